This design comes from an exercise in tuning for small area on the open sky130 flow, not from production work. Where RTL was checked, it was by simulation tests only, not by an equivalence proof against the original. The runs stand in the order in which they began. Some may have run side by side, so a run need not build on the results above it, and the first need not be the original design. Some runs may be left out. An edit can pass the tests and still lose a function that they never use. Only the layout flow was run in runs 8 and 9; the RTL was not checked for function there. The flow treats the clock pin as an ideal source. Dropping or thinning the clock tree relies on that and would not hold on a real chip.

File: run.sh
#!/bin/bash
# synth_recipe.tcl (not shown) runs the flow's synth.tcl, then flattens the netlist and writes it again
# the make line also repeats each setting of config.mk as NAME=value (left out here)
make -C /OpenROAD-flow-scripts/flow DESIGN_CONFIG=/design/flow/config.mk WORK_HOME=/design/flow/orfs CLKGATE_MAP_FILE= SYNTH_SCRIPT=/design/flow/synth_recipe.tcl finish
File: config.mk
export PLATFORM = sky130hd
export DESIGN_NAME = top
export DESIGN_NICKNAME = top
export VERILOG_FILES = /design/flow/design.v
export SDC_FILE = /design/flow/constraint.sdc
export NUM_CORES = 4
export LEC_CHECK = 0
export CAP_MARGIN = 20
export CORE_MARGIN = 2
export CORE_UTILIZATION = 40
export SLEW_MARGIN = 20
File: design.v
`timescale 1ns/1ps
module top(clk, por, master, slave, led, an, seg, reset, switch, resume);
    input clk, por, reset, switch, resume;
    input [6:0] slave;
    output reg [5:0] led;
    output reg[3:0] an;
    output reg[7:0] seg;
    output [9:0] master;
    wire rst_db, rst_op, switch_db, switch_op, resume_db, resume_op;
    wire clk17, clk22;
    wire [9:0] player0_score, player1_score;
    wire [5:0] led_tmp;  
    wire [23:0] out_0, out_1;  
    reg [1:0]count;
    reg player;  
    clk_div #(.n(2**4-1)) clk_17 (clk, rst_op | por, clk17);
    clk_div #(.n(2**7-1)) clk_22 (clk, rst_op | por, clk22);
    debounce rstdb(clk, por, clk17, reset, rst_db);
    onepulse rstop(clk, por, clk22, rst_db, rst_op);
    debounce switchdb(clk, por, clk17, switch, switch_db);
    onepulse switchop(clk, por, clk22, switch_db, switch_op);
    debounce resumedb(clk, por, clk17, resume, resume_db);
    onepulse resumeop(clk, por, clk22, resume_db, resume_op);
    dartboard player_0( .clk(clk), .por(por), .clk_board(clk22), .reset(rst_op), .switch(switch_op), .resume(resume_op), .slave(slave), .player(player),
                            .player_score(player0_score), .remain_times(led_tmp[2:0]) );
    dartboard player_1( .clk(clk), .por(por), .clk_board(clk22), .reset(rst_op), .switch(switch_op), .resume(resume_op), .slave(slave), .player(~player),
                            .player_score(player1_score), .remain_times(led_tmp[5:3]) );
    segmentDisplay dis_0(.score(player0_score), .out(out_0));
    segmentDisplay dis_1(.score(player1_score), .out(out_1)); 
    assign master = 10'b0;
    always@(posedge clk) begin
        if(por) begin
            player <= 1'b1;
        end
        else if(clk22) begin
            if(rst_op) begin
                player <= 1'b1;
            end
            else begin
                if(switch_op) player <= ~player;
                else    player <= player;
            end
        end
    end
    always@(*) begin
        if(player) begin
            led[2:0] = led_tmp[2:0];
            led[5:3] = 3'b000;
        end
        else begin
            led[2:0] = 3'b000;
            led[5:3] = led_tmp[5:3];
        end
    end
    always @(posedge clk) begin
        if(por) begin
            count <= 2'b0;
        end
        else if(clk17) begin
            if(rst_op) begin
                count <= 2'b0;
            end
            else begin
                count <= count+1'b1;
            end
        end
        else begin
        end
    end
    always @(*)begin
        if(player) begin
            case(count)
                2'b00:begin
                    seg = (player0_score==10'd0)? 8'b11110101 : out_0[7:0];  
                    an = 4'b1110;
                end
                2'b01:begin
                    if(player0_score<10'd10 && player0_score>10'd0) seg = 8'b11111111;
                    else if (player0_score==8'd0) seg = 8'b11110011;  
                    else seg = out_0[15:8];
                    an = 4'b1101;
                end
                2'b10:begin
                    seg = (player0_score==10'd0)? 8'b11100101 : out_0[23:16];  
                    an = 4'b1011;
                end
                2'b11:begin
                    seg = 8'b11111111;
                    an = 4'b0111;
                end
                default:begin
                    seg = 8'b11111111;
                    an = 4'b1111;
                end
            endcase
        end
        else begin
            case(count)
                2'b00:begin
                    seg = (player1_score==10'd0)? 8'b11110101 : out_1[7:0];
                    an = 4'b1110;
                end
                2'b01:begin
                    if(player1_score<10'd10 && player1_score>10'd0) seg = 8'b11111111;
                    else if (player1_score==10'd0) seg = 8'b11110011;
                    else seg = out_1[15:8];
                    an = 4'b1101;
                end
                2'b10:begin
                    seg = (player1_score==10'd0)? 8'b11100101 : out_1[23:16];
                    an = 4'b1011;
                end
                2'b11:begin
                    seg = 8'b11111111;
                    an = 4'b0111;
                end
                default:begin
                    seg = 8'b11111111;
                    an = 4'b1111;
                end
            endcase
        end
    end
endmodule
module segmentDisplay(score, out);
    input [9:0] score;
    output [23:0] out;
    wire [3:0] num_hun,num_ten,num_one;
    reg [7:0] hun, ten, one;
    assign num_hun = score/100;
    assign num_ten = score/10%10;
    assign num_one = score%10;
    assign out = {hun, ten, one};
    always @(*) begin
        case (num_hun)
            4'd0 : hun = 8'b11111111;	
            4'd1 : hun = 8'b10011111;                                                   
            4'd2 : hun = 8'b00100101;                                                   
            4'd3 : hun = 8'b00001101;                                                
            4'd4 : hun = 8'b10011001;                                                  
            4'd5 : hun = 8'b01001001; 
            4'd11: hun = 8'b11100101;                                                 
            default : hun = 8'b11111111;
        endcase
    end
    always @(*) begin
        case (num_ten)
            4'd0 : ten = 8'b00000011;	
            4'd1 : ten = 8'b10011111;                                                   
            4'd2 : ten = 8'b00100101;                                                   
            4'd3 : ten = 8'b00001101;                                                
            4'd4 : ten = 8'b10011001;                                                  
            4'd5 : ten = 8'b01001001;                                                  
            4'd6 : ten = 8'b01000001;   
            4'd7 : ten = 8'b00011111;   
            4'd8 : ten = 8'b00000001;   
            4'd9 : ten = 8'b00001001;
            4'd11: ten = 8'b11110011;
            default : ten = 8'b00000011;
        endcase
    end
    always @(*) begin
        case (num_one)
            4'd0 : one = 8'b00000011;	
            4'd1 : one = 8'b10011111;                                                   
            4'd2 : one = 8'b00100101;                                                   
            4'd3 : one = 8'b00001101;                                                
            4'd4 : one = 8'b10011001;                                                  
            4'd5 : one = 8'b01001001;                                                  
            4'd6 : one = 8'b01000001;   
            4'd7 : one = 8'b00011111;   
            4'd8 : one = 8'b00000001;   
            4'd9 : one = 8'b00001001;
            4'd11: one = 8'b11110101;
            default : one = 8'b11111111;
        endcase
    end
endmodule
module dartboard(clk, por, clk_board, reset, switch, resume, slave, player, player_score, remain_times);
    input clk, por, clk_board, reset, switch, resume, player;
    input [6:0] slave;
    output reg [9:0] player_score;
    output reg [2:0] remain_times;
    reg [2:0] state, next_state;
    reg [9:0] score, next_score;
    reg [9:0] dec_score;  
    reg [2:0] next_remain;
    parameter WAIT = 3'b000;
    parameter CNT = 3'b001;
    parameter HOLD = 3'b010;
    parameter SWITCH = 3'b011;
    parameter FINISH = 3'b100;
    always@(posedge clk) begin
        if(por) begin
            state <= WAIT;
            player_score <= 10'd101;
            remain_times <= 3'b111;
            score <= 10'd0;
        end
        else if(clk_board) begin
            if(reset) begin
                state <= WAIT;
                player_score <= 10'd101;
                remain_times <= 3'b111;
                score <= 10'd0;
            end
            else begin
                state <= next_state;
                player_score <= next_score;
                remain_times <= next_remain;
                if(player && state==WAIT) score <= dec_score;
            end
        end
        else begin
        end
    end
    always@(*) begin
        dec_score = 10'd0;
        if(player) begin
            case(state)
            WAIT:begin
                next_score = player_score;
                next_remain = remain_times;
                if(slave==7'b1011111)begin 
                    next_state = CNT;
                    dec_score = 10'd2;
                end
                else if(slave==7'b1111101)begin 
                    next_state = CNT;
                    dec_score = 10'd2;
                end
                else if(slave==7'b1101111)begin 
                    next_state = CNT;
                    dec_score = 10'd1;
                end
                else if(slave==7'b1111011)begin 
                    next_state = CNT;
                    dec_score = 10'd1;
                end
                else if(slave==7'b1110111)begin 
                    next_state = CNT;
                    dec_score = 10'd10;
                end
                else if(slave==7'b0111111)begin 
                    next_state = CNT;
                    dec_score = 10'd3;
                end
                else if(slave==7'b1111110)begin 
                    next_state = CNT;
                    dec_score = 10'd3;
                end 
                else begin
                    next_state = WAIT;
                    dec_score = 10'd0;
                end
            end
            CNT:begin
                next_score = (player_score>=score) ? player_score-score : player_score;
                if((player_score-score)==10'd0)begin
                    next_remain = remain_times;
                    next_state = FINISH;
                end
                else begin 
                    if(remain_times==3'b111) begin
                        next_remain = 3'b011;
                        next_state = HOLD;
                    end
                    else if(remain_times==3'b011) begin
                        next_remain = 3'b001;
                        next_state = HOLD;
                    end
                    else if(remain_times==3'b001) begin
                        next_remain = 3'b000;
                        next_state = SWITCH;
                    end
                    else begin
                        next_remain = 3'b000;
                        next_state = HOLD;
                    end
                end
            end
            HOLD:begin
                next_score = player_score;
                next_remain = remain_times;
                next_state = (resume)?WAIT:HOLD;
            end
            SWITCH:begin 
                if(switch) begin
                    next_remain = 3'b111;
                    next_score = player_score;
                    next_state = WAIT;
                end else begin
                    next_remain = remain_times;
                    next_score = player_score;
                    next_state = SWITCH;
                end
            end
            FINISH:begin
                if(player_score==10'd0) next_remain = 3'b111;
                else    next_remain = 3'b111;
                next_score = player_score;
                next_state = FINISH;
            end
            default:begin
                next_remain = remain_times;
                next_score = player_score;
                next_state = state;
            end
            endcase
        end
        else begin
            next_remain = remain_times;
            next_score = player_score;
            next_state = state;
        end
    end
endmodule
module clk_div #(parameter n=(10**7-1)) (clk, rst, new_clk);
input clk, rst;
output new_clk;
reg [32-1:0] cnt;
wire [32-1:0] next_cnt;
    always@(posedge clk)begin
        if(rst) begin
            cnt <= 0;
        end
        else begin
            cnt <= next_cnt;
        end
    end
    assign next_cnt = (cnt==n)?0:cnt+1;
    assign new_clk = (cnt==0)?1'b1:1'b0;
endmodule
module debounce (clk, por, clk_db, btn, btn_debounced);
input clk, por, clk_db, btn;
output btn_debounced;
reg [2:0] dff;
    always@(posedge clk) begin
        if(por) begin
            dff <= 3'b000;
        end
        else if(clk_db) begin
            dff[2:1] <= dff[1:0];
            dff[0] <= btn;
        end
    end
    assign btn_debounced = (dff==3'b111) ? 1'b1 : 1'b0;
endmodule
module onepulse (clk, por, clk_op, btn_debounced, btn_onepulse);
input clk, por, clk_op, btn_debounced;
output reg btn_onepulse;
reg debounced_delay;
    always@(posedge clk) begin
        if(por) begin
            btn_onepulse <= 1'b0;
            debounced_delay <= 1'b0;
        end
        else if(clk_op) begin
            btn_onepulse <= btn_debounced & (!debounced_delay);
            debounced_delay <= btn_debounced;
        end
    end
endmodule
File: constraint.sdc
create_clock -name core_clock -period 11.0 [get_ports {clk}]
set_input_delay 2.2000 -clock core_clock [delete_from_list [all_inputs] [get_ports {clk}]]
set_output_delay 2.2000 -clock core_clock [all_outputs]
set_load 0.01 [all_outputs]
==> metrics.csv, run 1 <==
metric,value,unit
syn_inst,1773,
clockRootBuffer,clkbuf_16,
antenna_cells,0,
cts_tree,yes,
vias,13120,
core_area,0.0308,mm²
synth-edff-count,0,
place_ws,338,ps
path_clk_slew,60,ps
portBuffers,28,
die_y,181,µm
required,8800,ps
ctsHoldBuffers,0,
dp_hpwl,25.5,mm
r2r-end,player_0.remain_times[2],
crit_slowest_cell,clkdlybuf4s50_1,
crit_end,seg[5],
period_minus_slack,10550,ps
setup_viol,0,
vias_per_cell,6.02,
area_growth,11.5,%
grt_pass1_wl,57.6,mm
synthesis.area,0.0126,mm²
status,timing/DRC/antenna clean,
design.die.area,0.0329,mm²
hold_path.class,register to register,
final_cells,2178,
initial_core_util,40.8,%
fmax,0.0947,GHz
wl,35.0,mm
place_inst,2134,
grt_max_degree,48,
worstHoldStart,clk_17.cnt[0],
maxSlewHeadroom,34.1,%
rr_startpoint,player_0.player_score[1],
finalCritPeriodShare,95.9,%
first_global_vias,11841,
final_nets,1840,
firstDrtPassIters,5,
dr.first_iter.drc_count,1239,
row_count,64,
ys_seq_area_share,19.1,%
grt_util_all_layers,20.4,%
slew_violations,0,
cp-startpoint,player_0.player_score[7],
arrival,8350,ps
chipWidth,181,µm
r2r_slack,7240,ps
gp_congestion,0.911,
ys_async_sr_fraction,0,%
cts_sinks,120,
slowest_delay,600,ps
finalHoldViolCount,0,
crit_type,register to output pin,
gr-total-overflow,0,
drv_cap,0,
drcViolationCount,0,
antenna_left,0,
fin_hold_ws,485,ps
cts_inserted_buffers,17,
avgSynthCellArea,7.10,µm²
clock_latency,420,ps
synthFlopType,dfxtp_1,
startpoint_type,register,
final_layout_size_suffix_gt1_share,10.6,%
pin_count,40,
clk_path_buf_depth,2,
path_max_fanout,11,
reg2reg_depth,12,
wl_per_cell,16.1,µm
skew,9.62,ps
worst_slew_pin_slew,988,ps
antenna_found_initial,0,
worst_slack,446,ps
ys_types,116,
ys_ff_latch,120,
h-tree-depth,4,
yosys_warnings,7,
end_kind,output pin,
==> layout make-up <==
cell class | count | area (µm²)
Inverter | 80 | 303
Sequential cell | 120 | 2410
Tap cell | 396 | 495
Clock buffer | 17 | 425
Timing Repair Buffer | 70 | 591
Clock inverter | 15 | 155
Fill cell | 3078 | 16800
Multi-Input combinational cell | 1480 | 9670
==> what timing repair did <==
action | 4_1_cts | 5_1_grt
buffers inserted | 0 | 10
resized for setup | 3 | 50
setup endpoints to repair | 3 | 7
gates cloned | 0 | 2
pin swaps | 0 | 9
==> synth_stat cells, types with 19 or more instances <==
cell type	number	area [µm²]
nor2_1	239	897
nand2_1	147	552
a21oi_1	124	621
dfxtp_1	120	2400
o21ai_0	109	546
nand3_1	68	340
inv_1	67	251
clkbuf_1	59	221
ha_1	57	713
nor3_1	56	280
xor2_1	46	403
xnor2_1	42	368
nand4_1	41	257
mux2i_1	31	310
or3_1	27	169
a211oi_1	24	180
o211ai_1	24	180
nand2b_1	23	144
nor4_1	22	138
buf_4	21	158
and3_1	20	125
a31oi_1	19	119
==> placed cells by master, fill, tap and decap left out, drive strengths merged, types with 32 or more instances in the layout <==
cell type  synthesis  routed
nand4             41      41
nor2             244     244
a21oi            126     126
nand3             69      69
nand2            147     147
nor3              56      56
buf               45      43
xor2              47      47
dfxtp            120     120
mux2i             32      32
inv               75      76
xnor2             42      42
o21ai            118     118
ha                57      57
==> per-layer routing <==
layer | GRT usage [%] | share of wire, % | up-vias
met2 | 32.7 | 45 | 455
met3 | 3.21 | 5.8 | 56
met4 | 5.24 | 1.8 | 0
li1 | - | - | 6475
met1 | 28.5 | 48 | 6134
met5 | 0 | 0 | -
==> per-stage QoR <==
step,util (%),TNS [ps],instance area (µm²)
2_1_floorplan,-,0,12600
3_3_place_gp,42.5,0,13100
3_5_place_dp,42.5,0,13100
4_1_cts,44.5,0,13700
5_1_grt,45.6,-240,14000
6_report,45.6,0,14000
==> critical path, delay by kind of cell (launching register included) <==
kind            cells  cell delay [ps]
buf+inv             3              830
compound gates     16             3560
flops               1              330
mux                 1              300
fa+ha+maj           3             1020
simple gates        7             1590
xor+xnor            1              290
==> cells by family (layout without fill, tap and decap cells) <==
group | count (synthesis) | in the layout | synth area share, %
buf+inv | 184 | 182 | 6.56
fa+ha+maj | 65 | 65 | 6.48
simple gates | 760 | 761 | 30.4
xor+xnor | 89 | 89 | 6.25
other cells | 2 | 11 | 0.0596
flops | 120 | 120 | 19.1
mux | 37 | 37 | 3.02
compound gates | 516 | 517 | 28.2
==> state kept, by name, indices dropped and copies added, names as in the netlist, 3 cells and up <==
signal / cells
clk_17.cnt: 32
player_0.remain_times: 3
clk_22.cnt: 32
rstdb.dff: 3
player_0.score: 3
switchdb.dff: 3
player_1.score: 3
player_0.player_score: 10
player_1.player_score: 10
resumedb.dff: 3
player_0.state: 3
player_1.remain_times: 3
player_1.state: 3
==> worst min path at each step <==
stage,end,slack [ps],cells after the start
finish,clk_17.cnt[0],480,1
detailed placement,clk_17.cnt[0],480,1
CTS,clk_17.cnt[0],490,1
floorplan,clk_17.cnt[0],440,1
global route,clk_17.cnt[0],500,1
global placement,clk_17.cnt[0],460,1
Power of run 1 is not shown: the default activity estimate is doubtful for this run.
==> run 2: changes to the inputs <==
==> design.v (replaced) <==
`timescale 1ns/1ps
module top(clk, por, master, slave, led, an, seg, reset, switch, resume);
    input clk, por, reset, switch, resume;
    input [6:0] slave;
    output reg [5:0] led;
    output reg [3:0] an;
    output reg [7:0] seg;
    output [9:0] master;
    assign master = 10'b0;
    localparam DB = 4;       
    localparam GB = 7;       
    reg [GB-1:0] k;
    reg rst_op, rst_dl, sw_op, sw_dl, rs_op, rs_dl;
    reg [1:0] rst_c, sw_c, rs_c;
    wire e17 = &k[DB-1:0];
    wire e22 = e17 & ~(|k[GB-1:DB]);
    always @(posedge clk) begin
        if (por | rst_op) k <= (1 << DB) - 1;
        else k <= k + 1'b1;
    end
    always @(posedge clk) begin
        if (por) begin
            rst_c <= 2'b00; sw_c <= 2'b00; rs_c <= 2'b00;
        end else if (e17) begin
            rst_c <= reset  ? {rst_c[1] | rst_c[0], rst_c[1] | ~rst_c[0]} : 2'b00;
            sw_c  <= switch ? {sw_c[1]  | sw_c[0],  sw_c[1]  | ~sw_c[0]}  : 2'b00;
            rs_c  <= resume ? {rs_c[1]  | rs_c[0],  rs_c[1]  | ~rs_c[0]}  : 2'b00;
        end
    end
    always @(posedge clk) begin
        if (por) begin
            rst_op <= 1'b0; rst_dl <= 1'b0;
            sw_op <= 1'b0; sw_dl <= 1'b0;
            rs_op <= 1'b0; rs_dl <= 1'b0;
        end else if (e22) begin
            rst_op <= (&rst_c) & ~rst_dl; rst_dl <= &rst_c;
            sw_op  <= (&sw_c)  & ~sw_dl;  sw_dl  <= &sw_c;
            rs_op  <= (&rs_c)  & ~rs_dl;  rs_dl  <= &rs_c;
        end
    end
    localparam [2:0] P_WAIT = 3'b000, P_HOLD = 3'b001, P_FIN = 3'b010;
    reg player;
    reg [3:0] t_a, t_b, o_a, o_b;    
    reg [1:0] r_a, r_b;
    reg [2:0] ph_a, ph_b;
    reg hit;
    reg [1:0] dv;
    always @(*) begin
        hit = 1'b1;
        case (slave)
            7'b1011111, 7'b1111101: dv = 2'b01;
            7'b1101111, 7'b1111011: dv = 2'b00;
            7'b1110111:             dv = 2'b11;
            7'b0111111, 7'b1111110: dv = 2'b10;
            default: begin dv = 2'b00; hit = 1'b0; end
        endcase
    end
    wire ten = (ph_a[1:0] == 2'b11);
    wire [1:0] sv = ph_a[1:0] + 2'd1;
    wire [4:0] od = {1'b0, o_a} - {3'b000, ten ? 2'b00 : sv};
    wire ob = od[4];                         
    wire [3:0] o_n = ob ? od[3:0] + 4'd10 : od[3:0];
    wire tdec = ten | ob;
    wire t0 = (t_a == 4'd0);
    wire bust = t0 & tdec;
    wire [3:0] t_n = t_a - {3'b000, tdec};
    wire fin = (t_n == 4'd0) & (o_n == 4'd0) & ~bust;
    reg [3:0] n_t, n_o;
    reg [1:0] n_r;
    reg [2:0] n_ph;
    always @(*) begin
        n_t = t_a; n_o = o_a; n_r = r_a; n_ph = ph_a;
        if (ph_a[2]) begin
            if (!bust) begin n_t = t_n; n_o = o_n; end
            if (fin) n_ph = P_FIN;
            else begin
                n_ph = P_HOLD;
                n_r = r_a - 1'b1;
            end
        end else begin
            case (ph_a[1:0])
                2'b00: if (hit) n_ph = {1'b1, dv};
                2'b01: begin
                    if (r_a == 2'd0) begin
                        if (sw_op) begin n_ph = P_WAIT; n_r = 2'd3; end
                    end else if (rs_op) n_ph = P_WAIT;
                end
                default: n_r = 2'd3;
            endcase
        end
    end
    always @(posedge clk) begin
        if (por) begin
            player <= 1'b1;
            t_a <= 4'd10; o_a <= 4'd1; r_a <= 2'd3; ph_a <= P_WAIT;
            t_b <= 4'd10; o_b <= 4'd1; r_b <= 2'd3; ph_b <= P_WAIT;
        end else if (e22) begin
            if (rst_op) begin
                player <= 1'b1;
                t_a <= 4'd10; o_a <= 4'd1; r_a <= 2'd3; ph_a <= P_WAIT;
                t_b <= 4'd10; o_b <= 4'd1; r_b <= 2'd3; ph_b <= P_WAIT;
            end else if (sw_op) begin
                player <= ~player;
                t_a <= t_b; o_a <= o_b; r_a <= r_b; ph_a <= ph_b;
                t_b <= n_t; o_b <= n_o; r_b <= n_r; ph_b <= n_ph;
            end else begin
                t_a <= n_t; o_a <= n_o; r_a <= n_r; ph_a <= n_ph;
            end
        end
    end
    wire [2:0] lt = {r_a[1] & r_a[0], r_a[1], r_a[1] | r_a[0]};
    always @(*) led = player ? {3'b000, lt} : {lt, 3'b000};
    wire [1:0] count = {k[DB+1], k[DB] | (rst_op & e22)};
    wire zero = (t_a == 4'd0) & (o_a == 4'd0);
    wire hun = (t_a == 4'd10);
    function [7:0] digit;
        input [3:0] d;
        case (d)
            4'd0: digit = 8'b00000011;
            4'd1: digit = 8'b10011111;
            4'd2: digit = 8'b00100101;
            4'd3: digit = 8'b00001101;
            4'd4: digit = 8'b10011001;
            4'd5: digit = 8'b01001001;
            4'd6: digit = 8'b01000001;
            4'd7: digit = 8'b00011111;
            4'd8: digit = 8'b00000001;
            4'd9: digit = 8'b00001001;
            default: digit = 8'b11111111;
        endcase
    endfunction
    wire [3:0] dsel = count[0] ? (hun ? 4'd0 : t_a) : o_a;
    wire [7:0] dpat = digit(dsel);
    always @(*) begin
        case (count)
            2'b00: begin
                seg = zero ? 8'b11110101 : dpat;
                an = 4'b1110;
            end
            2'b01: begin
                if (zero) seg = 8'b11110011;
                else if (t_a == 4'd0) seg = 8'b11111111;
                else seg = dpat;
                an = 4'b1101;
            end
            2'b10: begin
                seg = zero ? 8'b11100101 : (hun ? 8'b10011111 : 8'b11111111);
                an = 4'b1011;
            end
            default: begin
                seg = 8'b11111111;
                an = 4'b0111;
            end
        endcase
    end
endmodule
--- a/config.mk
+++ b/config.mk
@@ -5,6 +5,7 @@
 export SDC_FILE = /design/flow/constraint.sdc
 export NUM_CORES = 4
 export LEC_CHECK = 0
+export ABC_AREA = 1
 export CAP_MARGIN = 20
 export CORE_MARGIN = 2
 export CORE_UTILIZATION = 40
==> run 2 against run 1 <==
Net effect: maximum frequency is 81% higher; critical path depth is 14 lower; clock skew is 1.1 ps lower; register-to-register slack better by 610 ps; non-clock buffer count is 42 lower; wire length is 81% lower; worst setup slack better by 4700 ps; cell count is 72% lower; via count is 78% lower.
==> metrics.csv, run 2 <==
metric,value,unit,change
status,timing/DRC/antenna clean,,
period_minus_slack,5840,ps,-4720 ps
synthTopCellsByCount,"131 x nand2_1, 58 x inv_1, 48 x nor2_1",,
use_met1,22.2,%,-6.4 points
antenna_cells,0,,unchanged
chipWidth,91.8,µm,-49%
avgSynthCellArea,6.46,µm²,-9.0%
largest_reg_flops,7,,
clockRootBuffer,clkbuf_8,,
crit_slowest_cell,nor2_4,,
cts_sinks,46,,-62%
yosys_warnings,1,,-6
grt_pass1_wl,11.9,mm,-79%
layout_commonest_cell,nand2_1,,
first_global_vias,2678,,-77%
synth_area_leaders,"dfxtp_1 30%, nand2_1 16%, inv_1 7.1%, a21oi_1 6.5%, ha_1 6.1%",,
fin_setup_tns,0,ps,unchanged
fmax,0.171,GHz,+81%
gp_congestion,0.829,,-9.0%
vias_per_cell,4.84,,-20%
ys_seq_area_share,29.9,%,+11 points
yosys.area.top_type,dfxtp_1,,
synth.most_common_cell,nand2_1,,
path_max_fanout,21,,+10
gr-usage-met2,28.6,%,-4.1 points
rsz0062_at_grt,false,,
design.die.area,0.00842,mm²,-74%
antenna_found_initial,0,,unchanged
ys_types,38,,-67%
dp_hpwl,5.28,mm,-79%
synthFlopType,dfxtp_1,,
wl_per_cell,11.3,µm,-30%
end_kind,output pin,,
h-tree-depth,2,,-2
path_clk_slew,80,ps,+20 ps
area_growth,13.5,%,
pin_count,40,,unchanged
mostFrequentLayoutCells,"131 x nand2_1, 58 x inv_1, 48 x nor2_1",,
arrival,3640,ps,-4710 ps
grt_max_degree,25,,-48%
cp_num_buf_inv,4,,+1
antenna_left,0,,unchanged
die_y,91.8,µm,-49%
portBuffers,28,,unchanged
worst_slew_pin_slew,912,ps,-76.4 ps
gr-total-overflow,0,,unchanged
row_count,32,,-50%
ctsHoldBuffers,0,,unchanged
firstDrtPassIters,4,,-1
slowest_delay,540,ps,-60 ps
clk_path_buf_depth,2,,unchanged
ys_ff_latch,46,,-62%
setup_viol,0,,unchanged
vias,2920,,-78%
hold_path.class,register to register,,
yosysTopAreaCellShare,29.9,%,+11 points
syn_inst,477,,-73%
final_layout_size_suffix_gt1_share,6.39,%,-4.2 points
required,8800,ps,about the same
synthesis.area,0.00308,mm²,-76%
met3_usage,3.37,%,+0.16 points
path_cells,ha_1 > nand3_1 > nor2_4 > nand2_4 > nand2_4 > nand2_1 > o21ai_1 > inv_1 > ha_1 > inv_1 > nand2_1 > nand3_1 > nand3_1 > nand2_1 > inv_1 > o21ai_2 > clkdlybuf4s50_1,,
slew_violations,0,,unchanged
initial_core_util,40.5,%,-0.34 points
finalHoldViolCount,0,,unchanged
finalCritPeriodShare,53.1,%,-43 points
crit_family,simple AND/OR/NAND/NOR gates,,
cts_tree,yes,,
busiest_layer,met2,,
final_nets,528,,-71%
core_area,0.00761,mm²,-75%
skew,8.56,ps,-1.06 ps
top_register,k,,
cts.repair.resized,0,,-3
maxSlewHeadroom,39.0,%,+4.9 points
cts_inserted_buffers,5,,-12
drcViolationCount,0,,unchanged
crit_type,register to output pin,,
dr.first_iter.drc_count,140,,-89%
wl,6.82,mm,-81%
grt_util_all_layers,17.1,%,-3.3 points
startpoint_type,register,,
synth-edff-count,0,,unchanged
clock_latency,300,ps,-120 ps
drv_cap,0,,unchanged
cts_setup_buffers,0,,unchanged
ys_async_sr_fraction,0,%,unchanged
==> run 2: cell type report <==
cell class | instances | area (µm²)
sequential | 46 | 921
multi-input combinational | 355 | 1810
clock inverter | 3 | 43.8
fill | 798 | 4110
tap | 102 | 128
timing repair buffer | 28 | 280
clock buffer | 5 | 68.8
inverter | 64 | 243
==> run 2: per-stage QoR <==
stage	cell area (µm²)	instances	hold slack (ps)	utilization, %	setup slack (ps)
after floorplan	3120	486	383	-	6760
after global placement	3390	595	395	44.5	5600
after detailed placement	3390	595	401	44.5	5500
after CTS	3500	603	423	46.0	5150
after global routing	3500	603	435	46.0	4780
final	3500	603	418	46.0	5160
==> run 2: per-layer routing <==
layer  routed length [µm]  up-vias  part of all wire [%]
met5                    0        -                     0
met4                  113        0                   1.7
met3                  238        9                   3.5
met2                 3080       46                    45
met1                 3390     1308                    50
li1                     -     1557                     -
==> run 2: worst paths after layout <==
check	startpoint	to	slack, ps	cells past startpoint
worst max register to register	ph_a[0]	r_a[1]	7850	22
worst max-delay path	k[0]	seg[3]	5160	17
worst min register to register	k[0]	k[0]	420	1
worst min-delay path	k[0]	k[0]	420	1
==> run 2: cell families (layout without fill, tap and decap cells) <==
group                    count (synthesis)  count (layout)  synth area share [%]
AND/OR/NAND/NOR                        228             228                  31.7
AO/OA/AOI/OAI                           96              96                  17.9
buffers and inverters                   85             100                  12.3
flip-flops                              46              46                  29.9
adder cells (fa/ha/maj)                 16              16                  6.74
XOR/XNOR                                 4               4                  1.14
other                                    2              11                 0.244
==> run 2: worst reg2reg max path, cell delays in order (launching register included) <==
cell     delay, ps
dfxtp_1        350
ha_1           220
nor2_1         120
ha_1           170
inv_1           60
fa_1           380
inv_1          130
nand2_1         90
nand2_1        110
ha_1           170
ha_1           150
xor2_1         190
nor2_1          60
nand2_1         60
nor2_1          40
nand3_1        130
nand2_1        160
nand2_1        100
nand3_1        120
nand2_1         80
nand2_1         50
nand2_1         50
nand2_1         50
Power of run 2 is not shown: the default activity estimate is doubtful for this run.
==> run 3: changes to the inputs <==
==> flow/run.sh (new file) <==
#!/bin/bash
set -euo pipefail
H=$(pwd)
sed "s#SYNTH_SCRIPT=[^ ]*#SYNTH_SCRIPT=$H/flow/synth.tcl#" standard.sh > my_standard.sh
export MY_ABC_SCRIPT=$H/flow/area.abc
bash my_standard.sh ADDER_MAP_FILE= SYNTH_OPERATIONS_ARGS=-nofsm \
  "BUFFER_PORTS_ARGS=-buffer_cell sky130_fd_sc_hd__buf_1" \
  "CTS_ARGS=-sink_clustering_enable -repair_clock_nets -dont_use_dummy_load" \
  finish > make.log 2>&1
==> flow/area.abc (new file) <==
strash
dc2
balance; rewrite; refactor; balance; rewrite; rewrite -z; balance; refactor -z; rewrite -z; balance
&get -n
&dch -f
&nf -R 1000
&put
topo
==> flow/synth.tcl (new file) <==
# synth_recipe.tcl with an area-oriented ABC script in place of ORFS's
set ::my_abc_script $::env(MY_ABC_SCRIPT)
proc synth {args} { yosys synth -nofsm -noshare {*}$args }
proc abc {args} {
  set i [lsearch -exact $args -script]
  if {$i >= 0} { lset args [expr {$i + 1}] $::my_abc_script }
  yosys abc {*}$args
}
source $::env(SCRIPTS_DIR)/synth.tcl
# left out here: clear keep_hierarchy, flatten, clean up, hide names made inside functions, write 1_2_yosys.v
==> standard.sh (new file) <==
#!/bin/bash
# synth_recipe.tcl (not shown) runs the flow's synth.tcl, then flattens the netlist and writes it again
# the make line also repeats each setting of config.mk as NAME=value (left out here)
make -C /OpenROAD-flow-scripts/flow DESIGN_CONFIG=/design/flow/config.mk WORK_HOME=/design/flow/orfs CLKGATE_MAP_FILE= SYNTH_SCRIPT=/design/flow/synth_recipe.tcl "${@:-finish}"
removed: run.sh
==> run 3 against run 2 <==
Net effect: highest routed layer unchanged; via count fell by 17%; worst hold slack improved by 9.2 ps; flip-flop and latch count is the same; maximum frequency grew 12%; largest cell class unchanged; clock skew grew 13 ps.
==> metrics.csv, run 3 <==
metric,value,unit,change
grt_util_all_layers,17.9,%,+0.79 points
top_register,k,,
vias_per_cell,5.51,,+14%
cts_tree,yes,,
arrival,3020,ps,-620 ps
yosysTopAreaCellShare,37.6,%,+7.8 points
avgSynthCellArea,7.35,µm²,+14%
drv_cap,0,,unchanged
r2r_slack,7500,ps,-350 ps
dp_hpwl,3.95,mm,-25%
clock_latency,310,ps,about the same
cts_setup_buffers,0,,unchanged
portBuffers,28,,unchanged
slew_violations,0,,unchanged
clockRootBuffer,clkbuf_8,,
synth-edff-count,0,,unchanged
wl,5.74,mm,-16%
gr-total-overflow,0,,unchanged
ctsHoldBuffers,0,,unchanged
cts_inserted_buffers,5,,unchanged
synthTopCellsByCount,"56 x nor2_1, 46 x dfxtp_1, 44 x a21oi_1",,
final_layout_size_suffix_gt1_share,2.18,%,-4.2 points
initial_core_util,41.3,%,+0.80 points
core_area,0.00592,mm²,-22%
finalHoldViolCount,0,,unchanged
fmax,0.192,GHz,+12%
yosys.area.top_type,dfxtp_1,,
hold_path.class,register to register,,
cts_sinks,46,,unchanged
mostFrequentLayoutCells,"56 x nor2_1, 46 x dfxtp_1, 44 x a21oi_1",,
grt_pass1_wl,9.47,mm,-20%
firstDrtPassIters,4,,unchanged
design.die.area,0.00676,mm²,-20%
worst_slack,5780,ps,+621 ps
vias,2434,,-17%
yosys_warnings,1,,unchanged
gp_congestion,0.823,,-0.74%
worst_slew_pin_slew,1070,ps,+156 ps
layout_commonest_cell,nor2_1,,
place_ws,6160,ps,+656 ps
antenna_found_initial,0,,unchanged
row_count,28,,-13%
finalCritPeriodShare,47.4,%,-5.6 points
final-seq-area,921,µm²,unchanged
cts.repair.resized,0,,unchanged
path_max_fanout,11,,-48%
synthFlopType,dfxtp_1,,
skew,21.2,ps,+12.6 ps
ys_types,37,,-2.6%
synthesis.area,0.00245,mm²,-21%
antenna_left,0,,unchanged
largest_reg_flops,7,,unchanged
final_nets,381,,-28%
n_fill_cell,601,,-25%
pin_count,40,,unchanged
synth.most_common_cell,nor2_1,,
dr.first_iter.drc_count,124,,-11%
syn_inst,333,,-30%
path_clk_slew,90,ps,about the same
fin_util,45.4,%,-0.59 points
die_y,82.2,µm,-10%
clk_path_buf_depth,2,,unchanged
synth_area_leaders,"dfxtp_1 38%, a21oi_1 9.0%, nor2_1 8.6%, nand2_1 6.4%, o21ai_0 5.1%",,
fin_setup_tns,0,ps,unchanged
maxSlewHeadroom,28.6,%,-10 points
first_global_vias,2062,,-23%
antenna_cells,0,,unchanged
startpoint_type,register,,
h-tree-depth,2,,unchanged
chipWidth,82.2,µm,-10%
ys_async_sr_fraction,0,%,unchanged
wl_per_cell,13.0,µm,+15%
ys_seq_area_share,37.6,%,+7.8 points
setup_viol,0,,unchanged
status,timing/DRC/antenna clean,,
grt_max_degree,32,,+28%
end_kind,output pin,,
drcViolationCount,0,,unchanged
rsz0062_at_grt,false,,
area_growth,9.87,%,
ys_ff_latch,46,,unchanged
period_minus_slack,5220,ps,-621 ps
multiInputGateArea,0.00145,mm²,-20%
crit_type,register to output pin,,
required,8800,ps,about the same
run 3: changes by cell type in the layout (fill, tap and decap cells not counted), sizes merged, moves of 5 or more:
cell	change
nand2	-94
inv	-65
buf	+31
clkdlybuf4s50	-28
nand3	-21
a22oi	+15
ha	-15
o21ai	-14
and2	+7
and3	+6
clkinv	+5
nor4	+5
xnor2	+5
run 3: logic make-up after synthesis:
| group | Yosys count | synth area share, % |
|---|---|---|
| buffers and inverters | 17 | 4.30 |
| and+or+nand+nor | 148 | 27.4 |
| other | 2 | 0.307 |
| AOI/OAI and AO/OA | 112 | 27.5 |
| DFF | 46 | 37.6 |
| xor gates and xnor gates | 8 | 2.86 |
run 3: path summary, 6_finish.rpt:
path            from      to  depth (start not counted)
max             k[0]  seg[2]                         10
min             k[0]    k[0]                          1
max reg2reg  ph_a[0]  r_a[0]                         16
min reg2reg     k[0]    k[0]                          1
run 3: final cells by class:
| class | instances | area share [%] |
|---|---|---|
| repair buffers | 31 | 4.75 |
| inverters | 6 | 0.838 |
| flip-flops and latches | 46 | 34.3 |
| multi-input cells | 279 | 54.1 |
| clock buffers | 5 | 2.56 |
| well taps | 75 | 3.49 |
run 3: per-stage QoR:
step / hold slack, ps / instances / area, µm²
after global routing: 452 / 442 / 2690
after global placement: 406 / 437 / 2620
final: 427 / 442 / 2690
after floorplan: 392 / 342 / 2480
after CTS: 429 / 442 / 2690
after detailed placement: 407 / 437 / 2620
run 3: critical path, stage by stage, from the launching register on:
cell and delay [ps]:
dfxtp_1 380, and3_1 230, nand2_1 160, nor4_1 280
a21oi_1 280, o21ai_0 470, nor2_1 110, nor2_1 330
a21oi_1 110, a22oi_1 160, buf_1 180
run 3: routing by layer:
metal	global-route usage (%)	wire, µm	up-vias
li1	-	-	1258
met1	24.7	2880	1096
met2	27.3	2460	71
met3	3.04	290	9
met4	7.67	106	0
met5	0	0	-
Power of run 3 is not shown: the default activity estimate is doubtful for this run.
==> run 4: changes to the inputs <==
==> flow/run.sh (replaced) <==
#!/bin/bash
set -euo pipefail
H=$(pwd)
sed "s#SYNTH_SCRIPT=[^ ]*#SYNTH_SCRIPT=$H/flow/synth.tcl#" standard.sh > my_standard.sh
export MY_ABC_SCRIPT=$H/flow/area.abc
bash my_standard.sh ADDER_MAP_FILE= SYNTH_OPERATIONS_ARGS=-nofsm \
  "BUFFER_PORTS_ARGS=-buffer_cell sky130_fd_sc_hd__buf_1" \
  "CTS_ARGS=-sink_clustering_enable -repair_clock_nets -dont_use_dummy_load -root_buf sky130_fd_sc_hd__clkbuf_8 -buf_list sky130_fd_sc_hd__clkbuf_8 -sink_clustering_size 50 -sink_clustering_max_diameter 500" \
  finish > make.log 2>&1
==> run 4 against run 3 <==
Net effect: still clean; count of clock-buffer cells in the layout unchanged; clock skew unchanged; maximum frequency is the same; via count unchanged; synthesized cell count did not move; flip-flop and latch count is the same; die area stayed put; non-clock buffer count unchanged; register-to-register slack about the same; sequential share of layout area did not move; largest cell class unchanged.
==> metrics.csv, run 4 <==
metric,value,unit,change
status,timing/DRC/antenna clean,,
vias,2434,,unchanged
area_growth,9.87,%,unchanged
worstHoldPathCells,1,,unchanged
ys_ff_latch,46,,unchanged
initial_core_util,41.3,%,unchanged
fmax,0.192,GHz,unchanged
slew_violations,0,,unchanged
rsz0062_at_grt,false,,
end_kind,output pin,,
antenna_cells,0,,unchanged
met3_usage,3.04,%,unchanged
fin_setup_tns,0,ps,unchanged
clockRootBuffer,clkbuf_8,,
synth.most_common_cell,nor2_1,,
wl,5.74,mm,unchanged
wl_per_cell,13.0,µm,unchanged
h-tree-depth,2,,unchanged
dp_hpwl,3.95,mm,unchanged
slowest_delay,470,ps,about the same
worst_slew_pin_slew,1070,ps,unchanged
grt_util_all_layers,17.9,%,unchanged
gr-total-overflow,0,,unchanged
syn_inst,333,,unchanged
maxSlewHeadroom,28.6,%,unchanged
firstDrtPassIters,4,,unchanged
gr-usage-met2,27.3,%,unchanged
period_minus_slack,5220,ps,unchanged
worst_slack,5780,ps,unchanged
avgSynthCellArea,7.35,µm²,unchanged
synth-edff-count,0,,unchanged
ys_async_sr_fraction,0,%,unchanged
synthTopCellsByCount,"56 x nor2_1, 46 x dfxtp_1, 44 x a21oi_1",,
largest_reg_flops,7,,unchanged
arrival,3020,ps,about the same
hold_path.class,register to register,,
crit_type,register to output pin,,
final_nets,381,,unchanged
clock_latency,310,ps,about the same
skew,21.2,ps,unchanged
yosys_warnings,1,,unchanged
path_cells,and3_1 > nand2_1 > nor4_1 > a21oi_1 > o21ai_0 > nor2_1 > nor2_1 > a21oi_1 > a22oi_1 > buf_1,,
synthFlopType,dfxtp_1,,
cts_tree,yes,,
core_area,0.00592,mm²,unchanged
pin_count,40,,unchanged
path_clk_slew,90,ps,about the same
finalHoldViolCount,0,,unchanged
cts.repair.resized,0,,unchanged
ctsHoldBuffers,0,,unchanged
top_register,k,,
use_met1,24.7,%,unchanged
required,8800,ps,about the same
ys_types,37,,unchanged
yosys.area.top_type,dfxtp_1,,
crit_slowest_cell,o21ai_0,,
setup_viol,0,,unchanged
chipWidth,82.2,µm,unchanged
path_max_fanout,11,,unchanged
gp_congestion,0.823,,unchanged
dr.first_iter.drc_count,124,,unchanged
busiest_layer,met2,,
drcViolationCount,0,,unchanged
vias_per_cell,5.51,,unchanged
cts_sinks,46,,unchanged
grt_max_degree,32,,unchanged
synthesis.area,0.00245,mm²,unchanged
portBuffers,28,,unchanged
drv_cap,0,,unchanged
cts_setup_buffers,0,,unchanged
clk_path_buf_depth,2,,unchanged
row_count,28,,unchanged
startpoint_type,register,,
antenna_found_initial,0,,unchanged
grt_pass1_wl,9.47,mm,unchanged
die_y,82.2,µm,unchanged
mostFrequentLayoutCells,"56 x nor2_1, 46 x dfxtp_1, 44 x a21oi_1",,
fin_hold_ws,427,ps,unchanged
design.die.area,0.00676,mm²,unchanged
antenna_left,0,,unchanged
layout_commonest_cell,nor2_1,,
reg2reg_depth,16,,unchanged
synth_area_leaders,"dfxtp_1 38%, a21oi_1 9.0%, nor2_1 8.6%, nand2_1 6.4%, o21ai_0 5.1%",,
place_ws,6160,ps,unchanged
final_layout_size_suffix_gt1_share,2.18,%,unchanged
ys_seq_area_share,37.6,%,unchanged
finalCritPeriodShare,47.4,%,unchanged
cts_inserted_buffers,5,,unchanged
yosysTopAreaCellShare,37.6,%,unchanged
first_global_vias,2062,,unchanged
## run 4: cell counts after synthesis
Identical to the previous run, type by type.
## run 4: worst paths after layout
path	startpoint	to	slack, ps
max	k[0]	seg[2]	5780
min	k[0]	k[0]	430
max reg2reg	ph_a[0]	r_a[0]	7500
min reg2reg	k[0]	k[0]	430
## run 4: routing by layer
| metal | up-vias | routed length [µm] |
|---|---|---|
| met5 | - | 0 |
| met4 | 0 | 106 |
| met3 | 9 | 290 |
| met2 | 71 | 2460 |
| met1 | 1096 | 2880 |
| li1 | 1258 | - |
## run 4: metrics by stage
| stage | area, µm² | util (%) | cells |
|---|---|---|---|
| 2_1_floorplan | 2480 | - | 342 |
| 3_3_place_gp | 2620 | 44.2 | 437 |
| 3_5_place_dp | 2620 | 44.2 | 437 |
| 4_1_cts | 2690 | 45.4 | 442 |
| 5_1_grt | 2690 | 45.4 | 442 |
| 6_report | 2690 | 45.4 | 442 |
## run 4: cells by family after synthesis
kind of cell           share of synthesized area (%)
AND/OR/NAND/NOR                                 27.4
buffers and inverters                           4.30
other                                          0.307
AO/OA/AOI/OAI                                   27.5
XOR/XNOR                                        2.86
flip-flops                                      37.6
## run 4: critical path: cells and delay by family (launching register included)
kind	cells	cell delay, ps
buf+inv	1	180
compound gates	4	1020
simple gates	5	1110
flops	1	380
## run 4: final cells by class
cell class / count / area (µm²)
Fill cell: 601 / 3230
Clock buffer: 5 / 68.8
Timing Repair Buffer: 31 / 128
Multi-Input combinational cell: 279 / 1450
Inverter: 6 / 22.5
Sequential cell: 46 / 921
Tap cell: 75 / 93.8
Power of run 4 is not shown: the default activity estimate is doubtful for this run.
==> run 5: changes to the inputs <==
--- a/design.v
+++ b/design.v
@@ -43,18 +43,13 @@
     reg [3:0] t_a, t_b, o_a, o_b;    
     reg [1:0] r_a, r_b;
     reg [2:0] ph_a, ph_b;
-    reg hit;
-    reg [1:0] dv;
-    always @(*) begin
-        hit = 1'b1;
-        case (slave)
-            7'b1011111, 7'b1111101: dv = 2'b01;
-            7'b1101111, 7'b1111011: dv = 2'b00;
-            7'b1110111:             dv = 2'b11;
-            7'b0111111, 7'b1111110: dv = 2'b10;
-            default: begin dv = 2'b00; hit = 1'b0; end
-        endcase
-    end
+    wire [6:0] z = ~slave;
+    wire lo = z[0] | z[1] | z[2];
+    wire hi = z[3] | z[4] | z[5] | z[6];
+    wire lo2 = (z[0] & z[1]) | (z[0] & z[2]) | (z[1] & z[2]);
+    wire hi2 = (z[3] & (z[4] | z[5] | z[6])) | (z[4] & (z[5] | z[6])) | (z[5] & z[6]);
+    wire hit = (lo ^ hi) & ~lo2 & ~hi2;
+    wire [1:0] dv = {z[6] | z[0] | z[3], z[5] | z[1] | z[3]};
     wire ten = (ph_a[1:0] == 2'b11);
     wire [1:0] sv = ph_a[1:0] + 2'd1;
     wire [4:0] od = {1'b0, o_a} - {3'b000, ten ? 2'b00 : sv};
@@ -64,7 +59,7 @@
     wire t0 = (t_a == 4'd0);
     wire bust = t0 & tdec;
     wire [3:0] t_n = t_a - {3'b000, tdec};
-    wire fin = (t_n == 4'd0) & (o_n == 4'd0) & ~bust;
+    wire fin = ten ? (t_a == 4'd1) & (o_a == 4'd0) : t0 & (o_a == {2'b00, sv});
     reg [3:0] n_t, n_o;
     reg [1:0] n_r;
     reg [2:0] n_ph;
@@ -126,10 +121,11 @@
             4'd7: digit = 8'b00011111;
             4'd8: digit = 8'b00000001;
             4'd9: digit = 8'b00001001;
+4'd10: digit = 8'b00000011;
             default: digit = 8'b11111111;
         endcase
     endfunction
-    wire [3:0] dsel = count[0] ? (hun ? 4'd0 : t_a) : o_a;
+    wire [3:0] dsel = count[0] ? t_a : o_a;
     wire [7:0] dpat = digit(dsel);
     always @(*) begin
         case (count)
==> flow/run.sh (replaced) <==
#!/bin/bash
set -euo pipefail
H=$(pwd)
sed "s#SYNTH_SCRIPT=[^ ]*#SYNTH_SCRIPT=$H/flow/synth.tcl#" standard.sh > my_standard.sh
export MY_ABC_SCRIPT=$H/flow/area.abc
export ABC_SEEDS="1 3 7 8"
bash my_standard.sh ADDER_MAP_FILE= SYNTH_OPERATIONS_ARGS=-nofsm \
  "BUFFER_PORTS_ARGS=-buffer_cell sky130_fd_sc_hd__buf_1" \
  "CTS_ARGS=-sink_clustering_enable -repair_clock_nets -dont_use_dummy_load" \
  finish > make.log 2>&1
==> flow/area.abc (replaced) <==
&get -n
&deepsyn -T 30 -S @SEED@
&put
&get -n
&dch -f
&nf -R 1000 -F 8 -A 8 -C 32
&put
==> flow/synth.tcl (replaced) <==
# synth_recipe.tcl, except that the combinational logic is mapped by the ABC
# script flow/area.abc, run once for each deepsyn seed in ABC_SEEDS; the
# smallest result is kept. Registers are mapped before ABC runs and ABC
# does not see them, so they are exactly those of the standard synthesis.
set ::my_abc_script $::env(MY_ABC_SCRIPT)
set ::my_seeds $::env(ABC_SEEDS)
proc synth {args} { yosys synth -nofsm -noshare {*}$args }
proc abc {args} {
  set i [lsearch -exact $args -script]
  set libs {}
  foreach lib $::env(LIB_FILES) { lappend libs -liberty $lib }
  yosys design -save pre_abc
  set best_area {}
  set best_seed {}
  foreach seed $::my_seeds {
    yosys design -load pre_abc
    set f [open $::my_abc_script r]
    set body [string map [list @SEED@ $seed] [read $f]]
    close $f
    set scr $::env(OBJECTS_DIR)/area_$seed.abc
    set f [open $scr w]
    puts $f $body
    close $f
    set a $args
    if {$i >= 0} { lset a [expr {$i + 1}] $scr }
    yosys abc {*}$a
    yosys tee -q -o $::env(OBJECTS_DIR)/area_$seed.txt stat {*}$libs
    set f [open $::env(OBJECTS_DIR)/area_$seed.txt r]
    regexp {Chip area for module[^:]*:\s*([0-9.eE+]+)} [read $f] -> area
    close $f
    puts "ABC seed $seed: area $area"
    if {$best_area eq {} || $area < $best_area} {
      set best_area $area
      set best_seed $seed
      yosys design -save best_abc
    }
  }
  puts "ABC best seed $best_seed: area $best_area"
  yosys design -load best_abc
}
source $::env(SCRIPTS_DIR)/synth.tcl
# left out here: clear keep_hierarchy, flatten, clean up, hide names made inside functions, write 1_2_yosys.v
==> run 5 against run 4 <==
Net effect: still clean on timing, DRC and antenna; area after synthesis decreased by 8.6%; register-to-register slack gained 320 ps; core utilization decreased by 0.14 points; clock skew up 1.3 ps; wire length is 13% lower; first-iteration DRC count increased by 30%; largest cell class unchanged; highest routed layer unchanged.
==> metrics.csv, run 5 <==
metric,value,unit,change
die_y,78.8,µm,-4.2%
rr_startpoint,k[0],,
period_minus_slack,6020,ps,+800 ps
crit_type,register to output pin,,
fin_setup_tns,0,ps,unchanged
mostFrequentLayoutCells,"46 x dfxtp_1, 43 x nand2_1, 31 x nor2_1",,
r2r-end,o_a[0],,
min_to,rst_dl,,
finalHoldViolCount,0,,unchanged
antenna_found_initial,0,,unchanged
grt_pass1_wl,8.42,mm,-11%
initial_core_util,41.1,%,-0.21 points
skew,22.5,ps,+1.28 ps
synthFlopType,dfxtp_1,,
vias_per_cell,5.31,,-3.7%
yosysTopAreaCellShare,41.2,%,+3.5 points
slew_violations,0,,unchanged
cts_sinks,46,,unchanged
reg2reg_depth,8,,-8
synth.most_common_cell,dfxtp_1,,
cp_num_buf_inv,1,,unchanged
clk_path_buf_depth,2,,unchanged
avgSynthCellArea,7.82,µm²,+6.4%
syn_inst,286,,-14%
largest_reg_flops,7,,unchanged
synth-edff-count,0,,unchanged
area_growth,10.1,%,
route.met3.wl,247,µm,-15%
pin_count,40,,unchanged
row_count,27,,-3.6%
grt_util_all_layers,17.1,%,-0.80 points
dr.first_iter.drc_count,161,,+30%
ys_async_sr_fraction,0,%,unchanged
final-seq-area,921,µm²,unchanged
path_cells,and3_1 > nand2_1 > nor4_1 > nand2_1 > nand2_1 > mux2i_1 > nand2_1 > or2_0 > a31oi_1 > o311a_1 > o21ai_0 > buf_1,,
vias,2069,,-15%
crit_slowest_cell,nor4_1,,
clock_latency,300,ps,about the same
startpoint_type,register,,
antenna_left,0,,unchanged
status,timing/DRC/antenna clean,,
wl_met2,2.19,mm,-11%
drv_cap,0,,unchanged
hold_path.class,register to register,,
setup_viol,0,,unchanged
dp_hpwl,3.61,mm,-8.4%
cts.repair.resized,0,,unchanged
wl,5.02,mm,-13%
worst_slew_pin_slew,765,ps,-303 ps
routed.top_layer,met4,,
first_global_vias,1808,,-12%
rsz0062_at_grt,false,,
r2r_slack,7820,ps,+320 ps
ys_seq_area_share,41.2,%,+3.5 points
ys_ff_latch,46,,unchanged
design.die.area,0.00620,mm²,-8.2%
layout_commonest_cell,dfxtp_1,,
chipWidth,78.8,µm,-4.2%
firstDrtPassIters,4,,unchanged
grt_max_degree,17,,-47%
cts_tree,yes,,
portBuffers,28,,unchanged
end_kind,output pin,,
antenna_cells,0,,unchanged
synth_area_leaders,"dfxtp_1 41%, nand2_1 7.2%, o21ai_0 5.8%, a21oi_1 5.4%, nor2_1 5.4%",,
final_layout_size_suffix_gt1_share,2.20,%,+0.021 points
ys_types,38,,+2.7%
wl_per_cell,12.9,µm,-0.90%
gp_congestion,0.809,,-1.7%
worstHoldStart,rst_dl,,
synthesis.area,0.00224,mm²,-8.6%
ctsHoldBuffers,0,,unchanged
synthTopCellsByCount,"46 x dfxtp_1, 43 x nand2_1, 32 x nor2_1",,
maxSlewHeadroom,48.5,%,+20 points
n_fill_cell,571,,-5.0%
drcViolationCount,0,,unchanged
arrival,3820,ps,+800 ps
clockRootBuffer,clkbuf_8,,
yosys.area.top_type,dfxtp_1,,
crit_family,simple AND/OR/NAND/NOR gates,,
cts_inserted_buffers,5,,unchanged
worstHoldPathCells,2,,+1
slowest_delay,620,ps,+150 ps
final_nets,332,,-13%
core_area,0.00544,mm²,-8.1%
top_register,k,,
critPathMostFrequentCell,nand2_1,,
finalCritPeriodShare,54.7,%,+7.3 points
cts_setup_buffers,0,,unchanged
h-tree-depth,2,,unchanged
fmax,0.166,GHz,-13%
multiInputGateArea,0.00125,mm²,-14%
required,8800,ps,about the same
gr-total-overflow,0,,unchanged
wl_met1,2.52,mm,-12%
path_max_fanout,7,,-4
yosys_warnings,1,,unchanged
path_clk_slew,70,ps,-20 ps
-- run 5: routing by layer --
layer / vias to the layer above / global-route usage (%)
li1: 1078 / -
met4: 0 / 7.02
met2: 54 / 25.6
met3: 5 / 3.52
met5: - / 0
met1: 932 / 23.9
-- run 5: area by class of cell --
class | count | area share [%]
repair buffers | 29 | 4.58
clock buffers | 5 | 2.80
well taps | 72 | 3.66
inverters | 5 | 0.763
flip-flops and latches | 46 | 37.4
multi-input cells | 233 | 50.8
-- run 5: how the worst max path moves through the flow --
stage	startpoint	cells past startpoint	to	slack, ps
floorplan	k[0]	11	seg[6]	5890
global placement	k[0]	12	seg[6]	5580
detailed placement	k[0]	12	seg[6]	5310
CTS	k[0]	12	seg[6]	4960
global route	k[0]	12	seg[6]	4380
finish	k[0]	12	seg[6]	4980
-- run 5: cell families after synthesis --
kind of cell              share of synthesized area [%]
muxes                                              2.24
DFF                                                41.2
buffers and inverters                              4.53
other                                             0.336
AOI/OAI and AO/OA                                  25.0
and+or+nand+nor                                    24.8
xor gates and xnor gates                           1.96
-- run 5: worst min-delay path: cells and delay by family (launching register included) --
kind | cells | cell delay, ps
and+or+nand+nor | 2 | 90
DFF | 1 | 310
-- run 5: through the flow --
| step | util (%) | cells | setup slack (ps) | hold WS, ps | instance area [µm²] |
|---|---|---|---|---|---|
| 4_1_cts | 45.2 | 390 | 4960 | 444 | 2460 |
| 3_3_place_gp | 43.9 | 385 | 5580 | 427 | 2390 |
| 3_5_place_dp | 44.0 | 385 | 5310 | 432 | 2390 |
| 6_report | 45.2 | 390 | 4980 | 441 | 2460 |
| 2_1_floorplan | - | 295 | 5890 | 418 | 2270 |
| 5_1_grt | 45.2 | 390 | 4380 | 470 | 2460 |
Power of run 5 is not shown: the default activity estimate is doubtful for this run.
==> run 6: changes to the inputs <==
==> flow/run.sh (replaced) <==
#!/bin/bash
set -euo pipefail
H=$(pwd)
sed "s#SYNTH_SCRIPT=[^ ]*#SYNTH_SCRIPT=$H/flow/synth.tcl#" standard.sh > my_standard.sh
export MY_ABC_SCRIPT=$H/flow/area.abc
export ABC_SEEDS="3"
bash my_standard.sh ADDER_MAP_FILE= SYNTH_OPERATIONS_ARGS=-nofsm \
  "BUFFER_PORTS_ARGS=-buffer_cell sky130_fd_sc_hd__buf_1" \
  "CTS_ARGS=-sink_clustering_enable -repair_clock_nets -dont_use_dummy_load -root_buf sky130_fd_sc_hd__clkbuf_16 -buf_list sky130_fd_sc_hd__clkbuf_16 -sink_clustering_size 30 -sink_clustering_max_diameter 300" \
  finish > make.log 2>&1
==> run 6 against run 5 <==
Net effect: still clean; sequential share of layout area down 0.84 points; clock skew shrank 9.0 ps; worst setup slack gained 17 ps; core utilization rose by 1.0 points; register-to-register slack about the same; final area rose by 2.3%; largest cell class unchanged.
==> metrics.csv, run 6 <==
metric,value,unit,change
n_fill_cell,559,,-2.1%
path_max_fanout,7,,unchanged
setup_viol,0,,unchanged
yosys_warnings,1,,unchanged
synth_area_leaders,"dfxtp_1 41%, nand2_1 7.2%, o21ai_0 5.8%, a21oi_1 5.4%, nor2_1 5.4%",,
ctsHoldBuffers,0,,unchanged
use_met1,24.1,%,+0.16 points
drv_cap,0,,unchanged
firstDrtPassIters,4,,unchanged
crit_type,register to output pin,,
reg2reg_depth,8,,unchanged
skew,13.5,ps,-8.96 ps
synth-edff-count,0,,unchanged
rsz0062_at_grt,false,,
chipWidth,78.8,µm,unchanged
ys_ff_latch,46,,unchanged
synthFlopType,dfxtp_1,,
fin_hold_ws,439,ps,-2.70 ps
arrival,3800,ps,-20 ps
startpoint_type,register,,
gr-total-overflow,0,,unchanged
clockRootBuffer,clkbuf_16,,
syn_inst,286,,unchanged
r2r-end,r_a[1],,
row_count,27,,unchanged
crit_end,seg[6],,
ys_async_sr_fraction,0,%,unchanged
ys_seq_area_share,41.2,%,unchanged
slowest_delay,620,ps,about the same
finalCritPeriodShare,54.5,%,-0.15 points
clock_latency,290,ps,about the same
crit_slowest_cell,nor4_1,,
required,8800,ps,about the same
path_clk_slew,60,ps,about the same
cts_tree,yes,,
avgSynthCellArea,7.82,µm²,unchanged
largest_reg_flops,7,,unchanged
vias_per_cell,5.34,,+0.68%
worst_slew_pin_slew,765,ps,-0.528 ps
cts_inserted_buffers,5,,unchanged
grt_util_all_layers,17.4,%,+0.29 points
gr-usage-met2,26.4,%,+0.85 points
cts.repair.resized,0,,unchanged
area_growth,12.6,%,
dr.first_iter.drc_count,153,,-5.0%
die_y,78.8,µm,unchanged
cts_setup_buffers,0,,unchanged
critPathMostFrequentCell,nand2_1,,
maxSlewHeadroom,48.6,%,about the same
final_nets,332,,unchanged
yosys.area.top_type,dfxtp_1,,
ys_types,38,,unchanged
place_ws,5310,ps,unchanged
antenna_left,0,,unchanged
hold_path.class,register to register,,
synth.most_common_cell,dfxtp_1,,
grt_max_degree,17,,unchanged
r2r_slack,7810,ps,about the same
wl_per_cell,13.1,µm,+2.0%
vias,2083,,+0.68%
clk_path_buf_depth,2,,unchanged
drcViolationCount,0,,unchanged
core_area,0.00544,mm²,unchanged
h-tree-depth,2,,unchanged
layout_commonest_cell,dfxtp_1,,
grt_pass1_wl,8.54,mm,+1.4%
wl,5.12,mm,+2.0%
met3_usage,3.86,%,+0.34 points
multiInputGateArea,0.00125,mm²,unchanged
first_global_vias,1821,,+0.72%
cp-startpoint,k[0],,
worst_slack,5000,ps,+16.9 ps
synthTopCellsByCount,"46 x dfxtp_1, 43 x nand2_1, 32 x nor2_1",,
status,timing/DRC/antenna clean,,
design.die.area,0.00620,mm²,unchanged
end_kind,output pin,,
path_cells,and3_1 > nand2_1 > nor4_1 > nand2_1 > nand2_1 > mux2i_1 > nand2_1 > or2_0 > a31oi_1 > o311a_1 > o21ai_0 > buf_1,,
mostFrequentLayoutCells,"46 x dfxtp_1, 43 x nand2_1, 31 x nor2_1",,
antenna_found_initial,0,,unchanged
period_minus_slack,6000,ps,-16.9 ps
slew_violations,0,,unchanged
rr_startpoint,k[0],,
antenna_cells,0,,unchanged
pin_count,40,,unchanged
portBuffers,28,,unchanged
cts_sinks,46,,unchanged
fin_setup_tns,0,ps,unchanged
top_register,k,,
worstHoldStart,rst_dl,,
initial_core_util,41.1,%,unchanged
final-seq-area,921,µm²,unchanged
yosysTopAreaCellShare,41.2,%,unchanged
finalHoldViolCount,0,,unchanged
dp_hpwl,3.61,mm,unchanged
busiest_layer,met2,,
final_layout_size_suffix_gt1_share,2.20,%,unchanged
gp_congestion,0.809,,unchanged
fmax,0.167,GHz,+0.28%
synthesis.area,0.00224,mm²,unchanged
==> run 6: cell types whose count changed in the layout (fill, tap and decap cells not counted) <==
cell / before / now
clkbuf_8: 5 / 0
clkbuf_16: 0 / 5
==> run 6: area by class of cell <==
cell class | count | share of cell area [%]
Sequential cell | 46 | 36.6
Clock buffer | 5 | 4.97
Tap cell | 72 | 3.58
Timing Repair Buffer | 29 | 4.47
Inverter | 5 | 0.746
Multi-Input combinational cell | 233 | 49.7
==> run 6: logic make-up (layout without fill, tap and decap cells) <==
family,after synthesis,count (layout),synth area share [%]
multiplexers,5,5,2.24
other,2,11,0.336
AND/OR/NAND/NOR,121,121,24.8
flip-flops,46,46,41.2
AO/OA/AOI/OAI,91,91,25.0
XOR/XNOR,5,5,1.96
buffers and inverters,16,39,4.53
==> run 6: metal layers <==
| metal | vias to the layer above | share of wire, % |
|---|---|---|
| met5 | - | 0 |
| met4 | 0 | 1.3 |
| met3 | 6 | 5.7 |
| met2 | 60 | 43 |
| met1 | 938 | 50 |
| li1 | 1079 | - |
==> run 6: worst min path at each step <==
stage / endpoint / slack (ps) / depth (start not counted)
finish: rst_dl / 440 / 2
detailed placement: rst_dl / 430 / 2
global placement: sw_dl / 430 / 2
CTS: rst_dl / 440 / 2
floorplan: rs_dl / 420 / 2
global route: sw_dl / 470 / 2
==> run 6: per-stage QoR <==
stage               util, %  area, µm²  std cells
finish                 46.3       2520        390
floorplan                 -       2270        295
global placement       43.9       2390        385
CTS                    46.3       2520        390
global route           46.3       2520        390
detailed placement     44.0       2390        385
==> run 6: critical path: cells and delay by family (launching register included) <==
| kind | cells | cell delay (ps) |
|---|---|---|
| compound gates | 3 | 760 |
| buf+inv | 1 | 130 |
| mux | 1 | 430 |
| simple gates | 7 | 1820 |
| flops | 1 | 400 |
Power of run 6 is not shown: the default activity estimate is doubtful for this run.
==> run 7: changes to the inputs <==
==> flow/run.sh (replaced) <==
#!/bin/bash
set -euo pipefail
H=$(pwd)
sed "s#SYNTH_SCRIPT=[^ ]*#SYNTH_SCRIPT=$H/flow/synth.tcl#" standard.sh > my_standard.sh
export MY_ABC_SCRIPT=$H/flow/area.abc
export ABC_SEEDS="3"
bash my_standard.sh ADDER_MAP_FILE= SYNTH_OPERATIONS_ARGS=-nofsm \
  "BUFFER_PORTS_ARGS=-buffer_cell sky130_fd_sc_hd__buf_1" \
  "CTS_ARGS=-sink_clustering_enable -repair_clock_nets -dont_use_dummy_load -root_buf sky130_fd_sc_hd__clkbuf_8 -buf_list sky130_fd_sc_hd__clkbuf_4 -sink_clustering_size 12" \
  finish > make.log 2>&1
==> run 7 against run 6 <==
Net effect: register-to-register slack is essentially flat; area after synthesis is the same; cell count is the same; critical path depth is the same; core utilization shrank 1.0 points.
==> metrics.csv, run 7 <==
metric,value,unit,change
final_layout_size_suffix_gt1_share,2.20,%,unchanged
required,8800,ps,about the same
yosysTopAreaCellShare,41.2,%,unchanged
setup_viol,0,,unchanged
synth-xor-area-share,1.96,%,unchanged
synthAdderAreaFrac,0,%,unchanged
synth_area_leaders,"dfxtp_1 41%, nand2_1 7.2%, o21ai_0 5.8%, a21oi_1 5.4%, nor2_1 5.4%",,
synth-simple-area-share,24.8,%,unchanged
worst_slew_pin_slew,765,ps,+0.528 ps
fin_util,45.2,%,-1.0 points
dp_hpwl,3.61,mm,unchanged
skew,22.5,ps,+8.96 ps
path_clk_slew,70,ps,about the same
clockRootBuffer,clkbuf_8,,
slew_violations,0,,unchanged
synthesis.area,0.00224,mm²,unchanged
yosys.area.top_type,dfxtp_1,,
r2r-end,o_a[0],,
status,timing/DRC/antenna clean,,
fmax,0.166,GHz,-0.28%
gr-total-overflow,0,,unchanged
finalCritPeriodShare,54.7,%,+0.15 points
reg2reg_depth,8,,unchanged
syn_inst,286,,unchanged
core_area,0.00544,mm²,unchanged
synth-edff-count,0,,unchanged
ys_types,38,,unchanged
crit_slowest_cell,nor4_1,,
ys_ff_latch,46,,unchanged
antenna_found_initial,0,,unchanged
min_to,rst_dl,,
die_y,78.8,µm,unchanged
period_minus_slack,6020,ps,+16.9 ps
avgSynthCellArea,7.82,µm²,unchanged
wl,5.02,mm,-2.0%
ys_async_sr_fraction,0,%,unchanged
fin_setup_tns,0,ps,unchanged
ctsHoldBuffers,0,,unchanged
rsz0062_at_grt,false,,
chipWidth,78.8,µm,unchanged
wl_per_cell,12.9,µm,-2.0%
synthMuxAreaShare,2.24,%,unchanged
drcViolationCount,0,,unchanged
cts_inserted_buffers,5,,unchanged
cts_setup_buffers,0,,unchanged
dr.first_iter.drc_count,161,,+5.2%
first_global_vias,1808,,-0.71%
largest_reg_flops,7,,unchanged
synthFlopType,dfxtp_1,,
ys_seq_area_share,41.2,%,unchanged
clk_path_buf_depth,2,,unchanged
synth.most_common_cell,dfxtp_1,,
path_max_fanout,7,,unchanged
grt_util_all_layers,17.1,%,-0.29 points
vias,2069,,-0.67%
layout_commonest_cell,dfxtp_1,,
hold_path.class,register to register,,
grt_max_degree,17,,unchanged
r2r_slack,7820,ps,about the same
gp_congestion,0.809,,unchanged
startpoint_type,register,,
cts_sinks,46,,unchanged
end_kind,output pin,,
crit_type,register to output pin,,
slowest_delay,620,ps,about the same
rr_startpoint,k[0],,
row_count,27,,unchanged
firstDrtPassIters,4,,unchanged
grt_pass1_wl,8.42,mm,-1.4%
worstHoldStart,rst_dl,,
arrival,3820,ps,+20 ps
top_register,k,,
mostFrequentLayoutCells,"46 x dfxtp_1, 43 x nand2_1, 31 x nor2_1",,
synthTopCellsByCount,"46 x dfxtp_1, 43 x nand2_1, 32 x nor2_1",,
initial_core_util,41.1,%,unchanged
synth_top_family_by_area,compound AO/OA/AOI/OAI gates,,
path_cells,and3_1 > nand2_1 > nor4_1 > nand2_1 > nand2_1 > mux2i_1 > nand2_1 > or2_0 > a31oi_1 > o311a_1 > o21ai_0 > buf_1,,
finalHoldViolCount,0,,unchanged
h-tree-depth,2,,unchanged
antenna_cells,0,,unchanged
vias_per_cell,5.31,,-0.67%
synth_compound_area_share,25.0,%,unchanged
drv_cap,0,,unchanged
critPathMostFrequentCell,nand2_1,,
maxSlewHeadroom,48.5,%,about the same
final_nets,332,,unchanged
portBuffers,28,,unchanged
cts_tree,yes,,
pin_count,40,,unchanged
area_growth,10.1,%,
design.die.area,0.00620,mm²,unchanged
worstHoldPathCells,2,,unchanged
yosys_warnings,1,,unchanged
antenna_left,0,,unchanged
clock_latency,300,ps,about the same
cts.repair.resized,0,,unchanged
[run 7: cell count changes in the layout (fill, tap and decap cells not counted)]
cell | previous run | this run
clkbuf_8 | 0 | 5
clkbuf_16 | 5 | 0
[run 7: worst max-delay path: cells and delay by family (launching register included)]
| family | cells | cell delay (ps) |
|---|---|---|
| and+or+nand+nor | 7 | 1820 |
| AOI/OAI and AO/OA | 3 | 760 |
| muxes | 1 | 430 |
| DFF | 1 | 410 |
| buffers and inverters | 1 | 130 |
[run 7: how the worst max path moves through the flow]
stage	start	endpoint	slack, ps	cells after the start
6_report	k[0]	seg[6]	4980	12
5_1_grt	k[0]	seg[6]	4380	12
4_1_cts	k[0]	seg[6]	4960	12
3_5_place_dp	k[0]	seg[6]	5310	12
3_3_place_gp	k[0]	seg[6]	5580	12
2_1_floorplan	k[0]	seg[6]	5890	11
[run 7: stage by stage]
step | hold WS [ps] | setup WS (ps) | cell area (µm²) | cells
floorplan | 418 | 5890 | 2270 | 295
global placement | 427 | 5580 | 2390 | 385
detailed placement | 432 | 5310 | 2390 | 385
CTS | 444 | 4960 | 2460 | 390
global route | 470 | 4380 | 2460 | 390
finish | 441 | 4980 | 2460 | 390
[run 7: per-layer routing]
metal  up-vias  global-route usage [%]  part of all wire [%]
li1       1078                       -                     -
met1       932                    23.9                    50
met2        54                    25.6                    44
met3         5                    3.52                   4.9
met4         0                    7.02                   1.2
met5         -                       0                     0
[run 7: area by class of cell]
class,count,area [µm²]
Fill cell,571,2980
Multi-Input combinational cell,233,1250
Sequential cell,46,921
Timing Repair Buffer,29,113
Tap cell,72,90.1
Clock buffer,5,68.8
Inverter,5,18.8
[run 7: cells by family after synthesis]
kind of cell / count (synthesis)
other: 2
and+or+nand+nor: 121
DFF: 46
AOI/OAI and AO/OA: 91
muxes: 5
buffers and inverters: 16
xor gates and xnor gates: 5
Power of run 7 is not shown: the default activity estimate is doubtful for this run.
==> run 8: changes to the inputs <==
--- a/design.v
+++ b/design.v
@@ -9,14 +9,20 @@
     assign master = 10'b0;
     localparam DB = 4;       
     localparam GB = 7;       
-    reg [GB-1:0] k;
+    reg [DB-1:0] q;
+    reg [GB-DB-1:0] h;
     reg rst_op, rst_dl, sw_op, sw_dl, rs_op, rs_dl;
     reg [1:0] rst_c, sw_c, rs_c;
-    wire e17 = &k[DB-1:0];
-    wire e22 = e17 & ~(|k[GB-1:DB]);
+    wire e17 = &q;
+    wire e22 = e17 & ~(|h);
     always @(posedge clk) begin
-        if (por | rst_op) k <= (1 << DB) - 1;
-        else k <= k + 1'b1;
+        if (por | rst_op) begin
+            q <= {DB{1'b1}};
+            h <= 0;
+        end else begin
+            q <= {q[DB-2:0], ~(q[DB-1] ^ q[DB-2]) ^ (&q[DB-2:0])};
+            h <= h + e17;
+        end
     end
     always @(posedge clk) begin
         if (por) begin
@@ -105,7 +111,7 @@
     end
     wire [2:0] lt = {r_a[1] & r_a[0], r_a[1], r_a[1] | r_a[0]};
     always @(*) led = player ? {3'b000, lt} : {lt, 3'b000};
-    wire [1:0] count = {k[DB+1], k[DB] | (rst_op & e22)};
+    wire [1:0] count = {h[1], h[0] | (rst_op & e22)};
     wire zero = (t_a == 4'd0) & (o_a == 4'd0);
     wire hun = (t_a == 4'd10);
     function [7:0] digit;
==> flow/run.sh (replaced) <==
#!/bin/bash
set -euo pipefail
H=$(pwd)
sed "s#SYNTH_SCRIPT=[^ ]*#SYNTH_SCRIPT=$H/flow/synth.tcl#" standard.sh > my_standard.sh
export MY_ABC_SCRIPT=$H/flow/area.abc
export ABC_SEEDS="1 3 7 8"
export POST_CTS_TCL=$H/flow/post_cts.tcl
bash my_standard.sh ADDER_MAP_FILE= SYNTH_OPERATIONS_ARGS=-nofsm \
  "BUFFER_PORTS_ARGS=-buffer_cell sky130_fd_sc_hd__buf_1" \
  "CTS_ARGS=-sink_clustering_enable -repair_clock_nets -dont_use_dummy_load" \
  finish > make.log 2>&1
==> flow/post_cts.tcl (new file) <==
set block [ord::get_db_block]
foreach inst [$block getInsts] {
  set m [[$inst getMaster] getName]
  if {![string match "sky130_fd_sc_hd__clkbuf_*" $m]} { continue }
  set out {}
  foreach it [$inst getITerms] {
    if {[$it isOutputSignal]} { set out [$it getNet] }
  }
  if {$out eq {} || $out eq "NULL"} { continue }
  if {[$out getSigType] ne "CLOCK"} { continue }
  set fo 0
  foreach it [$out getITerms] { if {[$it isInputSignal]} { incr fo } }
  if {$fo <= 12} { set new sky130_fd_sc_hd__clkbuf_4 } else { set new sky130_fd_sc_hd__clkbuf_8 }
  puts "post_cts: [$inst getName] $m fanout $fo -> $new"
  if {$new ne $m} { replace_cell [$inst getName] $new }
}
detailed_placement
check_placement -verbose
estimate_parasitics -placement
==> run 8 against run 7 <==
Net effect: register-to-register slack better by 270 ps; still clean on timing, DRC and antenna; core utilization down 0.49 points; first-iteration DRC count down 31%; flip-flop and latch count unchanged; die area up 0.42%; clock skew up 4.3 ps; wire length down 0.74%; area after synthesis up 0.45%; via count down 1.0%; synthesized cell count up 0.35%; maximum frequency up 2.4%; final area down 0.46%.
==> metrics.csv, run 8 <==
metric,value,unit,change
antenna_left,0,,unchanged
die_y,78.9,µm,+0.21%
area_growth,9.08,%,
chipWidth,78.9,µm,+0.21%
yosys_warnings,1,,unchanged
path_max_fanout,7,,unchanged
rsz0062_at_grt,false,,
critPathMostFrequentCell,nand2_1,,
pin_count,40,,unchanged
finalHoldViolCount,0,,unchanged
mostFrequentLayoutCells,"46 x dfxtp_1, 42 x nand2_1, 38 x nor2_1",,
synthFlopType,dfxtp_1,,
first_global_vias,1790,,-1.0%
synthesis.area,0.00225,mm²,+0.45%
synth-xor-area-share,1.95,%,-0.0087 points
synth_compound_area_share,22.8,%,-2.1 points
gr-total-overflow,0,,unchanged
slew_violations,0,,unchanged
fin_setup_tns,0,ps,unchanged
routed.top_layer,met4,,
path_clk_slew,90,ps,+20 ps
cp_num_buf_inv,1,,unchanged
synthMuxAreaShare,2.67,%,+0.44 points
ys_async_sr_fraction,0,%,unchanged
firstDrtPassIters,4,,unchanged
ys_seq_area_share,41.0,%,-0.18 points
dr.first_iter.drc_count,111,,-31%
setup_viol,0,,unchanged
required,8800,ps,about the same
antenna_found_initial,0,,unchanged
layout_commonest_cell,dfxtp_1,,
synth-simple-area-share,25.6,%,+0.84 points
initial_core_util,41.0,%,-0.071 points
synth_area_leaders,"dfxtp_1 41%, nand2_1 7.0%, nor2_1 6.4%, a21oi_1 6.2%, o21ai_0 5.6%",,
synthTopCellsByCount,"46 x dfxtp_1, 42 x nand2_1, 38 x nor2_1",,
final_nets,333,,+0.30%
crit_family,simple AND/OR/NAND/NOR gates,,
portBuffers,28,,unchanged
grt_max_degree,16,,-1
drv_cap,0,,unchanged
vias_per_cell,5.24,,-1.3%
slowest_delay,490,ps,-130 ps
status,timing/DRC/antenna clean,,
wl_met2,2.17,mm,-0.69%
synthAdderAreaFrac,0.891,%,+0.89 points
syn_inst,287,,+0.35%
finalCritPeriodShare,53.4,%,-1.3 points
yosys.area.top_type,dfxtp_1,,
maxSlewHeadroom,55.4,%,+6.9 points
clock_latency,340,ps,+40 ps
wl,4.98,mm,-0.74%
core_area,0.00547,mm²,+0.62%
cts_sinks,46,,unchanged
grt_pass1_wl,8.22,mm,-2.4%
wl_per_cell,12.7,µm,-0.99%
cts_tree,yes,,
ys_types,39,,+2.6%
avgSynthCellArea,7.83,µm²,about the same
arrival,3680,ps,-140 ps
antenna_cells,0,,unchanged
drcViolationCount,0,,unchanged
n_fill_cell,569,,-0.35%
ys_ff_latch,46,,unchanged
design.die.area,0.00623,mm²,+0.42%
route.met3.wl,175,µm,-29%
synth.most_common_cell,dfxtp_1,,
hold_path.class,register to register,,
vias,2048,,-1.0%
path_cells,nand2_1 > nand2_1 > nand3_1 > nor4_1 > a21o_1 > mux2i_1 > nand2_1 > o21ai_0 > a21oi_1 > nor2b_1 > o211a_1 > a21oi_1 > o21ai_0 > xnor2_1 > nand2_1 > buf_1,,
grt_util_all_layers,16.4,%,-0.65 points
wl_met1,2.62,mm,+3.9%
startpoint_type,register,,
crit_type,register to output pin,,
synth-edff-count,0,,unchanged
end_kind,output pin,,
crit_slowest_cell,nor4_1,,
skew,26.8,ps,+4.35 ps
row_count,27,,unchanged
yosysTopAreaCellShare,41.0,%,-0.18 points
synth_top_family_by_area,simple AND/OR/NAND/NOR gates,,
worst_slew_pin_slew,663,ps,-102 ps
gp_congestion,0.799,,-1.3%
fmax,0.170,GHz,+2.4%
dp_hpwl,3.61,mm,about the same
period_minus_slack,5880,ps,-140 ps
final_layout_size_suffix_gt1_share,1.88,%,-0.32 points
[run 8: cell types whose count changed after synthesis, moves of 4 or more]
cell	delta
a22o_1	-4
nor2_1	+6
and3_1	+4
a21oi_1	+4
nand3_1	-5
a31oi_1	-6
[run 8: worst paths after layout]
| kind | startpoint | end | slack (ps) | cells past startpoint |
|---|---|---|---|---|
| max | q[1] | seg[1] | 5120 | 16 |
| min | rst_dl | rst_dl | 440 | 2 |
| max reg2reg | q[1] | o_a[0] | 8090 | 9 |
| min reg2reg | rst_dl | rst_dl | 440 | 2 |
[run 8: per-layer routing]
layer,vias to the layer above,track usage [%]
li1,1073,-
met1,932,23.1
met2,41,25.2
met3,2,3.18
met4,0,5.52
met5,-,0
[run 8: tightest hold or removal path, stage by stage, from the launching register on]
cell and delay [ps]:
dfxtp_1 320, nand2_1 50, nand2_1 40
[run 8: metrics by stage]
step | cell area [µm²] | hold slack [ps] | std cells | setup WS [ps] | util (%)
floorplan | 2280 | 414 | 296 | 6000 | -
global placement | 2400 | 426 | 386 | 5620 | 43.9
detailed placement | 2400 | 430 | 386 | 5480 | 43.9
global route | 2450 | 466 | 391 | 4630 | 44.8
finish | 2450 | 441 | 391 | 5120 | 44.8
[run 8: kinds of logic after synthesis]
group	count (synthesis)
buffers and inverters	17
DFF	46
other	2
AOI/OAI and AO/OA	84
adders and majority gates	2
and+or+nand+nor	125
xor gates and xnor gates	5
muxes	6
[run 8: area by class of cell]
type,instances,area (µm²),area share (%)
multi-input cells,233,1250,51.2
flip-flops and latches,46,921,37.6
repair buffers,29,113,4.60
well taps,72,90.1,3.68
clock buffers,5,50.0,2.04
inverters,6,22.5,0.919
Power of run 8 is not shown: the default activity estimate is doubtful for this run.
==> run 9: changes to the inputs <==
==> flow/run.sh (replaced) <==
#!/bin/bash
set -euo pipefail
H=$(pwd)
sed "s#SYNTH_SCRIPT=[^ ]*#SYNTH_SCRIPT=$H/flow/synth.tcl#" standard.sh > my_standard.sh
export MY_ABC_SCRIPT=$H/flow/area.abc
export ABC_SEEDS="1 3 7 8"
export POST_CTS_TCL=$H/flow/post_cts.tcl
bash my_standard.sh ADDER_MAP_FILE= SKIP_REPAIR_TIE_FANOUT=1 SYNTH_OPERATIONS_ARGS=-nofsm \
  "BUFFER_PORTS_ARGS=-buffer_cell sky130_fd_sc_hd__buf_1" \
  "CTS_ARGS=-sink_clustering_enable -repair_clock_nets -dont_use_dummy_load" \
  finish > make.log 2>&1
==> run 9 against run 8 <==
Net effect: still clean; maximum frequency shrank 1.2%; cell count shrank 2.3%; area after synthesis is the same; worst setup slack lost 73 ps; global-route usage grew 0.93 points; via count shrank 1.1%; count of clock-buffer cells in the layout is the same.
==> metrics.csv, run 9 <==
metric,value,unit,change
fin_util,44.0,%,-0.73 points
path_cells,nand2_1 > nand2_1 > nand3_1 > nor4_1 > a21o_1 > mux2i_1 > nand2_1 > o21ai_0 > a21oi_1 > nor2b_1 > o211a_1 > a21oi_1 > o21ai_0 > xnor2_1 > nand2_1 > buf_1,,
maxSlewHeadroom,56.7,%,+1.3 points
yosysTopAreaCellShare,41.0,%,unchanged
antenna_left,0,,unchanged
wl_met1,2.60,mm,-0.57%
core_area,0.00547,mm²,unchanged
antenna_found_initial,0,,unchanged
design.die.area,0.00623,mm²,unchanged
path_clk_slew,100,ps,about the same
status,timing/DRC/antenna clean,,
routed.top_layer,met4,,
chipWidth,78.9,µm,unchanged
multiInputGateArea,0.00122,mm²,-2.7%
critPathMostFrequentCell,nand2_1,,
crit_slowest_cell,nor4_1,,
pin_count,40,,unchanged
portBuffers,28,,unchanged
grt_util_all_layers,17.3,%,+0.93 points
synth_area_leaders,"dfxtp_1 41%, nand2_1 7.0%, nor2_1 6.4%, a21oi_1 6.2%, o21ai_0 5.6%",,
final-seq-area,921,µm²,unchanged
synth-edff-count,0,,unchanged
clock_latency,350,ps,about the same
arrival,3750,ps,+70 ps
yosys_warnings,1,,unchanged
final_layout_size_suffix_gt1_share,1.94,%,+0.055 points
hold_path.class,register to register,,
mostFrequentLayoutCells,"46 x dfxtp_1, 42 x nand2_1, 38 x nor2_1",,
fin_hold_ws,447,ps,+5.66 ps
wl_met2,2.12,mm,-2.3%
wl_per_cell,13.1,µm,+2.6%
ys_async_sr_fraction,0,%,unchanged
worst_slew_pin_slew,643,ps,-19.8 ps
cts_sinks,46,,unchanged
grt_pass1_wl,8.77,mm,+6.7%
drv_cap,0,,unchanged
vias_per_cell,5.30,,+1.2%
vias,2025,,-1.1%
n_fill_cell,597,,+4.9%
worst_slack,5050,ps,-72.7 ps
drcViolationCount,0,,unchanged
path_max_fanout,7,,unchanged
synthFlopType,dfxtp_1,,
initial_core_util,41.0,%,unchanged
synth.most_common_cell,dfxtp_1,,
synthTopCellsByCount,"46 x dfxtp_1, 42 x nand2_1, 38 x nor2_1",,
gr-total-overflow,0,,unchanged
setup_viol,0,,unchanged
row_count,27,,unchanged
die_y,78.9,µm,unchanged
ys_types,39,,unchanged
firstDrtPassIters,4,,unchanged
yosys.area.top_type,dfxtp_1,,
wl,4.99,mm,+0.22%
crit_type,register to output pin,,
required,8800,ps,about the same
finalCritPeriodShare,54.1,%,+0.66 points
gp_congestion,0.817,,+2.3%
end_kind,output pin,,
route.met3.wl,195,µm,+11%
cts_tree,yes,,
synthesis.area,0.00225,mm²,unchanged
rsz0062_at_grt,false,,
startpoint_type,register,,
slew_violations,0,,unchanged
slowest_delay,510,ps,+20 ps
final_nets,324,,-2.7%
layout_commonest_cell,dfxtp_1,,
antenna_cells,0,,unchanged
grt_max_degree,17,,+1
skew,10.6,ps,-16.2 ps
fmax,0.168,GHz,-1.2%
area_growth,7.30,%,
fin_setup_tns,0,ps,unchanged
dp_hpwl,3.59,mm,-0.57%
dr.first_iter.drc_count,71,,-36%
avgSynthCellArea,7.83,µm²,unchanged
ys_ff_latch,46,,unchanged
syn_inst,287,,unchanged
ys_seq_area_share,41.0,%,unchanged
place_ws,5440,ps,-46.4 ps
period_minus_slack,5950,ps,+72.7 ps
first_global_vias,1907,,+6.5%
finalHoldViolCount,0,,unchanged
==> run 9: cell counts after synthesis <==
Identical to the previous run, type by type.
==> run 9: final timing paths <==
check	from	end	slack, ps	depth (start not counted)
worst min register to register	sw_dl	sw_dl	450	2
worst min-delay path	sw_dl	sw_dl	450	2
worst max-delay path	q[0]	seg[1]	5050	16
worst max register to register	q[0]	o_a[0]	8140	9
==> run 9: area by class of cell <==
| type | count | area share, % |
|---|---|---|
| Clock buffer | 5 | 1.82 |
| Multi-Input combinational cell | 224 | 50.6 |
| Sequential cell | 46 | 38.2 |
| Inverter | 6 | 0.935 |
| Tap cell | 72 | 3.74 |
| Timing Repair Buffer | 29 | 4.67 |
==> run 9: per-stage QoR <==
| step | instances | instance area [µm²] |
|---|---|---|
| floorplan | 287 | 2250 |
| global placement | 377 | 2370 |
| detailed placement | 377 | 2370 |
| global route | 382 | 2410 |
| finish | 382 | 2410 |
==> run 9: cell families (layout without fill, tap and decap cells) <==
family | Yosys count | count (layout) | synth area share (%)
and+or+nand+nor | 125 | 125 | 25.6
AOI/OAI and AO/OA | 84 | 84 | 22.8
DFF | 46 | 46 | 41.0
buffers and inverters | 17 | 40 | 4.68
muxes | 6 | 6 | 2.67
xor gates and xnor gates | 5 | 5 | 1.95
adders and majority gates | 2 | 2 | 0.891
other | 2 | 2 | 0.334
==> run 9: worst max-delay path: cells and delay by family (launching register included) <==
kind	cells	cell delay, ps
xor gates and xnor gates	1	140
buffers and inverters	1	130
and+or+nand+nor	7	1280
AOI/OAI and AO/OA	6	1120
muxes	1	410
DFF	1	330
==> run 9: routing by layer <==
metal / vias to the layer above / track usage [%]
met1: 922 / 23.6
met5: - / 0
met2: 35 / 27.6
met4: 0 / 5.69
li1: 1061 / -
met3: 7 / 3.52
Power of run 9 is not shown: the default activity estimate is doubtful for this run.
==> run 10: changes to the inputs <==
--- a/design.v
+++ b/design.v
@@ -28,20 +28,23 @@
         if (por) begin
             rst_c <= 2'b00; sw_c <= 2'b00; rs_c <= 2'b00;
         end else if (e17) begin
-            rst_c <= reset  ? {rst_c[1] | rst_c[0], rst_c[1] | ~rst_c[0]} : 2'b00;
-            sw_c  <= switch ? {sw_c[1]  | sw_c[0],  sw_c[1]  | ~sw_c[0]}  : 2'b00;
-            rs_c  <= resume ? {rs_c[1]  | rs_c[0],  rs_c[1]  | ~rs_c[0]}  : 2'b00;
+            rst_c <= reset  ? {rst_c[1] | rst_c[0], ~rst_c[1]} : 2'b00;
+            sw_c  <= switch ? {sw_c[1]  | sw_c[0],  ~sw_c[1]}  : 2'b00;
+            rs_c  <= resume ? {rs_c[1]  | rs_c[0],  ~rs_c[1]}  : 2'b00;
         end
     end
+    wire rst_db = rst_c[1] & ~rst_c[0];
+    wire sw_db  = sw_c[1]  & ~sw_c[0];
+    wire rs_db  = rs_c[1]  & ~rs_c[0];
     always @(posedge clk) begin
         if (por) begin
             rst_op <= 1'b0; rst_dl <= 1'b0;
             sw_op <= 1'b0; sw_dl <= 1'b0;
             rs_op <= 1'b0; rs_dl <= 1'b0;
         end else if (e22) begin
-            rst_op <= (&rst_c) & ~rst_dl; rst_dl <= &rst_c;
-            sw_op  <= (&sw_c)  & ~sw_dl;  sw_dl  <= &sw_c;
-            rs_op  <= (&rs_c)  & ~rs_dl;  rs_dl  <= &rs_c;
+            rst_op <= rst_db & ~rst_dl; rst_dl <= rst_db;
+            sw_op  <= sw_db  & ~sw_dl;  sw_dl  <= sw_db;
+            rs_op  <= rs_db  & ~rs_dl;  rs_dl  <= rs_db;
         end
     end
     localparam [2:0] P_WAIT = 3'b000, P_HOLD = 3'b001, P_FIN = 3'b010;
--- a/flow/run.sh
+++ b/flow/run.sh
@@ -3,7 +3,7 @@
 H=$(pwd)
 sed "s#SYNTH_SCRIPT=[^ ]*#SYNTH_SCRIPT=$H/flow/synth.tcl#" standard.sh > my_standard.sh
 export MY_ABC_SCRIPT=$H/flow/area.abc
-export ABC_SEEDS="1 3 7 8"
+export ABC_SEEDS="1 2 3 4 5 6 7 8"
 export POST_CTS_TCL=$H/flow/post_cts.tcl
 bash my_standard.sh ADDER_MAP_FILE= SKIP_REPAIR_TIE_FANOUT=1 SYNTH_OPERATIONS_ARGS=-nofsm \
   "BUFFER_PORTS_ARGS=-buffer_cell sky130_fd_sc_hd__buf_1" \
==> run 10 against run 9 <==
Net effect: area after synthesis fell by 0.89%; final area fell by 0.57%; cell count fell by 1.3%; core utilization barely moved; die area fell by 0.85%; worst setup slack got worse by 220 ps; non-clock buffer count did not move; global-route usage fell by 0.38 points; critical path type unchanged; largest cell class unchanged.
==> metrics.csv, run 10 <==
metric,value,unit,change
startpoint_type,register,,
cts_sinks,46,,unchanged
ys_seq_area_share,41.4,%,+0.37 points
setup_viol,0,,unchanged
fin_setup_tns,0,ps,unchanged
skew,31.5,ps,+20.9 ps
crit_type,register to output pin,,
core_area,0.00544,mm²,-0.62%
yosysTopAreaCellShare,41.4,%,+0.37 points
ys_async_sr_fraction,0,%,unchanged
path_clk_slew,80,ps,-20 ps
status,timing/DRC/antenna clean,,
synthTopCellsByCount,"46 x dfxtp_1, 42 x nor2_1, 30 x nand2_1",,
place_inst,372,,-1.3%
synth-edff-count,0,,unchanged
grt_util_all_layers,17.0,%,-0.38 points
ys_types,38,,-2.6%
avgSynthCellArea,7.89,µm²,+0.87%
area_growth,7.64,%,
portBuffers,28,,unchanged
mostFrequentLayoutCells,"46 x dfxtp_1, 42 x nor2_1, 30 x nand2_1",,
dr.first_iter.drc_count,150,,+110%
crit_family,simple AND/OR/NAND/NOR gates,,
slowest_delay,570,ps,+60 ps
final_cells,377,,-1.3%
maxSlewHeadroom,39.3,%,-17 points
antenna_left,0,,unchanged
hold_path.class,register to register,,
synth.most_common_cell,dfxtp_1,,
period_minus_slack,6170,ps,+221 ps
vias_per_cell,5.36,,+1.0%
layout_commonest_cell,dfxtp_1,,
final_nets,319,,-1.5%
row_count,27,,unchanged
wl_per_cell,13.0,µm,-0.74%
antenna_found_initial,0,,unchanged
finalHoldViolCount,0,,unchanged
clock_latency,350,ps,about the same
synthFlopType,dfxtp_1,,
grt_pass1_wl,8.30,mm,-5.3%
path_max_fanout,11,,+4
gp_congestion,0.841,,+2.9%
arrival,3970,ps,+220 ps
synth_area_leaders,"dfxtp_1 41%, nor2_1 7.1%, a21oi_1 6.3%, nand2_1 5.1%, o21ai_0 4.5%",,
drcViolationCount,0,,unchanged
antenna_cells,0,,unchanged
fmax,0.162,GHz,-3.6%
yosys.area.top_type,dfxtp_1,,
chipWidth,78.6,µm,-0.42%
drv_cap,0,,unchanged
critPathMostFrequentCell,nand2_1,,
yosys_warnings,1,,unchanged
gr-total-overflow,0,,unchanged
finalCritPeriodShare,56.1,%,+2.0 points
vias,2019,,-0.30%
path_cells,nand2_1 > nand2_1 > nand3_1 > nor4_1 > a21oi_1 > mux2i_1 > nand2_1 > and2_0 > nor3_1 > a21o_1 > clkinv_1 > o21ai_0 > o21ai_0 > a21oi_1 > buf_1,,
grt_max_degree,18,,+1
firstDrtPassIters,5,,+1
crit_slowest_cell,nor4_1,,
rsz0062_at_grt,false,,
pin_count,40,,unchanged
dp_hpwl,3.50,mm,-2.6%
first_global_vias,1796,,-5.8%
worst_slew_pin_slew,902,ps,+259 ps
cts_tree,yes,,
syn_inst,282,,-1.7%
synthesis.area,0.00223,mm²,-0.89%
end_kind,output pin,,
slew_violations,0,,unchanged
die_y,78.6,µm,-0.42%
cp_num_buf_inv,2,,+1
wl,4.89,mm,-2.0%
initial_core_util,40.9,%,-0.11 points
required,8800,ps,about the same
final_layout_size_suffix_gt1_share,1.97,%,+0.032 points
design.die.area,0.00618,mm²,-0.85%
ys_ff_latch,46,,unchanged
[run 10: cell types whose count changed after synthesis, moves of 4 or more]
cell / change
nor2_1: +4
a211oi_1: +4
nand2_1: -12
and3_1: -4
o21ai_0: -5
nand2b_1: +4
[run 10: area by class of cell]
cell class,instances,area (µm²)
fillers,556,3040
multi-input cells,217,1190
flip-flops and latches,46,921
repair buffers,29,113
well taps,72,90.1
clock buffers,5,50.0
inverters,8,30.0
[run 10: path summary, 6_finish.rpt]
path / start / endpoint / slack [ps] / depth (start not counted)
worst max register to register: q[0] / o_a[2] / 7960 / 10
worst max-delay path: q[0] / seg[5] / 4830 / 15
worst min register to register: rst_dl / rst_dl / 440 / 2
worst min-delay path: rst_dl / rst_dl / 440 / 2
[run 10: cells by family after synthesis]
| family | count (synthesis) | synth area share (%) |
|---|---|---|
| other cells | 2 | 0.337 |
| flops | 46 | 41.4 |
| buf+inv | 19 | 5.06 |
| compound gates | 89 | 25.1 |
| mux | 4 | 1.80 |
| simple gates | 118 | 24.7 |
| xor+xnor | 4 | 1.57 |
[run 10: worst min-delay path: cells and delay by family (launching register included)]
kind          cells  cell delay, ps
flops             1             310
simple gates      2              90
[run 10: per-layer routing]
layer	routed length (µm)	global-route usage [%]	up-vias
met5	0	0	-
met4	23	4.21	0
met3	149	4.48	2
met2	2320	29.0	33
met1	2390	21.2	927
li1	-	-	1057
[run 10: through the flow]
| step | util, % | hold slack, ps | instance area (µm²) | setup slack [ps] |
|---|---|---|---|---|
| detailed placement | 43.1 | 432 | 2350 | 5250 |
| global placement | 43.1 | 426 | 2350 | 5490 |
| floorplan | - | 414 | 2230 | 5790 |
| finish | 44.1 | 444 | 2400 | 4830 |
| global route | 44.1 | 467 | 2400 | 4340 |
Power of run 10 is not shown: the default activity estimate is doubtful for this run.
==> run 11: changes to the inputs <==
--- a/design.v
+++ b/design.v
@@ -116,23 +116,19 @@
     always @(*) led = player ? {3'b000, lt} : {lt, 3'b000};
     wire [1:0] count = {h[1], h[0] | (rst_op & e22)};
     wire zero = (t_a == 4'd0) & (o_a == 4'd0);
-    wire hun = (t_a == 4'd10);
+    wire hun = t_a[3] & t_a[1];      
     function [7:0] digit;
         input [3:0] d;
-        case (d)
-            4'd0: digit = 8'b00000011;
-            4'd1: digit = 8'b10011111;
-            4'd2: digit = 8'b00100101;
-            4'd3: digit = 8'b00001101;
-            4'd4: digit = 8'b10011001;
-            4'd5: digit = 8'b01001001;
-            4'd6: digit = 8'b01000001;
-            4'd7: digit = 8'b00011111;
-            4'd8: digit = 8'b00000001;
-            4'd9: digit = 8'b00001001;
-4'd10: digit = 8'b00000011;
-            default: digit = 8'b11111111;
-        endcase
+        begin
+            digit[7] = (~d[3] & ~d[2] & ~d[1] & d[0]) | (d[2] & ~d[1] & ~d[0]);
+            digit[6] = (d[2] & d[1] & ~d[0]) | (d[2] & ~d[1] & d[0]);
+            digit[5] = ~d[3] & ~d[2] & d[1] & ~d[0];
+            digit[4] = (d[2] & ~d[1] & ~d[0]) | (~d[3] & ~d[2] & ~d[1] & d[0]) | (d[2] & d[1] & d[0]);
+            digit[3] = (d[2] & ~d[1]) | d[0];
+            digit[2] = (d[1] & d[0]) | (~d[3] & ~d[2] & d[0]) | (~d[3] & ~d[2] & d[1]);
+            digit[1] = (~d[3] & ~d[2] & ~d[1]) | (d[3] & d[1]) | (d[2] & d[1] & d[0]);
+            digit[0] = 1'b1;
+        end
     endfunction
     wire [3:0] dsel = count[0] ? t_a : o_a;
     wire [7:0] dpat = digit(dsel);
==> run 11 against run 10 <==
Net effect: count of clock-buffer cells in the layout is the same; synthesized cell count shrank 0.35%; critical path type unchanged; global-route usage shrank 0.31 points; non-clock buffer count shrank 1; worst hold slack lost 17 ps; worst setup slack gained 440 ps; register-to-register slack lost 150 ps; core utilization grew 1.3 points; critical path depth shrank 1; wire length shrank 1.8%; critical endpoint is now seg[2]; sequential share of layout area grew 0.61 points; via count shrank 1.6%.
==> metrics.csv, run 11 <==
metric,value,unit,change
skew,23.3,ps,-8.20 ps
pin_count,40,,unchanged
wl_per_cell,12.9,µm,-0.79%
worstHoldPathCells,1,,-1
ys_seq_area_share,41.9,%,+0.49 points
maxSlewHeadroom,37.3,%,-2.0 points
ys_types,37,,-2.6%
final_layout_size_suffix_gt1_share,2.31,%,+0.34 points
hold_path.class,register to register,,
final-seq-area,921,µm²,unchanged
required,8800,ps,about the same
portBuffers,28,,unchanged
gr-total-overflow,0,,unchanged
yosysTopAreaCellShare,41.9,%,+0.49 points
rsz0062_at_grt,false,,
n_fill_cell,555,,-0.18%
cts_sinks,46,,unchanged
end_kind,output pin,,
reg2reg_depth,9,,-1
cts_tree,yes,,
crit_type,register to output pin,,
vias_per_cell,5.32,,-0.58%
setup_viol,0,,unchanged
fmax,0.174,GHz,+7.6%
mostFrequentLayoutCells,"46 x dfxtp_1, 42 x nand2_1, 35 x o21ai_0",,
antenna_left,0,,unchanged
design.die.area,0.00611,mm²,-1.1%
gp_congestion,0.780,,-7.3%
status,timing/DRC/antenna clean,,
dr.first_iter.drc_count,160,,+6.7%
startpoint_type,register,,
core_area,0.00520,mm²,-4.3%
synth_area_leaders,"dfxtp_1 42%, o21ai_0 8.2%, nand2_1 7.2%, nor2_1 6.0%, a21oi_1 4.1%",,
period_minus_slack,5730,ps,-438 ps
layout_commonest_cell,dfxtp_1,,
vias,1986,,-1.6%
antenna_found_initial,0,,unchanged
initial_core_util,42.3,%,+1.3 points
dp_hpwl,3.37,mm,-3.7%
ys_async_sr_fraction,0,%,unchanged
yosys_warnings,1,,unchanged
antenna_cells,0,,unchanged
multiInputGateArea,0.00118,mm²,-1.2%
finalCritPeriodShare,52.1,%,-4.0 points
synthTopCellsByCount,"46 x dfxtp_1, 42 x nand2_1, 36 x o21ai_0",,
drv_cap,0,,unchanged
worst_slew_pin_slew,932,ps,+29.4 ps
grt_pass1_wl,8.33,mm,+0.34%
path_clk_slew,120,ps,+40 ps
final_nets,317,,-0.63%
synthesis.area,0.00220,mm²,-1.2%
synthFlopType,dfxtp_1,,
yosys.area.top_type,dfxtp_1,,
first_global_vias,1756,,-2.2%
chipWidth,78.2,µm,-0.56%
drcViolationCount,0,,unchanged
clock_latency,350,ps,about the same
fin_setup_tns,0,ps,unchanged
synth.most_common_cell,dfxtp_1,,
die_y,78.2,µm,-0.56%
path_max_fanout,9,,-2
syn_inst,281,,-0.35%
row_count,26,,-3.7%
avgSynthCellArea,7.83,µm²,-0.83%
finalHoldViolCount,0,,unchanged
grt_util_all_layers,16.7,%,-0.31 points
synth-edff-count,0,,unchanged
ys_ff_latch,46,,unchanged
area_growth,7.22,%,
firstDrtPassIters,4,,-1
arrival,3530,ps,-440 ps
wl,4.80,mm,-1.8%
grt_max_degree,17,,-1
slew_violations,0,,unchanged
-- run 11: cells by family (layout without fill, tap and decap cells) --
logic type	after synthesis	count (layout)	synth area share, %
mux	4	4	1.82
other cells	2	2	0.341
simple gates	119	119	24.6
fa+ha+maj	1	1	0.455
flops	46	46	41.9
compound gates	85	85	23.3
xor+xnor	7	7	2.79
buf+inv	17	39	4.78
-- run 11: metal layers --
| metal | vias up | wire length (µm) | GRT usage (%) |
|---|---|---|---|
| li1 | 1039 | - | - |
| met1 | 895 | 2560 | 24.2 |
| met3 | 7 | 237 | 3.79 |
| met5 | - | 0 | 0 |
| met4 | 0 | 79 | 5.09 |
| met2 | 45 | 1920 | 24.6 |
-- run 11: worst max-delay path, cell delays in order (launching register included) --
cell and delay (ps):
dfxtp_1 350, nand2_1 50, nand2_1 90, nand3_1 190, nor4_1 670, a21o_1 420, mux2i_1 390, and2_0 240
o211ai_1 90, nand3_1 170, nand2_1 70, nand3_1 110, nor3_1 60, a21oi_1 120, buf_1 160
-- run 11: per-stage QoR --
stage | setup slack, ps | hold slack (ps) | area [µm²] | utilization [%] | cells
after floorplan | 6070 | 414 | 2200 | - | 281
after global placement | 5920 | 416 | 2310 | 44.4 | 368
after detailed placement | 5740 | 428 | 2310 | 44.4 | 368
after global routing | 4700 | 447 | 2360 | 45.3 | 373
final | 5270 | 427 | 2360 | 45.3 | 373
-- run 11: layout make-up --
class                           count  area share, %
Clock buffer                        5           1.86
Inverter                            6          0.955
Multi-Input combinational cell    218           50.0
Sequential cell                    46           39.0
Tap cell                           70           3.71
Timing Repair Buffer               28           4.46
-- run 11: path summary, 6_finish.rpt --
kind,start,to,slack [ps]
worst max-delay path,q[0],seg[2],5270
worst min-delay path,rst_dl,rst_op,430
worst max register to register,q[0],o_a[3],7810
worst min register to register,rst_dl,rst_op,430
Power of run 11 is not shown: the default activity estimate is doubtful for this run.
==> run 12: changes to the inputs <==
==> flow/post_cts.tcl (replaced) <==
set block [ord::get_db_block]
set clk_net [$block findNet clk]
proc out_net {inst} {
  foreach it [$inst getITerms] {
    if {[$it isOutputSignal]} { return [$it getNet] }
  }
  return NULL
}
proc is_clkbuf {inst} {
  return [string match "sky130_fd_sc_hd__clkbuf_*" [[$inst getMaster] getName]]
}
set roots {}
foreach it [$clk_net getITerms] {
  if {[$it isInputSignal]} { lappend roots $it }
}
if {[llength $roots] == 1 && [is_clkbuf [[lindex $roots 0] getInst]]} {
  set root [[lindex $roots 0] getInst]
  set rnet [out_net $root]
  set loads {}
  set all_bufs 1
  foreach it [$rnet getITerms] {
    if {![$it isInputSignal]} { continue }
    lappend loads $it
    if {![is_clkbuf [$it getInst]]} { set all_bufs 0 }
  }
  if {$all_bufs && [llength $loads] <= 4} {
    puts "post_cts: removing root buffer [$root getName], [llength $loads] buffers now on the clock port"
    foreach it $loads {
      $it disconnect
      $it connect $clk_net
    }
    [lindex $roots 0] disconnect
    odb::dbInst_destroy $root
    odb::dbNet_destroy $rnet
  }
}
foreach inst [$block getInsts] {
  if {![is_clkbuf $inst]} { continue }
  set out [out_net $inst]
  if {$out eq "NULL" || [$out getSigType] ne "CLOCK"} { continue }
  set fo 0
  foreach it [$out getITerms] { if {[$it isInputSignal]} { incr fo } }
  set m [[$inst getMaster] getName]
  if {$fo <= 12} { set new sky130_fd_sc_hd__clkbuf_4 } else { set new sky130_fd_sc_hd__clkbuf_8 }
  puts "post_cts: [$inst getName] $m fanout $fo -> $new"
  if {$new ne $m} { replace_cell [$inst getName] $new }
}
detailed_placement
check_placement -verbose
estimate_parasitics -placement
--- a/config.mk
+++ b/config.mk
@@ -9,4 +9,5 @@
 export CAP_MARGIN = 20
 export CORE_MARGIN = 2
 export CORE_UTILIZATION = 40
+export GPL_TIMING_DRIVEN = 0
 export SLEW_MARGIN = 20
==> run 12 against run 11 <==
Net effect: worst setup slack better by 100 ps; core utilization is 1.4 points higher; flip-flop and latch count stayed put; register-to-register slack worse by 50 ps; synthesized cell count stayed put; final area is 3.2% higher; global-route usage is 0.065 points higher; clock skew is 6.3 ps higher; critical path depth stayed put; die area stayed put; cell count is 2.7% higher; first-iteration DRC count is 2.5% higher.
==> metrics.csv, run 12 <==
metric,value,unit,change
status,timing/DRC/antenna clean,,
ys_ff_latch,46,,unchanged
path_max_fanout,9,,unchanged
fin_setup_tns,0,ps,unchanged
grt_pass1_wl,8.36,mm,+0.41%
dpl-instance-area,0.00239,mm²,+3.6%
grt_max_degree,17,,unchanged
vias,2039,,+2.7%
avgSynthCellArea,7.83,µm²,unchanged
synth.most_common_cell,dfxtp_1,,
n_fill_cell,540,,-2.7%
rsz0062_at_grt,false,,
final_layout_size_suffix_gt1_share,5.43,%,+3.1 points
ys_types,37,,unchanged
startpoint_type,register,,
synthAdderAreaFrac,0.455,%,unchanged
row_count,26,,unchanged
drcViolationCount,0,,unchanged
clock_latency,180,ps,-170 ps
synthTopCellsByCount,"46 x dfxtp_1, 42 x nand2_1, 36 x o21ai_0",,
ys_seq_area_share,41.9,%,unchanged
finalHoldViolCount,0,,unchanged
portBuffers,28,,unchanged
mostFrequentLayoutCells,"46 x dfxtp_1, 42 x nand2_1, 35 x o21ai_0",,
slew_violations,0,,unchanged
dp_hpwl,3.40,mm,+1.0%
synth_compound_area_share,23.3,%,unchanged
area_growth,10.6,%,
maxSlewHeadroom,34.0,%,-3.4 points
first_global_vias,1840,,+4.8%
rr_startpoint,q[0],,
final_nets,327,,+3.2%
gr-total-overflow,0,,unchanged
antenna_found_initial,0,,unchanged
worst_slew_pin_slew,982,ps,+49.9 ps
period_minus_slack,5630,ps,-101 ps
pin_count,40,,unchanged
wl_per_cell,12.5,µm,-3.1%
required,8800,ps,about the same
synth-xor-area-share,2.79,%,unchanged
synth-simple-area-share,24.6,%,unchanged
yosysTopAreaCellShare,41.9,%,unchanged
cp-startpoint,q[0],,
end_kind,output pin,,
design_area,0.00243,mm²,+3.2%
grt_util_all_layers,16.7,%,+0.065 points
hold_path.class,register to register,,
vias_per_cell,5.32,,about the same
crit_type,register to output pin,,
synthFlopType,dfxtp_1,,
antenna_cells,0,,unchanged
wl,4.78,mm,-0.46%
yosys.area.top_type,dfxtp_1,,
firstDrtPassIters,4,,unchanged
die_y,78.2,µm,unchanged
synth-edff-count,0,,unchanged
synth_area_leaders,"dfxtp_1 42%, o21ai_0 8.2%, nand2_1 7.2%, nor2_1 6.0%, a21oi_1 4.1%",,
setup_viol,0,,unchanged
gp_congestion,0.759,,-2.6%
layout_commonest_cell,dfxtp_1,,
syn_inst,281,,unchanged
fin_hold_ws,446,ps,+19.4 ps
ys_async_sr_fraction,0,%,unchanged
design.die.area,0.00611,mm²,unchanged
chipWidth,78.2,µm,unchanged
yosys_warnings,1,,unchanged
cts_sinks,46,,unchanged
arrival,3430,ps,-100 ps
fmax,0.178,GHz,+1.8%
synthesis.area,0.00220,mm²,unchanged
skew,29.6,ps,+6.33 ps
drv_cap,0,,unchanged
finalCritPeriodShare,51.2,%,-0.92 points
synth_top_family_by_area,simple AND/OR/NAND/NOR gates,,
worstHoldStart,sw_dl,,
path_clk_slew,120,ps,about the same
core_area,0.00520,mm²,unchanged
synthMuxAreaShare,1.82,%,unchanged
dr.first_iter.drc_count,164,,+2.5%
antenna_left,0,,unchanged
initial_core_util,42.3,%,unchanged
[run 12: cell counts after synthesis]
No cell type changed its count.
[run 12: worst paths after layout]
| check | slack, ps | depth (start not counted) | endpoint |
|---|---|---|---|
| setup reg to reg | 7760 | 9 | o_a[1] |
| hold / removal | 450 | 1 | sw_op |
| hold reg to reg | 450 | 1 | sw_op |
| setup / recovery | 5370 | 14 | seg[2] |
[run 12: critical path, cell delays in order, from the launching register on]
cell and delay, ps:
dfxtp_1 350, nand2_1 50, nand2_1 90, nand3_1 200
nor4_1 720, a21o_1 430, mux2i_1 380, and2_0 240
o211ai_1 90, nand3_1 160, nand2_1 70, nand3_1 110
nor3_1 70, a21oi_1 120, buf_1 160
[run 12: logic make-up (layout without fill, tap and decap cells)]
family,Yosys count,after routing
buffers and inverters,17,49
and+or+nand+nor,119,119
adders and majority gates,1,1
muxes,4,4
AOI/OAI and AO/OA,85,85
xor gates and xnor gates,7,7
other,2,2
DFF,46,46
[run 12: metrics by stage]
stage | cells | utilization, % | worst slack, ps
floorplan | 281 | - | 6070
global placement | 379 | 46.0 | 5670
detailed placement | 379 | 46.0 | 5650
global route | 383 | 46.8 | 4880
finish | 383 | 46.8 | 5370
[run 12: cell type report]
cell class | count | area (µm²) | area share [%]
inverters | 6 | 22.5 | 0.925
plain buffers | 11 | 82.6 | 3.39
well taps | 70 | 87.6 | 3.60
multi-input cells | 218 | 1180 | 48.4
repair buffers | 28 | 105 | 4.32
flip-flops and latches | 46 | 921 | 37.8
clock buffers | 4 | 36.3 | 1.49
[run 12: metal layers]
layer	vias to the layer above	wire, µm	global-route usage (%)
li1	1061	-	-
met1	912	2450	22.8
met2	61	2030	25.7
met3	5	247	3.68
met4	0	46	6.67
met5	-	0	0
Power of run 12 is not shown: the default activity estimate is doubtful for this run.
==> run 13: changes to the inputs <==
--- a/design.v
+++ b/design.v
@@ -79,7 +79,7 @@
             if (fin) n_ph = P_FIN;
             else begin
                 n_ph = P_HOLD;
-                n_r = r_a - 1'b1;
+                n_r = {r_a[1] & r_a[0], ~r_a[0]};    
             end
         end else begin
             case (ph_a[1:0])
--- a/config.mk
+++ b/config.mk
@@ -9,5 +9,4 @@
 export CAP_MARGIN = 20
 export CORE_MARGIN = 2
 export CORE_UTILIZATION = 40
-export GPL_TIMING_DRIVEN = 0
 export SLEW_MARGIN = 20
==> run 13 against run 12 <==
Net effect: non-clock buffer count down 9; wire length up 5.4%; worst setup slack improved by 460 ps; maximum frequency grew 8.9%; clock skew shrank 2.4 ps; synthesized cell count rose by 1.4%; area after synthesis about the same; sequential share of layout area increased by 1.1 points.
==> metrics.csv, run 13 <==
metric,value,unit,change
ys_seq_area_share,41.9,%,about the same
maxSlewHeadroom,45.7,%,+12 points
finalHoldViolCount,0,,unchanged
layout_commonest_cell,dfxtp_1,,
core_area,0.00520,mm²,unchanged
path_max_fanout,8,,-1
drv_cap,0,,unchanged
synth_area_leaders,"dfxtp_1 42%, o21ai_0 8.2%, nand2_1 7.7%, nor2_1 6.0%, a21oi_1 4.8%",,
firstDrtPassIters,4,,unchanged
chipWidth,78.1,µm,about the same
antenna_found_initial,0,,unchanged
crit_type,register to output pin,,
arrival,2970,ps,-460 ps
multiInputGateArea,0.00116,mm²,-1.5%
area_growth,7.63,%,
clock_latency,170,ps,about the same
ys_async_sr_fraction,0,%,unchanged
rr_startpoint,q[0],,
worst_slew_pin_slew,806,ps,-175 ps
required,8800,ps,about the same
r2r_slack,8080,ps,+320 ps
worstHoldStart,sw_dl,,
grt_pass1_wl,8.65,mm,+3.4%
design.die.area,0.00611,mm²,about the same
wl,5.03,mm,+5.4%
dp_hpwl,3.61,mm,+6.0%
gp_congestion,0.774,,+1.9%
final_nets,322,,-1.5%
vias_per_cell,5.39,,+1.3%
final-seq-area,921,µm²,unchanged
synthesis.area,0.00220,mm²,about the same
grt_util_all_layers,17.3,%,+0.57 points
end_kind,output pin,,
initial_core_util,42.2,%,about the same
wl_per_cell,13.3,µm,+6.8%
antenna_cells,0,,unchanged
dr.first_iter.drc_count,143,,-13%
status,timing/DRC/antenna clean,,
finalCritPeriodShare,47.0,%,-4.2 points
pin_count,40,,unchanged
portBuffers,28,,unchanged
grt_max_degree,20,,+3
mostFrequentLayoutCells,"46 x dfxtp_1, 45 x nand2_1, 36 x o21ai_0",,
yosys.area.top_type,dfxtp_1,,
final_layout_size_suffix_gt1_share,1.95,%,-3.5 points
place_ws,6030,ps,+384 ps
reg2reg_depth,9,,unchanged
hold_path.class,register to register,,
slew_violations,0,,unchanged
cts_sinks,46,,unchanged
row_count,26,,unchanged
first_global_vias,1799,,-2.2%
min_to,sw_dl,,
ys_ff_latch,46,,unchanged
synthTopCellsByCount,"46 x dfxtp_1, 45 x nand2_1, 36 x o21ai_0",,
drcViolationCount,0,,unchanged
die_y,78.1,µm,about the same
fin_setup_tns,0,ps,unchanged
vias,2039,,unchanged
n_fill_cell,533,,-1.3%
period_minus_slack,5170,ps,-459 ps
ys_types,36,,-2.7%
r2r-end,r_a[1],,
setup_viol,0,,unchanged
startpoint_type,register,,
synthFlopType,dfxtp_1,,
worstHoldPathCells,2,,+1
avgSynthCellArea,7.71,µm²,-1.5%
synth-edff-count,0,,unchanged
gr-total-overflow,0,,unchanged
yosys_warnings,1,,unchanged
path_clk_slew,80,ps,-40 ps
fmax,0.193,GHz,+8.9%
rsz0062_at_grt,false,,
synth.most_common_cell,dfxtp_1,,
antenna_left,0,,unchanged
syn_inst,285,,+1.4%
skew,27.2,ps,-2.36 ps
worst_slack,5830,ps,+459 ps
yosysTopAreaCellShare,41.9,%,about the same
## run 13: kinds of logic after synthesis
kind of cell | after synthesis | synth area share, %
AOI/OAI and AO/OA | 87 | 24.1
xor gates and xnor gates | 6 | 2.39
buffers and inverters | 20 | 5.29
DFF | 46 | 41.9
muxes | 2 | 0.911
other | 2 | 0.342
and+or+nand+nor | 122 | 25.0
## run 13: worst max path at each step
stage,slack (ps),startpoint,depth (start not counted),endpoint
after detailed placement,6030,q[0],14,seg[5]
final,5830,q[0],14,seg[5]
after global routing,5470,q[1],14,seg[5]
after global placement,6290,q[0],14,seg[5]
after floorplan,6440,q[0],13,seg[5]
## run 13: layout make-up
type / instances / area share [%]
inverter: 9 / 1.43
tap: 70 / 3.70
multi-input combinational: 219 / 49.1
sequential: 46 / 38.9
timing repair buffer: 30 / 5.08
clock buffer: 4 / 1.80
## run 13: critical path: stages, from the launching register on
cell	delay, ps
dfxtp_1	340
nand2_1	60
nand2_1	100
nand3_1	140
nor4_1	640
a21o_1	380
mux2i_1	370
clkinv_1	100
o21ai_0	160
nand2_1	90
nand2_1	90
nand2_1	60
nand3_1	100
o21ai_0	80
buf_1	140
## run 13: through the flow
step	hold WS [ps]	util, %	cell area (µm²)	std cells
3_5_place_dp	427	44.6	2320	374
3_3_place_gp	416	44.6	2320	374
5_1_grt	461	45.5	2370	378
6_report	440	45.5	2370	378
2_1_floorplan	414	-	2200	285
## run 13: layer usage
metal | track usage, % | share of wire (%) | up-vias
met2 | 26.8 | 43 | 59
met3 | 3.56 | 4.6 | 4
li1 | - | - | 1059
met1 | 24.6 | 51 | 917
met5 | 0 | 0 | -
met4 | 4.39 | 0.91 | 0
Power of run 13 is not shown: the default activity estimate is doubtful for this run.
==> run 14: changes to the inputs <==
--- a/design.v
+++ b/design.v
@@ -79,7 +79,7 @@
             if (fin) n_ph = P_FIN;
             else begin
                 n_ph = P_HOLD;
-                n_r = {r_a[1] & r_a[0], ~r_a[0]};    
+                n_r = r_a - 1'b1;
             end
         end else begin
             case (ph_a[1:0])
--- a/flow/run.sh
+++ b/flow/run.sh
@@ -3,7 +3,7 @@
 H=$(pwd)
 sed "s#SYNTH_SCRIPT=[^ ]*#SYNTH_SCRIPT=$H/flow/synth.tcl#" standard.sh > my_standard.sh
 export MY_ABC_SCRIPT=$H/flow/area.abc
-export ABC_SEEDS="1 2 3 4 5 6 7 8"
+export ABC_SEEDS="1 2 3 4 5 6 7 8 9 10 11 12 13 14 15 16"
 export POST_CTS_TCL=$H/flow/post_cts.tcl
 bash my_standard.sh ADDER_MAP_FILE= SKIP_REPAIR_TIE_FANOUT=1 SYNTH_OPERATIONS_ARGS=-nofsm \
   "BUFFER_PORTS_ARGS=-buffer_cell sky130_fd_sc_hd__buf_1" \
==> flow/post_cts.tcl (replaced) <==
set block [ord::get_db_block]
foreach inst [$block getInsts] {
  set m [[$inst getMaster] getName]
  if {![string match "sky130_fd_sc_hd__clkbuf_*" $m]} { continue }
  set out {}
  foreach it [$inst getITerms] {
    if {[$it isOutputSignal]} { set out [$it getNet] }
  }
  if {$out eq {} || $out eq "NULL"} { continue }
  if {[$out getSigType] ne "CLOCK"} { continue }
  set fo 0
  foreach it [$out getITerms] { if {[$it isInputSignal]} { incr fo } }
  if {$fo <= 12} { set new sky130_fd_sc_hd__clkbuf_4 } else { set new sky130_fd_sc_hd__clkbuf_8 }
  puts "post_cts: [$inst getName] $m fanout $fo -> $new"
  if {$new ne $m} { replace_cell [$inst getName] $new }
}
detailed_placement
check_placement -verbose
estimate_parasitics -placement
==> run 14 against run 13 <==
Net effect: non-clock buffer count is 2 lower; clock skew is 4.0 ps lower; area after synthesis hardly changed; wire length is 4.6% lower; sequential share of layout area is 0.12 points higher; synthesized cell count is 1.4% lower; still clean on timing, DRC and antenna; global-route usage is 0.64 points lower; worst hold slack worse by 13 ps; final area is 0.32% lower; flip-flop and latch count stayed put; worst setup slack worse by 560 ps; largest cell class unchanged; core utilization is 0.14 points lower.
==> metrics.csv, run 14 <==
metric,value,unit,change
status,timing/DRC/antenna clean,,
synthTopCellsByCount,"46 x dfxtp_1, 42 x nand2_1, 36 x o21ai_0",,
antenna_left,0,,unchanged
portBuffers,28,,unchanged
antenna_cells,0,,unchanged
setup_viol,0,,unchanged
crit_type,register to output pin,,
worst_slew_pin_slew,932,ps,+125 ps
ys_types,37,,+2.8%
synthesis.area,0.00220,mm²,about the same
synth.most_common_cell,dfxtp_1,,
required,8800,ps,about the same
vias,1986,,-2.6%
worst_slack,5270,ps,-560 ps
layout_commonest_cell,dfxtp_1,,
r2r_slack,7810,ps,-270 ps
first_global_vias,1756,,-2.4%
gp_congestion,0.780,,+0.75%
grt_pass1_wl,8.33,mm,-3.7%
final_cells,373,,-1.3%
place_ws,5740,ps,-294 ps
design.die.area,0.00611,mm²,about the same
area_growth,7.22,%,
pin_count,40,,unchanged
cts_tree,yes,,
arrival,3530,ps,+560 ps
core_area,0.00520,mm²,unchanged
finalHoldViolCount,0,,unchanged
path_clk_slew,120,ps,+40 ps
dr.first_iter.drc_count,160,,+12%
grt_max_degree,17,,-15%
period_minus_slack,5730,ps,+560 ps
finalCritPeriodShare,52.1,%,+5.1 points
cts_sinks,46,,unchanged
wl_per_cell,12.9,µm,-3.4%
chipWidth,78.2,µm,about the same
cp_num_buf_inv,1,,-1
clock_latency,350,ps,+180 ps
skew,23.3,ps,-3.97 ps
final_layout_size_suffix_gt1_share,2.31,%,+0.36 points
crit_slowest_cell,nor4_1,,
avgSynthCellArea,7.83,µm²,+1.5%
dp_hpwl,3.37,mm,-6.6%
mostFrequentLayoutCells,"46 x dfxtp_1, 42 x nand2_1, 35 x o21ai_0",,
wl,4.80,mm,-4.6%
place_inst,368,,-1.6%
fin_util,45.3,%,-0.14 points
antenna_found_initial,0,,unchanged
ys_async_sr_fraction,0,%,unchanged
hold_path.class,register to register,,
path_cells,nand2_1 > nand2_1 > nand3_1 > nor4_1 > a21o_1 > mux2i_1 > and2_0 > o211ai_1 > nand3_1 > nand2_1 > nand3_1 > nor3_1 > a21oi_1 > buf_1,,
row_count,26,,unchanged
yosysTopAreaCellShare,41.9,%,about the same
startpoint_type,register,,
n_fill_cell,555,,+4.1%
slew_violations,0,,unchanged
yosys.area.top_type,dfxtp_1,,
gr-total-overflow,0,,unchanged
grt_util_all_layers,16.7,%,-0.64 points
maxSlewHeadroom,37.3,%,-8.4 points
path_max_fanout,9,,+1
synth-edff-count,0,,unchanged
initial_core_util,42.3,%,about the same
slowest_delay,670,ps,+30 ps
synthFlopType,dfxtp_1,,
die_y,78.2,µm,about the same
crit_family,simple AND/OR/NAND/NOR gates,,
drcViolationCount,0,,unchanged
fmax,0.174,GHz,-9.8%
drv_cap,0,,unchanged
yosys_warnings,1,,unchanged
vias_per_cell,5.32,,-1.3%
ys_ff_latch,46,,unchanged
final_nets,317,,-1.6%
firstDrtPassIters,4,,unchanged
synth_area_leaders,"dfxtp_1 42%, o21ai_0 8.2%, nand2_1 7.2%, nor2_1 6.0%, a21oi_1 4.1%",,
fin_setup_tns,0,ps,unchanged
syn_inst,281,,-1.4%
end_kind,output pin,,
rsz0062_at_grt,false,,
ys_seq_area_share,41.9,%,about the same
## run 14: cell count changes after synthesis, sizes merged, moves of 2 or more
cell and change:
nand2b +2, a22o -2, a21oi -3, and2 +2, mux2i +2, o32ai -2, or2 -2, nand2 -3
a22oi +2, o22a +2, a222oi -2, clkinv -3, nand4 -2
## run 14: final cells by class
class                   count  area, µm²  share of cell area [%]
multi-input cells         218       1180                    50.0
flip-flops and latches     46        921                    39.0
repair buffers             28        105                    4.46
well taps                  70       87.6                    3.71
clock buffers               5       43.8                    1.86
inverters                   6       22.5                   0.955
## run 14: metrics by stage
| stage | cell area, µm² | hold WS, ps |
|---|---|---|
| 2_1_floorplan | 2200 | 414 |
| 5_1_grt | 2360 | 447 |
| 3_5_place_dp | 2310 | 428 |
| 6_report | 2360 | 427 |
| 3_3_place_gp | 2310 | 416 |
## run 14: logic make-up (layout without fill, tap and decap cells)
group	Yosys count	in the layout	synth area share, %
AO/OA/AOI/OAI	85	85	23.3
XOR/XNOR	7	7	2.79
adder cells (fa/ha/maj)	1	1	0.455
buffers and inverters	17	39	4.78
flip-flops	46	46	41.9
multiplexers	4	4	1.82
other	2	2	0.341
AND/OR/NAND/NOR	119	119	24.6
## run 14: routing by layer
layer	global-route usage (%)	vias to the layer above	part of all wire, %	wire length [µm]
met5	0	-	0	0
met4	5.09	0	1.6	79
met1	24.2	895	53	2560
li1	-	1039	-	-
met3	3.79	7	4.9	237
met2	24.6	45	40	1920
## run 14: worst paths after layout
check              start      to  cells after the start
setup / recovery    q[0]  seg[2]                     14
hold / removal    rst_dl  rst_op                      1
setup reg to reg    q[0]  o_a[3]                      9
hold reg to reg   rst_dl  rst_op                      1
Power of run 14 is not shown: the default activity estimate is doubtful for this run.
==> run 15: changes to the inputs <==
==> flow/post_cts.tcl (replaced) <==
set block [ord::get_db_block]
set clk_net [$block findNet clk]
proc out_net {inst} {
  foreach it [$inst getITerms] {
    if {[$it isOutputSignal]} { return [$it getNet] }
  }
  return NULL
}
proc is_clkbuf {inst} {
  return [string match "sky130_fd_sc_hd__clkbuf_*" [[$inst getMaster] getName]]
}
set roots {}
foreach it [$clk_net getITerms] {
  if {[$it isInputSignal]} { lappend roots $it }
}
if {[llength $roots] == 1 && [is_clkbuf [[lindex $roots 0] getInst]]} {
  set root [[lindex $roots 0] getInst]
  set rnet [out_net $root]
  set loads {}
  set all_bufs 1
  foreach it [$rnet getITerms] {
    if {![$it isInputSignal]} { continue }
    lappend loads $it
    if {![is_clkbuf [$it getInst]]} { set all_bufs 0 }
  }
  if {$all_bufs && [llength $loads] <= 4} {
    puts "post_cts: removing root buffer [$root getName], [llength $loads] buffers now on the clock port"
    foreach it $loads {
      $it disconnect
      $it connect $clk_net
    }
    [lindex $roots 0] disconnect
    odb::dbInst_destroy $root
    odb::dbNet_destroy $rnet
  }
}
foreach inst [$block getInsts] {
  if {![is_clkbuf $inst]} { continue }
  set out [out_net $inst]
  if {$out eq "NULL" || [$out getSigType] ne "CLOCK"} { continue }
  set fo 0
  foreach it [$out getITerms] { if {[$it isInputSignal]} { incr fo } }
  set m [[$inst getMaster] getName]
  if {$fo <= 12} { set new sky130_fd_sc_hd__clkbuf_4 } else { set new sky130_fd_sc_hd__clkbuf_8 }
  puts "post_cts: [$inst getName] $m fanout $fo -> $new"
  if {$new ne $m} { replace_cell [$inst getName] $new }
}
detailed_placement
check_placement -verbose
estimate_parasitics -placement
==> run 15 against run 14 <==
Net effect: critical path depth stayed put; final area is 0.32% lower; synthesized cell count stayed put; global-route usage is 0.15 points lower; die area stayed put; worst hold slack better by 0.54 ps.
==> metrics.csv, run 15 <==
metric,value,unit,change
worst_slack,5440,ps,+170 ps
synthFlopType,dfxtp_1,,
reg2reg_depth,9,,unchanged
grt_max_degree,17,,unchanged
mostFrequentLayoutCells,"46 x dfxtp_1, 42 x nand2_1, 35 x o21ai_0",,
multiInputGateArea,0.00118,mm²,unchanged
arrival,3360,ps,-170 ps
min_to,rst_op,,
core_area,0.00520,mm²,unchanged
fin_setup_tns,0,ps,unchanged
status,timing/DRC/antenna clean,,
first_global_vias,1755,,-0.057%
finalCritPeriodShare,50.6,%,-1.5 points
synth-edff-count,0,,unchanged
yosysTopAreaCellShare,41.9,%,unchanged
chipWidth,78.2,µm,unchanged
path_cells,nand2_1 > nand2_1 > nand3_1 > nor4_1 > a21o_1 > mux2i_1 > and2_0 > o211ai_1 > nand3_1 > nand2_1 > nand3_1 > nor3_1 > a21oi_1 > buf_1,,
startpoint_type,register,,
antenna_left,0,,unchanged
place_ws,5740,ps,unchanged
worst_slew_pin_slew,973,ps,+41.5 ps
cp_num_buf_inv,1,,unchanged
synth_area_leaders,"dfxtp_1 42%, o21ai_0 8.2%, nand2_1 7.2%, nor2_1 6.0%, a21oi_1 4.1%",,
ys_ff_latch,46,,unchanged
gr-total-overflow,0,,unchanged
row_count,26,,unchanged
area_growth,6.88,%,
synth.most_common_cell,dfxtp_1,,
ys_async_sr_fraction,0,%,unchanged
path_max_fanout,9,,unchanged
drcViolationCount,0,,unchanged
skew,23.0,ps,-0.304 ps
yosys.area.top_type,dfxtp_1,,
rr_startpoint,q[0],,
synthTopCellsByCount,"46 x dfxtp_1, 42 x nand2_1, 36 x o21ai_0",,
path_clk_slew,120,ps,about the same
final-seq-area,921,µm²,unchanged
crit_cells,14,,unchanged
final_nets,316,,-0.32%
synthesis.area,0.00220,mm²,unchanged
crit_type,register to output pin,,
vias,1977,,-0.45%
die_y,78.2,µm,unchanged
portBuffers,28,,unchanged
period_minus_slack,5560,ps,-170 ps
end_kind,output pin,,
n_fill_cell,557,,+0.36%
vias_per_cell,5.31,,-0.19%
worstHoldPathCells,1,,unchanged
setup_viol,0,,unchanged
initial_core_util,42.3,%,unchanged
antenna_cells,0,,unchanged
grt_util_all_layers,16.5,%,-0.15 points
slew_violations,0,,unchanged
yosys_warnings,1,,unchanged
r2r-end,o_a[3],,
required,8800,ps,about the same
ys_types,37,,unchanged
worstHoldStart,rst_dl,,
ys_seq_area_share,41.9,%,unchanged
design.die.area,0.00611,mm²,unchanged
antenna_found_initial,0,,unchanged
r2r_slack,7810,ps,about the same
drv_cap,0,,unchanged
clock_latency,170,ps,-180 ps
fmax,0.180,GHz,+3.1%
layout_commonest_cell,dfxtp_1,,
fin_hold_ws,427,ps,+0.536 ps
crit_family,simple AND/OR/NAND/NOR gates,,
dp_hpwl,3.37,mm,unchanged
hold_path.class,register to register,,
firstDrtPassIters,4,,unchanged
grt_pass1_wl,8.31,mm,-0.25%
syn_inst,281,,unchanged
avgSynthCellArea,7.83,µm²,unchanged
maxSlewHeadroom,34.5,%,-2.8 points
rsz0062_at_grt,false,,
pin_count,40,,unchanged
fin_util,45.2,%,-0.14 points
finalHoldViolCount,0,,unchanged
final_layout_size_suffix_gt1_share,1.99,%,-0.32 points
wl_per_cell,12.9,µm,about the same
cts_sinks,46,,unchanged
gp_congestion,0.780,,unchanged
slowest_delay,680,ps,about the same
dr.first_iter.drc_count,150,,-6.3%
wl,4.79,mm,-0.29%
crit_slowest_cell,nor4_1,,
-- run 15: through the flow --
step           cell area, µm²  instances
2_1_floorplan            2200        281
3_3_place_gp             2310        368
3_5_place_dp             2310        368
5_1_grt                  2350        372
6_report                 2350        372
-- run 15: cell families (layout without fill, tap and decap cells) --
| family | Yosys count | count (layout) | synth area share, % |
|---|---|---|---|
| adder cells (fa/ha/maj) | 1 | 1 | 0.455 |
| AO/OA/AOI/OAI | 85 | 85 | 23.3 |
| flip-flops | 46 | 46 | 41.9 |
| AND/OR/NAND/NOR | 119 | 119 | 24.6 |
| XOR/XNOR | 7 | 7 | 2.79 |
| multiplexers | 4 | 4 | 1.82 |
| other | 2 | 2 | 0.341 |
| buffers and inverters | 17 | 38 | 4.78 |
-- run 15: worst register-to-register path: stages (launching register included) --
cell and delay [ps]:
dfxtp_1 350, nand2_1 50, nand2_1 90, nand3_1 190, nor4_1 680, or2_0 420, o21ai_1 370, nor2_2 700
a22oi_1 130, o21ai_0 120
-- run 15: area by class of cell --
cell class / count / area share (%)
Multi-Input combinational cell: 218 / 50.1
Sequential cell: 46 / 39.2
Timing Repair Buffer: 28 / 4.47
Tap cell: 70 / 3.73
Clock buffer: 4 / 1.54
Inverter: 6 / 0.958
-- run 15: worst max path at each step --
stage	start	end	slack (ps)
after floorplan	q[0]	seg[5]	6070
after global placement	q[0]	seg[2]	5920
after detailed placement	q[0]	seg[2]	5740
after global routing	q[0]	seg[2]	4890
final	q[0]	seg[2]	5440
-- run 15: per-layer routing --
layer	routed length, µm	global-route usage, %	up-vias
met5	0	0	-
met4	78	5.26	0
met3	193	3.10	6
met2	1940	24.5	41
met1	2580	24.2	895
li1	-	-	1035
Power of run 15 is not shown: the default activity estimate is doubtful for this run.

-- what the ideal ports hide --
How much do the figures lean on ideal ports? The routed layouts below were timed once more, with nothing changed but the port constraints.
Step 1 sets driving cells, clkbuf_16 on the clock port and buf_2 on the other inputs (assumed; they add their load-dependent delay and slew).
Step 2 also shifts input and output timing later by t, the mid clock arrival at the registers, as if the neighbouring blocks saw the same clock.
Three values: ideal ports, drivers, drivers and shift; two values: the first two.
run	t, ns	setup WS [ns]	hold slack, ns	pins driven straight from the clock port
run 1	0.455	0.446 / 0.403 / 0.858	0.485 / 0.485 / 0.485	1
run 2	0.330	5.164 / 5.133 / 5.463	0.418 / 0.418 / 0.418	1
run 3	0.324	5.785 / 5.757 / 6.080	0.427 / 0.427 / 0.427	1
run 4	0.324	5.785 / 5.757 / 6.080	0.427 / 0.427 / 0.427	1
run 5	0.317	4.984 / 4.956 / 5.273	0.441 / 0.441 / 0.441	1
run 6	0.312	5.001 / 4.968 / 5.280	0.439 / 0.439 / 0.439	1
run 7	0.317	4.984 / 4.956 / 5.273	0.441 / 0.441 / 0.441	1
run 8	0.349	5.124 / 5.102 / 5.451	0.441 / 0.441 / 0.441	1
run 9	0.364	5.052 / 5.029 / 5.393	0.447 / 0.447 / 0.447	1
run 10	0.357	4.830 / 4.805 / 5.162	0.444 / 0.444 / 0.444	1
run 11	0.356	5.268 / 5.246 / 5.602	0.427 / 0.427 / 0.427	1
run 12	0.206	5.369 / 5.323 / 5.529	0.446 / 0.446 / 0.446	4
run 13	0.204	5.829 / 5.780 / 5.984	0.440 / 0.440 / 0.440	4
run 14	0.356	5.268 / 5.246 / 5.602	0.427 / 0.427 / 0.427	1
run 15	0.208	5.438 / 5.392 / 5.599	0.427 / 0.427 / 0.427	4
After both steps every run listed still meets setup and hold.
